Context: an optimization exercise on an open-source flow, tuned for small area and a short achievable clock period. The choices shown serve that exercise and are no tape-out recipe. At most, simulation tests tie the RTL to the original design; equivalence was not proved. Order is by start time. A run may have started before the one above it ended, and the first run may already hold edits. Some runs may be left out. An edit can pass the tests and still lose a function that they never use. Function not checked in runs 2, 3, 5 and 6: the RTL went through the layout flow alone. No driver is modelled on the clock port, so clocking that relies on it looks cheaper here than on a real chip.

### flow/run.sh
#!/bin/bash
# synth_recipe.tcl (not shown) runs the flow's synth.tcl, then flattens the netlist and writes it again
# the make line also repeats each setting of config.mk as NAME=value (left out here)
make -C /OpenROAD-flow-scripts/flow DESIGN_CONFIG=/design/flow/config.mk WORK_HOME=/design/flow/orfs CLKGATE_MAP_FILE= SYNTH_SCRIPT=/design/flow/synth_recipe.tcl finish
### flow/config.mk
export PLATFORM = sky130hd
export DESIGN_NAME = user_logic
export DESIGN_NICKNAME = user_logic
export VERILOG_FILES = /design/flow/design.v
export SDC_FILE = /design/flow/constraint.sdc
export NUM_CORES = 4
export LEC_CHECK = 0
export CAP_MARGIN = 20
export CORE_MARGIN = 2
export CORE_UTILIZATION = 40
export SLEW_MARGIN = 20
### flow/constraint.sdc
create_clock -name core_clock -period 10.0 [get_ports {Bus2IP_Clk}]
set_input_delay 2.0000 -clock core_clock [delete_from_list [all_inputs] [get_ports {Bus2IP_Clk}]]
set_output_delay 2.0000 -clock core_clock [all_outputs]
set_load 0.01 [all_outputs]
### flow/design.v
`timescale 1ns / 1ps
module acc_step_gen(
    input clk,
    input reset,
    input [31:0] dt_val,
    input [31:0] steps_val,
    input load,
    output reg [31:0] steps,
    output reg [31:0] dt,
    output reg stopped,
    output reg step_stb, 	 
    output reg done 		 
    );
reg [31:0] dt_limit;
reg [31:0] steps_limit;
reg [31:0] next_dt;
reg [31:0] next_steps;
reg next_stopped;
always @(posedge clk)
	begin
		if (reset)
			begin
				dt_limit <= 0;
				steps_limit <= 0;
			end
		else if (load)
			begin
				dt_limit <= dt_val;
				steps_limit <= steps_val;
			end
	end
always @(*)
	begin
		if (reset)
			begin
				next_steps <= 0;
				next_dt <= 0;
				next_stopped <= 1;
			end
		else if (load)
			begin
				next_steps <= 0;
				next_dt <= 0;
				next_stopped <= 0;
			end
		else if (stopped)
			begin
				next_steps <= 0;
				next_dt <= 0;
				next_stopped <= 1;
			end
		else
			begin
				next_steps <= steps;
				next_dt <= dt + 1;
				next_stopped <= 0;
				if (dt >= dt_limit - 1)
					begin
						next_dt <= 0;
						next_steps <= steps + 1;
						if (steps >= steps_limit - 1)
							begin
								next_stopped <= 1;
							end
					end
			end
	end
always @(*)
	begin
		if (reset)
			begin
				done <= 0;
				step_stb <= 0;
			end
		else if (stopped)
			begin
				done <= 0;
				step_stb <= 0;
			end
		else
			begin
				done <= 0;
				step_stb <= 0;
				if (dt >= dt_limit - 1)
					begin
						step_stb <= 1;
						if (steps >= steps_limit - 1)
							begin
								done <= 1;
							end
					end
			end
	end
always @(posedge clk)
	begin
		dt <= next_dt;
		steps <= next_steps;
		stopped <= next_stopped;
	end
endmodule
`timescale 1ns / 1ps
module acc_profile_gen(
    input clk,
    input reset,
    input acc_step,
    input load,
    input set_x,
    input set_v,
    input set_a,
    input set_j,
    input signed [63:0] x_val,
    input signed [31:0] v_val,
    input signed [31:0] a_val,
    input signed [31:0] j_val,
    input [5:0] step_bit,
	 output reg signed [63:0] x,
	 output reg signed [31:0] v,
	 output reg signed [31:0] a,
	 output reg signed [31:0] j,
	 output reg step,
	 output reg dir
);
reg signed [31:0] next_v;
reg signed [31:0] next_a;
reg signed [31:0] next_j;
always @(*)
	begin
		next_v <= v;
		next_a <= a;
		next_j <= j;
		if (reset)
			begin
				next_v <= 0;
				next_a <= 0;
				next_j <= 0;
			end
		else if (load)
			begin
				if (set_v)
					next_v <= v_val;
				if (set_a)
					next_a <= a_val;
				if (set_j)
					next_j <= j_val;
			end
		else if (acc_step)
			begin
				next_v <= v + a;
				next_a <= a + j;
			end
	end
reg next_dir;
reg next_step;
reg signed [63:0] next_x;
wire signed [63:0] x_acc;
assign x_acc = x + v;
always @(*)
	begin
		next_x <= x;
		next_dir <= dir;
		next_step <= 0;
		if (reset)
			begin
				next_x <= 0;
				next_dir <= 0;
			end
		else if (load && set_x)
			begin
				next_x <= x_val;
				next_dir <= 0;
			end
		else
			begin
				next_x <= x_acc;
				if (x[step_bit] != x_acc[step_bit])
					begin
						if (v>0)
							next_dir <= 1;
						else
							next_dir <= 0;
						next_step <= 1;
					end
			end
	end
always @(posedge clk)
	begin
		x <= next_x;
		v <= next_v;
		a <= next_a;
		j <= next_j;
		step <= next_step;
		dir <= next_dir;
	end
endmodule
`timescale 1ns / 1ps
module motor_step_gen(
    input clk,
	 input reset,
    input [31:0] pre_n,
    input [31:0] pulse_n,
    input [31:0] post_n,
    input step_stb,
    input step_dir,
    output reg step,
    output reg dir,
    output reg missed
    );
reg [31:0] cnt;
reg [31:0] next_cnt;
reg next_dir;
reg next_step;
reg next_missed;
always @(*)
	begin
		next_cnt <= 0;
		next_dir <= dir;
		next_step <= 0;
		next_missed <= 0;
		if (reset)
			begin
				next_dir <= 0;
			end
		else if (cnt == 0)
			begin
				if (step_stb)
					begin
						next_dir <= step_dir;
						next_cnt <= 1;
					end
			end
		else
			begin
				if (step_stb)
					next_missed <= 1;
				next_cnt <= cnt + 1;
				if (cnt < pre_n)
					next_step <= 0;
				else if (cnt < pulse_n)
					next_step <= 1;
				else if (cnt < post_n)
					next_step <= 0;
				else
					next_cnt <= 0;
			end
	end
always @(posedge clk)
	begin
		cnt <= next_cnt;
		dir <= next_dir;
		step <= next_step;
		missed <= next_missed;
	end
endmodule
module user_logic
(
  S_Dir,
  S_Step,
  S_Enable,
  E_Min,
  E_Max,
  E_Probe,
  A_Step,
  A_Load,
  Bus2IP_Clk,                      
  Bus2IP_Reset,                    
  Bus2IP_Addr,                     
  Bus2IP_CS,                       
  Bus2IP_RNW,                      
  Bus2IP_Data,                     
  Bus2IP_BE,                       
  Bus2IP_RdCE,                     
  Bus2IP_WrCE,                     
  IP2Bus_Data,                     
  IP2Bus_RdAck,                    
  IP2Bus_WrAck,                    
  IP2Bus_Error,                    
  IP2Bus_IntrEvent                 
);  
parameter C_SLV_AWIDTH                   = 32;
parameter C_SLV_DWIDTH                   = 32;
parameter C_NUM_REG                      = 32;
parameter C_NUM_MEM                      = 1;
parameter C_NUM_INTR                     = 4;
output S_Dir;
output S_Step;
output S_Enable;
input  E_Min;
input  E_Max;
input  E_Probe;
input  A_Step;
input  A_Load;
input                                     Bus2IP_Clk;
input                                     Bus2IP_Reset;
input      [0 : C_SLV_AWIDTH-1]           Bus2IP_Addr;
input      [0 : C_NUM_MEM-1]              Bus2IP_CS;
input                                     Bus2IP_RNW;
input      [C_SLV_DWIDTH-1:0]           Bus2IP_Data;
input      [0 : C_SLV_DWIDTH/8-1]         Bus2IP_BE;
input      [0 : C_NUM_REG-1]              Bus2IP_RdCE;
input      [0 : C_NUM_REG-1]              Bus2IP_WrCE;
output  reg   [C_SLV_DWIDTH-1:0]           IP2Bus_Data;
output                                    IP2Bus_RdAck;
output                                    IP2Bus_WrAck;
output                                    IP2Bus_Error;
output     [0 : C_NUM_INTR-1]             IP2Bus_IntrEvent;
  reg        [C_SLV_DWIDTH-1:0]           reg_cmd;					 
  reg        [C_SLV_DWIDTH-1:0]           reg_next_xl;				 
  reg        [C_SLV_DWIDTH-1:0]           reg_next_xh;				 
  reg        [C_SLV_DWIDTH-1:0]           reg_next_v;				 
  reg        [C_SLV_DWIDTH-1:0]           reg_next_a;				 
  reg        [C_SLV_DWIDTH-1:0]           reg_next_j;				 
  reg        [C_SLV_DWIDTH-1:0]           reg_next_dt;				 
  reg        [C_SLV_DWIDTH-1:0]           reg_next_steps;			 
  reg        [C_SLV_DWIDTH-1:0]           reg_pre_n;				 
  reg        [C_SLV_DWIDTH-1:0]           reg_pulse_n;				 
  reg        [C_SLV_DWIDTH-1:0]           reg_post_n;				 
  reg        [C_SLV_DWIDTH-1:0]           reg_step_bit;			 
  wire       [63:0]								  stat_x;					 
  wire       [C_SLV_DWIDTH-1:0]           stat_v;					 
  wire       [C_SLV_DWIDTH-1:0]           stat_a;					 
  wire       [C_SLV_DWIDTH-1:0]           stat_j;					 
  wire       [C_SLV_DWIDTH-1:0]           stat_dt;					 
  wire       [C_SLV_DWIDTH-1:0]           stat_steps;				 
  wire       [C_SLV_DWIDTH-1:0]           stat_status;				 
  wire        [C_SLV_DWIDTH-1:0]           stat_emin_xl;			 
  wire        [C_SLV_DWIDTH-1:0]           stat_emin_xh;			 
  wire        [C_SLV_DWIDTH-1:0]           stat_emax_xl;			 
  wire        [C_SLV_DWIDTH-1:0]           stat_emax_xh;			 
  wire        [C_SLV_DWIDTH-1:0]           stat_eprobe_xl;			 
  wire        [C_SLV_DWIDTH-1:0]           stat_eprobe_xh;			 
  reg        [C_SLV_DWIDTH-1:0]           stat_missed_steps;		 
  reg        [C_SLV_DWIDTH-1:0]           reg_stop_delay;			 
  reg        [C_SLV_DWIDTH-1:0]           reg_probe_delay;		 
  wire        [C_SLV_DWIDTH-1:0]           stat_min_bounce;    	 
  wire        [C_SLV_DWIDTH-1:0]           stat_max_bounce;    	 
  wire        [C_SLV_DWIDTH-1:0]           stat_probe_bounce;  	 
  wire       [0 : 31]                       slv_reg_write_sel;
  wire       [0 : 31]                       slv_reg_read_sel;
  reg        [C_SLV_DWIDTH-1:0]           slv_ip2bus_data;
  wire                                      slv_read_ack;
  wire                                      slv_write_ack;
  integer                                   byte_index, bit_index;
  wire                                      done;
  wire                                      stopped;
  wire													load;
  wire													missed;
  wire													step_dir;
  wire													step_stb;
  wire													acc_step_stb;
  assign
    slv_reg_write_sel = Bus2IP_WrCE[0:31],
    slv_reg_read_sel  = Bus2IP_RdCE[0:31],
    slv_write_ack     = Bus2IP_WrCE[0] || Bus2IP_WrCE[1] || Bus2IP_WrCE[2] || Bus2IP_WrCE[3] || Bus2IP_WrCE[4] || Bus2IP_WrCE[5] || Bus2IP_WrCE[6] || Bus2IP_WrCE[7] || Bus2IP_WrCE[8] || Bus2IP_WrCE[9] || Bus2IP_WrCE[10] || Bus2IP_WrCE[11] || Bus2IP_WrCE[12] || Bus2IP_WrCE[13] || Bus2IP_WrCE[14] || Bus2IP_WrCE[15] || Bus2IP_WrCE[16] || Bus2IP_WrCE[17] || Bus2IP_WrCE[18] || Bus2IP_WrCE[19] || Bus2IP_WrCE[20] || Bus2IP_WrCE[21] || Bus2IP_WrCE[22] || Bus2IP_WrCE[23] || Bus2IP_WrCE[24] || Bus2IP_WrCE[25] || Bus2IP_WrCE[26] || Bus2IP_WrCE[27] || Bus2IP_WrCE[28] || Bus2IP_WrCE[29] || Bus2IP_WrCE[30] || Bus2IP_WrCE[31],
    slv_read_ack      = Bus2IP_RdCE[0] || Bus2IP_RdCE[1] || Bus2IP_RdCE[2] || Bus2IP_RdCE[3] || Bus2IP_RdCE[4] || Bus2IP_RdCE[5] || Bus2IP_RdCE[6] || Bus2IP_RdCE[7] || Bus2IP_RdCE[8] || Bus2IP_RdCE[9] || Bus2IP_RdCE[10] || Bus2IP_RdCE[11] || Bus2IP_RdCE[12] || Bus2IP_RdCE[13] || Bus2IP_RdCE[14] || Bus2IP_RdCE[15] || Bus2IP_RdCE[16] || Bus2IP_RdCE[17] || Bus2IP_RdCE[18] || Bus2IP_RdCE[19] || Bus2IP_RdCE[20] || Bus2IP_RdCE[21] || Bus2IP_RdCE[22] || Bus2IP_RdCE[23] || Bus2IP_RdCE[24] || Bus2IP_RdCE[25] || Bus2IP_RdCE[26] || Bus2IP_RdCE[27] || Bus2IP_RdCE[28] || Bus2IP_RdCE[29] || Bus2IP_RdCE[30] || Bus2IP_RdCE[31];
  always @( posedge Bus2IP_Clk )
    begin: SLAVE_REG_WRITE_PROC
      if ( Bus2IP_Reset == 1 )
        begin
          reg_cmd <= 0;
          reg_next_xl <= 0;
          reg_next_xh <= 0;
          reg_next_v <= 0;
          reg_next_a <= 0;
          reg_next_j <= 0;
          reg_next_dt <= 0;
          reg_next_steps <= 0;
          reg_pre_n <= 0;
          reg_pulse_n <= 0;
          reg_post_n <= 0;
          reg_step_bit <= 0;
          reg_stop_delay <= 0;
          reg_probe_delay <= 0;
        end
      else
       begin
        case ( slv_reg_write_sel )
          32'b10000000000000000000000000000000 :
            for ( byte_index = 0; byte_index <= (C_SLV_DWIDTH/8)-1; byte_index = byte_index+1 )
              if ( Bus2IP_BE[byte_index] == 1 )
                for ( bit_index = byte_index*8; bit_index <= byte_index*8+7; bit_index = bit_index+1 )
                  reg_cmd[bit_index] <= Bus2IP_Data[bit_index];
          32'b01000000000000000000000000000000 :
            for ( byte_index = 0; byte_index <= (C_SLV_DWIDTH/8)-1; byte_index = byte_index+1 )
              if ( Bus2IP_BE[byte_index] == 1 )
                for ( bit_index = byte_index*8; bit_index <= byte_index*8+7; bit_index = bit_index+1 )
                  reg_next_xl[bit_index] <= Bus2IP_Data[bit_index];
          32'b00100000000000000000000000000000 :
            for ( byte_index = 0; byte_index <= (C_SLV_DWIDTH/8)-1; byte_index = byte_index+1 )
              if ( Bus2IP_BE[byte_index] == 1 )
                for ( bit_index = byte_index*8; bit_index <= byte_index*8+7; bit_index = bit_index+1 )
                  reg_next_xh[bit_index] <= Bus2IP_Data[bit_index];
          32'b00010000000000000000000000000000 :
            for ( byte_index = 0; byte_index <= (C_SLV_DWIDTH/8)-1; byte_index = byte_index+1 )
              if ( Bus2IP_BE[byte_index] == 1 )
                for ( bit_index = byte_index*8; bit_index <= byte_index*8+7; bit_index = bit_index+1 )
                  reg_next_v[bit_index] <= Bus2IP_Data[bit_index];
          32'b00001000000000000000000000000000 :
            for ( byte_index = 0; byte_index <= (C_SLV_DWIDTH/8)-1; byte_index = byte_index+1 )
              if ( Bus2IP_BE[byte_index] == 1 )
                for ( bit_index = byte_index*8; bit_index <= byte_index*8+7; bit_index = bit_index+1 )
                  reg_next_a[bit_index] <= Bus2IP_Data[bit_index];
          32'b00000100000000000000000000000000 :
            for ( byte_index = 0; byte_index <= (C_SLV_DWIDTH/8)-1; byte_index = byte_index+1 )
              if ( Bus2IP_BE[byte_index] == 1 )
                for ( bit_index = byte_index*8; bit_index <= byte_index*8+7; bit_index = bit_index+1 )
                  reg_next_j[bit_index] <= Bus2IP_Data[bit_index];
          32'b00000010000000000000000000000000 :
            for ( byte_index = 0; byte_index <= (C_SLV_DWIDTH/8)-1; byte_index = byte_index+1 )
              if ( Bus2IP_BE[byte_index] == 1 )
                for ( bit_index = byte_index*8; bit_index <= byte_index*8+7; bit_index = bit_index+1 )
                  reg_next_dt[bit_index] <= Bus2IP_Data[bit_index];
          32'b00000001000000000000000000000000 :
            for ( byte_index = 0; byte_index <= (C_SLV_DWIDTH/8)-1; byte_index = byte_index+1 )
              if ( Bus2IP_BE[byte_index] == 1 )
                for ( bit_index = byte_index*8; bit_index <= byte_index*8+7; bit_index = bit_index+1 )
                  reg_next_steps[bit_index] <= Bus2IP_Data[bit_index];
          32'b00000000100000000000000000000000 :
            for ( byte_index = 0; byte_index <= (C_SLV_DWIDTH/8)-1; byte_index = byte_index+1 )
              if ( Bus2IP_BE[byte_index] == 1 )
                for ( bit_index = byte_index*8; bit_index <= byte_index*8+7; bit_index = bit_index+1 )
                  reg_pre_n[bit_index] <= Bus2IP_Data[bit_index];
          32'b00000000010000000000000000000000 :
            for ( byte_index = 0; byte_index <= (C_SLV_DWIDTH/8)-1; byte_index = byte_index+1 )
              if ( Bus2IP_BE[byte_index] == 1 )
                for ( bit_index = byte_index*8; bit_index <= byte_index*8+7; bit_index = bit_index+1 )
                  reg_pulse_n[bit_index] <= Bus2IP_Data[bit_index];
          32'b00000000001000000000000000000000 :
            for ( byte_index = 0; byte_index <= (C_SLV_DWIDTH/8)-1; byte_index = byte_index+1 )
              if ( Bus2IP_BE[byte_index] == 1 )
                for ( bit_index = byte_index*8; bit_index <= byte_index*8+7; bit_index = bit_index+1 )
                  reg_post_n[bit_index] <= Bus2IP_Data[bit_index];
          32'b00000000000100000000000000000000 :
            for ( byte_index = 0; byte_index <= (C_SLV_DWIDTH/8)-1; byte_index = byte_index+1 )
              if ( Bus2IP_BE[byte_index] == 1 )
                for ( bit_index = byte_index*8; bit_index <= byte_index*8+7; bit_index = bit_index+1 )
                  reg_step_bit[bit_index] <= Bus2IP_Data[bit_index];
          32'b00000000000000000000000000010000 :
            for ( byte_index = 0; byte_index <= (C_SLV_DWIDTH/8)-1; byte_index = byte_index+1 )
              if ( Bus2IP_BE[byte_index] == 1 )
                for ( bit_index = byte_index*8; bit_index <= byte_index*8+7; bit_index = bit_index+1 )
                  reg_stop_delay[bit_index] <= Bus2IP_Data[bit_index];
          32'b00000000000000000000000000001000 :
            for ( byte_index = 0; byte_index <= (C_SLV_DWIDTH/8)-1; byte_index = byte_index+1 )
              if ( Bus2IP_BE[byte_index] == 1 )
                for ( bit_index = byte_index*8; bit_index <= byte_index*8+7; bit_index = bit_index+1 )
                  reg_probe_delay[bit_index] <= Bus2IP_Data[bit_index];
          default : ;
        endcase
        if ((slv_reg_write_sel != 32'b10000000000000000000000000000000) && (reg_cmd[0]) && (done || stopped))
          reg_cmd <= 0;
       end
    end  
  always @(*)
    begin: SLAVE_REG_READ_PROC
      case ( slv_reg_read_sel )
        32'b10000000000000000000000000000000 : slv_ip2bus_data <= reg_cmd;
        32'b01000000000000000000000000000000 : slv_ip2bus_data <= reg_next_xl;
        32'b00100000000000000000000000000000 : slv_ip2bus_data <= reg_next_xh;
        32'b00010000000000000000000000000000 : slv_ip2bus_data <= reg_next_v;
        32'b00001000000000000000000000000000 : slv_ip2bus_data <= reg_next_a;
        32'b00000100000000000000000000000000 : slv_ip2bus_data <= reg_next_j;
        32'b00000010000000000000000000000000 : slv_ip2bus_data <= reg_next_dt;
        32'b00000001000000000000000000000000 : slv_ip2bus_data <= reg_next_steps;
        32'b00000000100000000000000000000000 : slv_ip2bus_data <= reg_pre_n;
        32'b00000000010000000000000000000000 : slv_ip2bus_data <= reg_pulse_n;
        32'b00000000001000000000000000000000 : slv_ip2bus_data <= reg_post_n;
        32'b00000000000100000000000000000000 : slv_ip2bus_data <= reg_step_bit;
        32'b00000000000010000000000000000000 : slv_ip2bus_data <= stat_x[31:0];
        32'b00000000000001000000000000000000 : slv_ip2bus_data <= stat_x[63:32];
        32'b00000000000000100000000000000000 : slv_ip2bus_data <= stat_v;
        32'b00000000000000010000000000000000 : slv_ip2bus_data <= stat_a;
        32'b00000000000000001000000000000000 : slv_ip2bus_data <= stat_j;
        32'b00000000000000000100000000000000 : slv_ip2bus_data <= stat_dt;
        32'b00000000000000000010000000000000 : slv_ip2bus_data <= stat_steps;
        32'b00000000000000000001000000000000 : slv_ip2bus_data <= stat_status;
        32'b00000000000000000000100000000000 : slv_ip2bus_data <= stat_emin_xl;
        32'b00000000000000000000010000000000 : slv_ip2bus_data <= stat_emin_xh;
        32'b00000000000000000000001000000000 : slv_ip2bus_data <= stat_emax_xl;
        32'b00000000000000000000000100000000 : slv_ip2bus_data <= stat_emax_xh;
        32'b00000000000000000000000010000000 : slv_ip2bus_data <= stat_eprobe_xl;
        32'b00000000000000000000000001000000 : slv_ip2bus_data <= stat_eprobe_xh;
        32'b00000000000000000000000000100000 : slv_ip2bus_data <= stat_missed_steps;
        32'b00000000000000000000000000010000 : slv_ip2bus_data <= reg_stop_delay;
        32'b00000000000000000000000000001000 : slv_ip2bus_data <= reg_probe_delay;
        32'b00000000000000000000000000000100 : slv_ip2bus_data <= stat_min_bounce;
        32'b00000000000000000000000000000010 : slv_ip2bus_data <= stat_max_bounce;
        32'b00000000000000000000000000000001 : slv_ip2bus_data <= stat_probe_bounce;
        default : slv_ip2bus_data <= 0;
      endcase
    end  
  always @(*)
    for ( bit_index = 0; bit_index < C_SLV_DWIDTH; bit_index = bit_index+1 )
	    IP2Bus_Data[bit_index] <= slv_ip2bus_data[bit_index];
  assign IP2Bus_WrAck   = slv_write_ack;
  assign IP2Bus_RdAck   = slv_read_ack;
  assign IP2Bus_Error   = 0;
  assign IP2Bus_IntrEvent = 0;
  assign stat_emin_xl = 0;
  assign stat_emin_xh = 0;
  assign stat_emax_xl = 0;
  assign stat_emax_xh = 0;
  assign stat_eprobe_xl = 0;
  assign stat_eprobe_xh = 0;
  assign stat_min_bounce = 0;
  assign stat_max_bounce = 0;
  assign stat_probe_bounce = 0;
	acc_step_gen acc_step_gen (
    .clk(Bus2IP_Clk), 
    .reset(Bus2IP_Reset), 
    .dt_val(reg_next_dt), 
    .steps_val(reg_next_steps), 
    .load(load), 
    .steps(stat_steps), 
    .dt(stat_dt), 
    .stopped(stopped), 
    .step_stb(acc_step_stb), 
    .done(done)
    );
  assign stat_status[0] = stopped;
  assign stat_status[31:1] = 0;
  assign load = reg_cmd[0] && (done || stopped);
  assign S_Enable = ~reg_step_bit[31];
  acc_profile_gen acc_profile_gen (
    .clk(Bus2IP_Clk), 
    .reset(Bus2IP_Reset),
    .acc_step(acc_step_stb), 
    .load(load), 
    .set_x(reg_cmd[1]), 
    .set_v(reg_cmd[2]), 
    .set_a(reg_cmd[3]), 
    .set_j(reg_cmd[4]), 
    .x_val({reg_next_xh, reg_next_xl}), 
    .v_val(reg_next_v), 
    .a_val(reg_next_a), 
    .j_val(reg_next_j), 
    .step_bit(reg_step_bit[5:0]), 
    .x(stat_x), 
    .v(stat_v), 
    .a(stat_a), 
    .j(stat_j), 
    .step(step_stb), 
    .dir(step_dir)
    );
	motor_step_gen motor_step_gen (
    .clk(Bus2IP_Clk), 
    .reset(Bus2IP_Reset), 
    .pre_n(reg_pre_n), 
    .pulse_n(reg_pulse_n), 
    .post_n(reg_post_n), 
    .step_stb(step_stb), 
    .step_dir(step_dir), 
    .step(S_Step), 
    .dir(S_Dir), 
    .missed(missed)
    );
  always @(posedge Bus2IP_Clk)
	begin
		if (Bus2IP_Reset)
			stat_missed_steps <= 0;
		else if (slv_reg_write_sel == 32'b00000000000000000000000000100000)
			stat_missed_steps <= 0;
		else if (missed)
			stat_missed_steps <= stat_missed_steps + 1;
	end
endmodule
==> summary.txt, run 1 <==
top cells by area, synth - dfxtp_1, mux2i_1, ha_1, nor2_1, nand2_1
post-DP HPWL - 155300 um
syn avg cell area - 8.175 um^2
outcome - complete, no violations
global-route wire length before repair - 290500 um
R2R Path Start - acc_step_gen.steps_limit[6]
WL/cell - 27.67 um
RSZ-0062 raised after global routing - false
Final Max Tran Viols - 0
largest net degree at the start of global routing - 143
# setup viols final - 0
GP Congestion - 0.9810
Synth Instances - 5738
CTS hold repair buffers - 0
via count - 45180
clock skew - 0.01749 ns
synth warn - 4
initial antenna violation count - 11
Crit-path slowest cell - and3b_1
Async SR Flop Fraction - 0
final core utilization - 0.4552
post-CTS sizing - 0
Root Driver - clkbuf_16
max_slew headroom - 0.1866
Setup Buffers After CTS - 0
fmax - 0.1087 GHz
kind of critical path - primary input to primary output
Tmin final - 9.197 ns
core area - 0.1162 mm^2
Die Wd - 346.4 um
critical path startpoint category - primary input
H-tree levels - 3
DR vias/cell - 6.169
number of global-route vias before repair - 41510
crit share post-route - 0.9197
DR iter-0 viols - 5768
Hold Crit Class - flop to flop
crit-path max FO - 11
Tightest Pin Transition - 1.216 ns
TritonCTS clock tree - built
cell accounting for the most synthesized area - dfxtp_1
Sink Count - 806
synth unique cells - 85
Post-synth top cells - dfxtp_1, nor2_1, nand2_1
Data required, critical path - 8.00 ns
routed wire length - 202600 um
post-route setup TNS - 0 ns
Hold Fails Final Rpt - 0
Largest Register - acc_profile_gen.x
Clock Pin Slew Worst Setup and Hold Paths - 0.06 ns
CTS max path bufs - 3
All-Layer GR Usage - 0.3261
remaining global-route overflow - 0
max reg flops - 64
Yosys top cell area share - 0.3440
critical path cell sequence - clkdlybuf4s50_1, nor4_1, and2_1, nand3_1, or2_2, nor4_1, and3b_1, a221oi_1, and4_1, nand4_1, clkdlybuf4s50_1
worst setup path start - Bus2IP_RdCE[14]
# port buffers - 138
Vert. Die Dim - 346.4 um
Initial Utilization - 0.4037
count of max-cap constraint violations - 0
arrival time worst endpoint - 7.20 ns
die area - 0.1200 mm^2
most frequent cell after synthesis - dfxtp_1
# fillers - 11490
DRT Pass-1 Iters - 9
Area Overhead vs Synth - 12.78%
IO Pins - 183
post-route insts no fill - 7323
Mapped Area - 0.04691 mm^2
Main synth FF type - dfxtp_1
register area share after synthesis - 0.3440
CP max stage delay - 0.73 ns
share of cells above drive strength 1 - 0.05350
Post-synth EDFFs - 0
worst skew pair latency - 0.69 ns
hold path startpoint - reg_cmd[10]
row count - 125
Worst Setup End Kind - primary output
fin nets - 6155
drt drc - 0
cts bufs inserted - 92
DRT antenna net count - 0
placed cells - 7152
#FFs+latches synth - 806
[worst max-delay path, delay by kind of cell]
family / cells / cell delay, ns
AND/OR/NAND/NOR: 8 / 3.67
buffers and inverters: 2 / 1.16
AO/OA/AOI/OAI: 1 / 0.34
[cells in the final DEF, fill, tap and decap left out, types with 23 or more instances in the layout]
| cell type | Yosys | routed |
|---|---|---|
| a211oi_1 | 45 | 45 |
| a21o_1 | 107 | 107 |
| a21oi_1 | 429 | 429 |
| a221oi_1 | 75 | 75 |
| a222oi_1 | 31 | 31 |
| a22o_1 | 67 | 67 |
| a22oi_1 | 161 | 161 |
| a31oi_1 | 24 | 24 |
| and3_1 | 44 | 44 |
| buf_4 | 6 | 69 |
| clkbuf_16 | 0 | 93 |
| clkdlybuf4s50_1 | 0 | 137 |
| dfxtp_1 | 806 | 804 |
| ha_1 | 289 | 289 |
| inv_1 | 163 | 163 |
| mux2i_1 | 399 | 399 |
| mux4_2 | 23 | 23 |
| nand2_1 | 709 | 706 |
| nand2b_1 | 31 | 31 |
| nand3_1 | 160 | 160 |
| nand4_1 | 140 | 140 |
| nor2_1 | 776 | 775 |
| nor2b_1 | 27 | 27 |
| nor3_1 | 91 | 91 |
| nor3b_2 | 0 | 23 |
| nor4_1 | 48 | 47 |
| o21a_1 | 25 | 24 |
| o21ai_0 | 134 | 132 |
| or3_1 | 36 | 36 |
| xnor2_1 | 146 | 146 |
| xor2_1 | 134 | 134 |
[layout make-up]
cell class	count	area (um^2)	share of cell area
flip-flops and latches	806	16140	0.3051
clock inverters	32	361.6	0.006835
inverters	164	615.6	0.01164
repair buffers	217	2105	0.03978
diodes	5	12.51	0.0002365
clock buffers	134	2701	0.05106
well taps	1524	1907	0.03604
multi-input cells	4441	29060	0.5493
[cell families (layout without fill, tap and decap cells)]
kind of cell,count (synthesis),after routing,synth area share
AO/OA/AOI/OAI,1256,1256,0.1788
buffers and inverters,495,547,0.04036
AND/OR/NAND/NOR,2183,2183,0.2092
multiplexers,425,425,0.09691
XOR/XNOR,280,280,0.05228
adder cells (fa/ha/maj),292,292,0.07837
other,1,10,0.00007995
flip-flops,806,806,0.3440
[path summary, 6_finish.rpt]
path | slack [ns] | to | cells after the start
max | 0.80 | IP2Bus_Data[0] | 11
min | 0.46 | reg_cmd[10] | 2
max reg2reg | 1.54 | acc_profile_gen.v[31] | 22
min reg2reg | 0.46 | reg_cmd[10] | 2
[per-layer routing]
metal,track usage,vias to the layer above,share of wire
met5,0,-,0.00032
met2,0.4943,2323,0.43
li1,-,20570,-
met3,0.05049,551,0.083
met4,0.2108,10,0.074
met1,0.4306,21720,0.41
[through the flow]
stage	setup slack (ns)	hold slack, ns	instance area (um^2)
2_1_floorplan	3.245	0.4086	46920
3_3_place_gp	0.9294	0.4433	49820
3_5_place_dp	0.9209	0.4502	49820
4_1_cts	0.8830	0.4580	52880
5_1_grt	0.7081	0.4774	52890
6_report	0.8030	0.4585	52900
Power of run 1 is not shown: the default activity estimate is doubtful for this run.
==> run 2, diff against run 1 <==
==> flow/design.v (replaced) <==
module acc_step_gen(
    input clk,
    input reset,
    input [31:0] dt_val,
    input [31:0] steps_val,
    input load,
    output reg [31:0] steps,
    output reg [31:0] dt,
    output reg stopped,
    output step_stb,
    output done,
    output last
    );
reg [31:0] dt_limit;
reg [31:0] steps_limit;
always @(posedge clk)
	if (load)
		begin
			dt_limit <= dt_val;
			steps_limit <= steps_val;
		end
wire [31:0] dt_inc = dt + 32'd1;
wire [31:0] steps_inc = steps + 32'd1;
wire dt_hit = (dt_inc == dt_limit);
wire steps_hit = (steps_inc == steps_limit);
assign step_stb = ~stopped & dt_hit;
assign last = dt_hit & steps_hit;
assign done = step_stb & steps_hit;
always @(posedge clk)
	begin
		if (reset | load | stopped)
			begin
				dt <= 0;
				steps <= 0;
			end
		else if (dt_hit)
			begin
				dt <= 0;
				steps <= steps_inc;
			end
		else
			dt <= dt_inc;
		stopped <= reset | (~load & (stopped | last));
	end
endmodule
module acc_profile_gen(
    input clk,
    input reset,
    input acc_step,
    input load,
    input set_x,
    input set_v,
    input set_a,
    input set_j,
    input [63:0] x_val,
    input [31:0] v_val,
    input [31:0] a_val,
    input [31:0] j_val,
    input [5:0] step_bit,
    output reg [63:0] x,
    output reg [31:0] v,
    output reg [31:0] a,
    output reg [31:0] j,
    output reg step,
    output reg dir
);
wire [63:0] x_acc = x + {{32{v[31]}}, v};
wire [63:0] x_chg = x ^ x_acc;
wire chg = x_chg[step_bit];
wire ld_x = load & set_x;
wire v_pos = ~v[31] & (|v[30:0]);
always @(posedge clk)
	begin
		if (reset)
			x <= 0;
		else if (ld_x)
			x <= x_val;
		else
			x <= x_acc;
		if (reset)
			v <= 0;
		else if (load)
			begin
				if (set_v)
					v <= v_val;
			end
		else if (acc_step)
			v <= v + a;
		if (reset)
			a <= 0;
		else if (load)
			begin
				if (set_a)
					a <= a_val;
			end
		else if (acc_step)
			a <= a + j;
		if (reset)
			j <= 0;
		else if (load & set_j)
			j <= j_val;
		step <= ~reset & ~ld_x & chg;
		if (reset | ld_x)
			dir <= 0;
		else if (chg)
			dir <= v_pos;
	end
endmodule
module motor_step_gen(
    input clk,
    input reset,
    input [31:0] pre_n,
    input [31:0] pulse_n,
    input [31:0] post_n,
    input step_stb,
    input step_dir,
    output reg step,
    output reg dir,
    output reg missed
    );
reg [31:0] cnt;
wire idle = (cnt == 0);
wire lt_pre = cnt < pre_n;
wire lt_pulse = cnt < pulse_n;
wire lt_post = cnt < post_n;
always @(posedge clk)
	begin
		if (reset)
			cnt <= 0;
		else if (idle)
			cnt <= {31'd0, step_stb};
		else if (lt_pre | lt_pulse | lt_post)
			cnt <= cnt + 32'd1;
		else
			cnt <= 0;
		if (reset)
			dir <= 0;
		else if (idle & step_stb)
			dir <= step_dir;
		step <= ~reset & ~idle & ~lt_pre & lt_pulse;
		missed <= ~reset & ~idle & step_stb;
	end
endmodule
module bus_reg(
    input clk,
    input [3:0] en,
    input [31:0] wd,
    output reg [31:0] q
    );
always @(posedge clk)
	begin
		if (en[0]) q[7:0] <= wd[7:0];
		if (en[1]) q[15:8] <= wd[15:8];
		if (en[2]) q[23:16] <= wd[23:16];
		if (en[3]) q[31:24] <= wd[31:24];
	end
endmodule
module user_logic
(
  S_Dir,
  S_Step,
  S_Enable,
  E_Min,
  E_Max,
  E_Probe,
  A_Step,
  A_Load,
  Bus2IP_Clk,
  Bus2IP_Reset,
  Bus2IP_Addr,
  Bus2IP_CS,
  Bus2IP_RNW,
  Bus2IP_Data,
  Bus2IP_BE,
  Bus2IP_RdCE,
  Bus2IP_WrCE,
  IP2Bus_Data,
  IP2Bus_RdAck,
  IP2Bus_WrAck,
  IP2Bus_Error,
  IP2Bus_IntrEvent
);
parameter C_SLV_AWIDTH                   = 32;
parameter C_SLV_DWIDTH                   = 32;
parameter C_NUM_REG                      = 32;
parameter C_NUM_MEM                      = 1;
parameter C_NUM_INTR                     = 4;
output S_Dir;
output S_Step;
output S_Enable;
input  E_Min;
input  E_Max;
input  E_Probe;
input  A_Step;
input  A_Load;
input                                     Bus2IP_Clk;
input                                     Bus2IP_Reset;
input      [0 : C_SLV_AWIDTH-1]           Bus2IP_Addr;
input      [0 : C_NUM_MEM-1]              Bus2IP_CS;
input                                     Bus2IP_RNW;
input      [C_SLV_DWIDTH-1:0]             Bus2IP_Data;
input      [0 : C_SLV_DWIDTH/8-1]         Bus2IP_BE;
input      [0 : C_NUM_REG-1]              Bus2IP_RdCE;
input      [0 : C_NUM_REG-1]              Bus2IP_WrCE;
output reg [C_SLV_DWIDTH-1:0]             IP2Bus_Data;
output                                    IP2Bus_RdAck;
output                                    IP2Bus_WrAck;
output                                    IP2Bus_Error;
output     [0 : C_NUM_INTR-1]             IP2Bus_IntrEvent;
  wire clk = Bus2IP_Clk;
  wire rst = Bus2IP_Reset;
  wire [31:0] wd = rst ? 32'd0 : Bus2IP_Data;
  wire [3:0]  be = {Bus2IP_BE[3], Bus2IP_BE[2], Bus2IP_BE[1], Bus2IP_BE[0]};
  wire [3:0]  rst4 = {4{rst}};
  wire [31:0] reg_cmd;
  wire [31:0] reg_next_xl, reg_next_xh, reg_next_v, reg_next_a, reg_next_j;
  wire [31:0] reg_next_dt, reg_next_steps;
  wire [31:0] reg_pre_n, reg_pulse_n, reg_post_n, reg_step_bit;
  wire [31:0] reg_stop_delay, reg_probe_delay;
  reg  [31:0] stat_missed_steps;
  wire [63:0] stat_x;
  wire [31:0] stat_v, stat_a, stat_j, stat_dt, stat_steps;
  wire        stopped, done, last, acc_step_stb, load;
  wire        step_stb, step_dir, missed;
  wire        wr_cmd = Bus2IP_WrCE[0];
  wire [31:0] wd_cmd = (rst | ~wr_cmd) ? 32'd0 : Bus2IP_Data;
  wire [3:0]  en_cmd = rst4 | ({4{wr_cmd}} & be) | {4{~wr_cmd & load}};
  bus_reg r_cmd   (.clk(clk), .en(en_cmd), .wd(wd_cmd), .q(reg_cmd));
  bus_reg r_xl    (.clk(clk), .en(rst4 | ({4{Bus2IP_WrCE[1]}}  & be)), .wd(wd), .q(reg_next_xl));
  bus_reg r_xh    (.clk(clk), .en(rst4 | ({4{Bus2IP_WrCE[2]}}  & be)), .wd(wd), .q(reg_next_xh));
  bus_reg r_v     (.clk(clk), .en(rst4 | ({4{Bus2IP_WrCE[3]}}  & be)), .wd(wd), .q(reg_next_v));
  bus_reg r_a     (.clk(clk), .en(rst4 | ({4{Bus2IP_WrCE[4]}}  & be)), .wd(wd), .q(reg_next_a));
  bus_reg r_j     (.clk(clk), .en(rst4 | ({4{Bus2IP_WrCE[5]}}  & be)), .wd(wd), .q(reg_next_j));
  bus_reg r_dt    (.clk(clk), .en(rst4 | ({4{Bus2IP_WrCE[6]}}  & be)), .wd(wd), .q(reg_next_dt));
  bus_reg r_steps (.clk(clk), .en(rst4 | ({4{Bus2IP_WrCE[7]}}  & be)), .wd(wd), .q(reg_next_steps));
  bus_reg r_pre   (.clk(clk), .en(rst4 | ({4{Bus2IP_WrCE[8]}}  & be)), .wd(wd), .q(reg_pre_n));
  bus_reg r_pulse (.clk(clk), .en(rst4 | ({4{Bus2IP_WrCE[9]}}  & be)), .wd(wd), .q(reg_pulse_n));
  bus_reg r_post  (.clk(clk), .en(rst4 | ({4{Bus2IP_WrCE[10]}} & be)), .wd(wd), .q(reg_post_n));
  bus_reg r_sbit  (.clk(clk), .en(rst4 | ({4{Bus2IP_WrCE[11]}} & be)), .wd(wd), .q(reg_step_bit));
  bus_reg r_stopd (.clk(clk), .en(rst4 | ({4{Bus2IP_WrCE[27]}} & be)), .wd(wd), .q(reg_stop_delay));
  bus_reg r_probd (.clk(clk), .en(rst4 | ({4{Bus2IP_WrCE[28]}} & be)), .wd(wd), .q(reg_probe_delay));
  always @(posedge clk)
    if (rst | Bus2IP_WrCE[26])
      stat_missed_steps <= 0;
    else if (missed)
      stat_missed_steps <= stat_missed_steps + 32'd1;
  wire [0:31] rd = Bus2IP_RdCE;
  always @(*)
    IP2Bus_Data = ({32{rd[0]}}  & reg_cmd)
                | ({32{rd[1]}}  & reg_next_xl)
                | ({32{rd[2]}}  & reg_next_xh)
                | ({32{rd[3]}}  & reg_next_v)
                | ({32{rd[4]}}  & reg_next_a)
                | ({32{rd[5]}}  & reg_next_j)
                | ({32{rd[6]}}  & reg_next_dt)
                | ({32{rd[7]}}  & reg_next_steps)
                | ({32{rd[8]}}  & reg_pre_n)
                | ({32{rd[9]}}  & reg_pulse_n)
                | ({32{rd[10]}} & reg_post_n)
                | ({32{rd[11]}} & reg_step_bit)
                | ({32{rd[12]}} & stat_x[31:0])
                | ({32{rd[13]}} & stat_x[63:32])
                | ({32{rd[14]}} & stat_v)
                | ({32{rd[15]}} & stat_a)
                | ({32{rd[16]}} & stat_j)
                | ({32{rd[17]}} & stat_dt)
                | ({32{rd[18]}} & stat_steps)
                | {31'd0, rd[19] & stopped}
                | ({32{rd[26]}} & stat_missed_steps)
                | ({32{rd[27]}} & reg_stop_delay)
                | ({32{rd[28]}} & reg_probe_delay);
  assign IP2Bus_WrAck = |Bus2IP_WrCE;
  assign IP2Bus_RdAck = |Bus2IP_RdCE;
  assign IP2Bus_Error = 1'b0;
  assign IP2Bus_IntrEvent = 4'd0;
  assign load = reg_cmd[0] & (stopped | last);
  assign S_Enable = ~reg_step_bit[31];
  acc_step_gen acc_step_gen (
    .clk(clk),
    .reset(rst),
    .dt_val(reg_next_dt),
    .steps_val(reg_next_steps),
    .load(load),
    .steps(stat_steps),
    .dt(stat_dt),
    .stopped(stopped),
    .step_stb(acc_step_stb),
    .done(done),
    .last(last)
    );
  acc_profile_gen acc_profile_gen (
    .clk(clk),
    .reset(rst),
    .acc_step(acc_step_stb),
    .load(load),
    .set_x(reg_cmd[1]),
    .set_v(reg_cmd[2]),
    .set_a(reg_cmd[3]),
    .set_j(reg_cmd[4]),
    .x_val({reg_next_xh, reg_next_xl}),
    .v_val(reg_next_v),
    .a_val(reg_next_a),
    .j_val(reg_next_j),
    .step_bit(reg_step_bit[5:0]),
    .x(stat_x),
    .v(stat_v),
    .a(stat_a),
    .j(stat_j),
    .step(step_stb),
    .dir(step_dir)
    );
  motor_step_gen motor_step_gen (
    .clk(clk),
    .reset(rst),
    .pre_n(reg_pre_n),
    .pulse_n(reg_pulse_n),
    .post_n(reg_post_n),
    .step_stb(step_stb),
    .step_dir(step_dir),
    .step(S_Step),
    .dir(S_Dir),
    .missed(missed)
    );
endmodule
--- a/flow/config.mk
+++ b/flow/config.mk
@@ -8,4 +8,5 @@
 export CAP_MARGIN = 20
 export CORE_MARGIN = 2
 export CORE_UTILIZATION = 40
+export SETUP_SLACK_MARGIN = 4.5
 export SLEW_MARGIN = 20
==> run 2 against run 1 <==
Against the previous run: die area decreased by 4.3%; non-clock buffer count rose by 101; design area rose by 0.84%; first-iteration DRC count rose by 9.4%.
==> summary.txt, run 2 <==
Synth Instances - 4458
setup ws final - 4.258 ns
cell accounting for the most synthesized area - edfxtp_1
CTS max path bufs - 3
Adder-Cell Fraction of Synth Area - 0.06350
Post-synth EDFFs - 512
kind of critical path - primary input to primary output
Largest Register - acc_profile_gen.x
row count - 122
die area - 0.1149 mm^2
Root Driver - clkbuf_16
Sink Count - 806
fin nets - 4993
H-tree levels - 3
Die Wd - 339.0 um
Final Instance Area - 0.05334 mm^2
Compound-Gate Fraction of Synth Area - 0.1855
met2 GRT Util - 0.4860
syn avg cell area - 10.07 um^2
count of max-cap constraint violations - 0
max reg flops - 64
hold depth - 0
DRT Pass-1 Iters - 7
largest net degree at the start of global routing - 75
Initial Utilization - 0.4045
setup slack, reg-to-reg - 4.52 ns
r2r endpoint - acc_profile_gen.dir
R2R cell count - 16
Hold Crit Class - flop to flop
global-route wire length before repair - 276500 um
worst skew pair latency - 0.68 ns
# port buffers - 138
Placement Cell Area - 0.04753 mm^2
critical path cell sequence - buf_2, buf_8, a221oi_2, nand3_2, nor2_1, nand4_1, buf_2
share of cells above drive strength 1 - 0.1240
met3 Use GR - 0.09040
Clock Pin Slew Worst Setup and Hold Paths - 0.06 ns
#FFs+latches synth - 806
arrival time worst endpoint - 3.74 ns
number of global-route vias before repair - 36030
fmax - 0.1742 GHz
max_slew headroom - 0.1719
routed wire length - 205000 um
CP Buf/Inv Count - 3
Worst Setup End Kind - primary output
Synth Area in XOR/XNOR - 0.07370
top cells by area, synth - edfxtp_1, dfxtp_1, ha_1, a22oi_1, xnor2_1
crit share post-route - 0.5742
core area - 0.1110 mm^2
register area share after synthesis - 0.4737
Tmin final - 5.742 ns
IO Pins - 183
critical path startpoint category - primary input
synth unique cells - 100
remaining global-route overflow - 0
TritonCTS clock tree - built
post-route setup TNS - 0 ns
Crit-path slowest cell - a221oi_2
Mapped Area - 0.04489 mm^2
Data required, critical path - 8.00 ns
Main synth FF type - edfxtp_1
R2R Path Start - acc_profile_gen.v[0]
drt drc - 0
# setup viols final - 0
cell family with most CP delay - buffers and inverters
cts bufs inserted - 89
Hold Path End - acc_step_gen.steps_limit[12]
Hold Fails Final Rpt - 0
crit-path max FO - 27
synth warn - 5
post-DP HPWL - 141400 um
WL/cell - 33.11 um
most frequent cell after synthesis - edfxtp_1
via count - 39820
DR vias/cell - 6.432
most common cell after layout, fill and taps aside - edfxtp_1
grt peak-use layer - met2
Global Route met1 Usage - 0.4402
hold path startpoint - r_steps.q[12]
Most Frequent Cell on Critical Path - buf_2
GP Congestion - 0.9978
clock skew - 0.02136 ns
Final Max Tran Viols - 0
CP max stage delay - 0.35 ns
DR iter-0 viols - 6312
CTS hold repair buffers - 0
All-Layer GR Usage - 0.3391
DP Worst Slack - 3.236 ns
commonest cells after routing, fill and taps aside - edfxtp_1, nor2_1, nand2_1, dfxtp_1, a21oi_1
largest family of logic cells by synthesized area - compound AO/OA/AOI/OAI gates
Post-synth top cells - edfxtp_1, nor2_1, nand2_1
Yosys top cell area share - 0.3425
multiplexer share of the synthesized area - 0.01257
Area Overhead vs Synth - 18.85%
RSZ-0062 raised after global routing - true
fraction of the mapped netlist area in simple logic gates - 0.1550
DRT antenna net count - 0
Async SR Flop Fraction - 0
initial antenna violation count - 10
outcome - complete, no violations
Tightest Pin Transition - 1.240 ns
Vert. Die Dim - 339.0 um
run 2: per-layer routing:
metal	wire, um	up-vias
met3	25200	681
met1	77940	19260
li1	-	17050
met4	17760	8
met5	54	-
met2	84000	2821
run 2: final cells by class:
cell class / count / area (um^2)
fillers: 10220 / 57630
inverters: 152 / 578.1
diodes: 3 / 7.507
flip-flops and latches: 806 / 21260
multi-input cells: 3259 / 23010
clock inverters: 45 / 415.4
repair buffers: 318 / 3712
clock buffers: 120 / 2497
well taps: 1488 / 1862
run 2: how the worst max path moves through the flow:
| stage | endpoint | from | depth (start not counted) | slack (ns) |
|---|---|---|---|---|
| after floorplan | IP2Bus_Data[11] | Bus2IP_RdCE[27] | 7 | 4.96 |
| after global placement | IP2Bus_WrAck | Bus2IP_WrCE[9] | 5 | 3.29 |
| after detailed placement | acc_step_gen.steps[7] | acc_step_gen.dt[0] | 14 | 3.24 |
| after CTS | IP2Bus_Data[31] | Bus2IP_RdCE[5] | 10 | 4.24 |
| after global routing | IP2Bus_Data[16] | Bus2IP_RdCE[28] | 8 | 4.25 |
| final | IP2Bus_Data[19] | Bus2IP_RdCE[18] | 7 | 4.26 |
run 2: logic make-up (layout without fill, tap and decap cells):
| family | Yosys count | in the layout |
|---|---|---|
| fa+ha+maj | 226 | 226 |
| compound gates | 1194 | 1194 |
| simple gates | 1428 | 1428 |
| other cells | 1 | 8 |
| flops | 806 | 806 |
| buf+inv | 397 | 635 |
| mux | 51 | 51 |
| xor+xnor | 355 | 355 |
run 2: metrics by stage:
step	utilization	hold slack [ns]	cells
2_1_floorplan	-	0.4267	4462
3_3_place_gp	0.4283	0.4333	5905
3_5_place_dp	0.4283	0.4378	5905
4_1_cts	0.4700	0.4531	6137
5_1_grt	0.4806	0.4653	6188
6_report	0.4807	0.4553	6191
run 2: timing repair:
action | CTS | global route
cloned | 17 | 8
setup buffers | 50 | 42
endpoints found under the setup margin | 325 | 281
gates resized for setup | 366 | 129
pin swaps | 57 | 83
Power of run 2 is not shown: the default activity estimate is doubtful for this run.
==> run 3, diff against run 2 <==
--- a/flow/config.mk
+++ b/flow/config.mk
@@ -8,5 +8,5 @@
 export CAP_MARGIN = 20
 export CORE_MARGIN = 2
 export CORE_UTILIZATION = 40
-export SETUP_SLACK_MARGIN = 4.5
+export SETUP_SLACK_MARGIN = 3.5
 export SLEW_MARGIN = 20
==> run 3 against run 2 <==
Against the previous run: global-route usage down 2.0 points; die area stayed put; synthesized area unchanged; worst hold slack lost 0.0024 ns; design area decreased by 5.2%; core utilization down 2.5 points; via count down 3.4%; flip-flop and latch count unchanged; setup slack worse by 0.78 ns; clock skew fell by 0.0018 ns; critical endpoint is now IP2Bus_Data[31]; largest cell class unchanged.
==> summary.txt, run 3 <==
#FFs+latches synth - 806
CP max stage delay - 0.54 ns
critical path cell sequence - clkdlybuf4s50_1, buf_12, a22o_1, a221oi_1, nand3_1, nor2_1, nand4_1, clkdlybuf4s50_1
fmax - 0.1534 GHz
crit-path max FO - 33
Most Frequent Cell on Critical Path - clkdlybuf4s50_1
All-Layer GR Usage - 0.3192
DR iter-0 viols - 5295
hold depth - 0
Sink Count - 806
Data required, critical path - 8.00 ns
clock skew - 0.01955 ns
r2r endpoint - acc_profile_gen.j[23]
outcome - complete, no violations
largest net degree at the start of global routing - 75
most common cell after layout, fill and taps aside - edfxtp_1
Async SR Flop Fraction - 0
setup slack, reg-to-reg - 3.68 ns
register area share after synthesis - 0.4737
Clock Pin Slew Worst Setup and Hold Paths - 0.06 ns
GP Congestion - 0.9978
core area - 0.1110 mm^2
Root Driver - clkbuf_16
Largest Register - acc_profile_gen.x
Synth Instances - 4458
Tmin final - 6.519 ns
top cells by area, synth - edfxtp_1, dfxtp_1, ha_1, a22oi_1, xnor2_1
cell accounting for the most synthesized area - edfxtp_1
Hold Fails Final Rpt - 0
max_slew headroom - 0.1991
DRT antenna net count - 0
hold path startpoint - r_dt.q[6]
die area - 0.1149 mm^2
CTS hold repair buffers - 0
row count - 122
commonest cells after routing, fill and taps aside - edfxtp_1, nor2_1, nand2_1, dfxtp_1, a21oi_1
Post-synth top cells - edfxtp_1, nor2_1, nand2_1
number of global-route vias before repair - 35150
Worst Setup End Kind - primary output
Mapped Area - 0.04489 mm^2
synth unique cells - 100
WL/cell - 31.21 um
most frequent cell after synthesis - edfxtp_1
# setup viols final - 0
Crit-path slowest cell - clkdlybuf4s50_1
TritonCTS clock tree - built
R2R Path Start - acc_step_gen.dt[0]
routed wire length - 189500 um
max reg flops - 64
crit share post-route - 0.6519
global-route wire length before repair - 263000 um
IO Pins - 183
kind of critical path - primary input to primary output
via count - 38460
# port buffers - 138
Area Overhead vs Synth - 12.64%
post-DP HPWL - 141400 um
Initial Utilization - 0.4045
share of cells above drive strength 1 - 0.06524
critical path startpoint category - primary input
DRT Pass-1 Iters - 8
Vert. Die Dim - 339.0 um
Main synth FF type - edfxtp_1
cts bufs inserted - 89
synth warn - 5
Tightest Pin Transition - 1.199 ns
R2R cell count - 14
worst skew pair latency - 0.67 ns
DR vias/cell - 6.334
initial antenna violation count - 5
Final Max Tran Viols - 0
post-route setup TNS - 0 ns
Post-synth EDFFs - 512
drt drc - 0
Hold Path End - acc_step_gen.dt_limit[6]
Hold Crit Class - flop to flop
Die Wd - 339.0 um
H-tree levels - 3
Yosys top cell area share - 0.3425
fin nets - 4876
count of max-cap constraint violations - 0
RSZ-0062 raised after global routing - false
Setup Buffers After CTS - 0
CTS max path bufs - 3
arrival time worst endpoint - 4.52 ns
remaining global-route overflow - 0
syn avg cell area - 10.07 um^2
run 3: final cells by class:
cell class                 instances  area (um^2)
fill                           10500        60420
multi-input combinational       3259        22150
inverter                         152        575.6
tap                             1488         1862
sequential                       806        21260
timing repair buffer             201         1790
antenna                            1        2.502
clock buffer                     120         2497
clock inverter                    45        415.4
run 3: worst max path at each step:
stage,from,end,slack (ns),cells past startpoint
3_3_place_gp,Bus2IP_WrCE[9],IP2Bus_WrAck,3.29,5
5_1_grt,Bus2IP_RdCE[28],IP2Bus_Data[8],3.52,8
3_5_place_dp,acc_step_gen.dt[0],acc_step_gen.steps[7],3.24,14
2_1_floorplan,Bus2IP_RdCE[27],IP2Bus_Data[11],4.96,7
4_1_cts,Bus2IP_RdCE[3],IP2Bus_Data[15],3.52,8
6_report,Bus2IP_RdCE[12],IP2Bus_Data[31],3.48,8
run 3: repair_timing:
item                       4_1_cts  5_1_grt
cloned                           0        0
gates resized for setup          6       11
setup endpoints to repair       90      137
run 3: logic make-up after synthesis:
logic type,after synthesis,share of synthesized area
compound gates,1194,0.1855
fa+ha+maj,226,0.06350
other cells,1,0.00008355
mux,51,0.01257
simple gates,1428,0.1550
flops,806,0.4737
xor+xnor,355,0.07370
buf+inv,397,0.03602
run 3: per-stage QoR:
stage,hold slack [ns],area [um^2],std cells,util,setup slack [ns]
after floorplan,0.4267,44900,4462,-,4.956
after global placement,0.4333,47530,5905,0.4283,3.294
after detailed placement,0.4378,47530,5905,0.4283,3.236
after CTS,0.4531,50480,6070,0.4549,3.524
after global routing,0.4636,50550,6071,0.4556,3.518
final,0.4529,50560,6072,0.4556,3.481
run 3: critical path: cells and delay by family:
kind,cells,cell delay [ns]
AND/OR/NAND/NOR,3,0.48
AO/OA/AOI/OAI,2,0.77
buffers and inverters,3,1.18
run 3: routing by layer:
metal	vias to the layer above	part of all wire	wire, um	track usage
li1	16820	-	-	-
met1	18670	0.39	74590	0.4179
met4	8	0.084	15900	0.2251
met2	2420	0.43	80560	0.4738
met5	-	0.00028	54	0
met3	546	0.097	18430	0.06124
Power of run 3 is not shown: the default activity estimate is doubtful for this run.
==> run 4, diff against run 3 <==
--- a/flow/design.v
+++ b/flow/design.v
@@ -19,8 +19,9 @@
 			dt_limit <= dt_val;
 			steps_limit <= steps_val;
 		end
-wire [31:0] dt_inc = dt + 32'd1;
-wire [31:0] steps_inc = steps + 32'd1;
+wire [31:0] dt_inc, steps_inc;
+inc_fast i_dt (.a(dt), .s(dt_inc));
+inc_fast i_steps (.a(steps), .s(steps_inc));
 wire dt_hit = (dt_inc == dt_limit);
 wire steps_hit = (steps_inc == steps_limit);
 assign step_stb = ~stopped & dt_hit;
@@ -43,6 +44,21 @@
 		stopped <= reset | (~load & (stopped | last));
 	end
 endmodule
+module inc_fast (
+    input [31:0] a,
+    output [31:0] s
+    );
+genvar i;
+generate
+	for (i = 0; i < 32; i = i + 1)
+		begin: g
+			if (i == 0)
+				assign s[i] = ~a[0];
+			else
+				assign s[i] = a[i] ^ (&a[i-1:0]);
+		end
+endgenerate
+endmodule
 module acc_profile_gen(
     input clk,
     input reset,
@@ -64,9 +80,33 @@
     output reg step,
     output reg dir
 );
-wire [63:0] x_acc = x + {{32{v[31]}}, v};
-wire [63:0] x_chg = x ^ x_acc;
-wire chg = x_chg[step_bit];
+wire [31:0] xl_sum;
+wire        c32;
+add_bk #(.N(32)) add_x (.a(x[31:0]), .b(v), .s(xl_sum), .co(c32));
+wire [31:0] xh = x[63:32];
+wire        inc = c32 & ~v[31];
+wire        dec = ~c32 & v[31];
+reg  [31:0] ones, zeros;	 
+integer i;
+always @(*)
+	for (i = 0; i < 32; i = i + 1)
+		begin
+			ones[i] = &(xh | ({32{1'b1}} << i));
+			zeros[i] = ~|(xh & ~({32{1'b1}} << i));
+		end
+wire [31:0] xh_inc = xh ^ ones;
+wire [31:0] xh_dec = xh ^ zeros;
+wire [31:0] xh_acc = inc ? xh_inc : (dec ? xh_dec : xh);
+wire [63:0] x_acc = {xh_acc, xl_sum};
+wire [4:0] sb = step_bit[4:0];
+wire chg_lo = (x[31:0] ^ xl_sum) >> sb;
+wire one_sb = ones[sb];
+wire zero_sb = zeros[sb];
+wire chg_hi = (inc & one_sb) | (dec & zero_sb);
+wire chg = step_bit[5] ? chg_hi : chg_lo;
+wire [31:0] va_sum, aj_sum;
+add_bk #(.N(32)) add_v (.a(v), .b(a), .s(va_sum), .co());
+add_bk #(.N(32)) add_a (.a(a), .b(j), .s(aj_sum), .co());
 wire ld_x = load & set_x;
 wire v_pos = ~v[31] & (|v[30:0]);
 always @(posedge clk)
@@ -85,7 +125,7 @@
 					v <= v_val;
 			end
 		else if (acc_step)
-			v <= v + a;
+			v <= va_sum;
 		if (reset)
 			a <= 0;
 		else if (load)
@@ -94,7 +134,7 @@
 					a <= a_val;
 			end
 		else if (acc_step)
-			a <= a + j;
+			a <= aj_sum;
 		if (reset)
 			j <= 0;
 		else if (load & set_j)
@@ -106,6 +146,35 @@
 			dir <= v_pos;
 	end
 endmodule
+module add_bk #(parameter N = 32) (
+    input [N-1:0] a,
+    input [N-1:0] b,
+    output [N-1:0] s,
+    output co
+    );
+wire [N-1:0] p = a ^ b;
+reg [N-1:0] G, P;
+integer lv, k, d;
+always @(*)
+	begin
+		G = a & b;
+		P = p;
+		for (d = 1; d < N; d = d * 2)
+			for (k = 2*d - 1; k < N; k = k + 2*d)
+				begin
+					G[k] = G[k] | (P[k] & G[k-d]);
+					P[k] = P[k] & P[k-d];
+				end
+		for (d = N/4; d >= 1; d = d / 2)
+			for (k = 3*d - 1; k < N; k = k + 2*d)
+				begin
+					G[k] = G[k] | (P[k] & G[k-d]);
+					P[k] = P[k] & P[k-d];
+				end
+	end
+assign s = p ^ {G[N-2:0], 1'b0};
+assign co = G[N-1];
+endmodule
 module motor_step_gen(
     input clk,
     input reset,
@@ -120,9 +189,12 @@
     );
 reg [31:0] cnt;
 wire idle = (cnt == 0);
-wire lt_pre = cnt < pre_n;
-wire lt_pulse = cnt < pulse_n;
-wire lt_post = cnt < post_n;
+wire lt_pre, lt_pulse, lt_post;
+lt_cmp c_pre (.a(cnt), .b(pre_n), .lt(lt_pre));
+lt_cmp c_pulse (.a(cnt), .b(pulse_n), .lt(lt_pulse));
+lt_cmp c_post (.a(cnt), .b(post_n), .lt(lt_post));
+wire [31:0] cnt_inc;
+inc_split c_inc (.a(cnt), .s(cnt_inc));
 always @(posedge clk)
 	begin
 		if (reset)
@@ -130,7 +202,7 @@
 		else if (idle)
 			cnt <= {31'd0, step_stb};
 		else if (lt_pre | lt_pulse | lt_post)
-			cnt <= cnt + 32'd1;
+			cnt <= cnt_inc;
 		else
 			cnt <= 0;
 		if (reset)
@@ -141,6 +213,35 @@
 		missed <= ~reset & ~idle & step_stb;
 	end
 endmodule
+module lt_cmp (
+    input [31:0] a,
+    input [31:0] b,
+    output lt
+    );
+reg c;
+integer i;
+always @(*)
+	begin
+		c = 1'b0;
+		for (i = 0; i < 32; i = i + 1)
+			c = (~a[i] & b[i]) | (~a[i] & c) | (b[i] & c);
+	end
+assign lt = c;
+endmodule
+module inc_split (
+    input [31:0] a,
+    output [31:0] s
+    );
+reg [32:0] c;
+integer i;
+always @(*)
+	begin
+		c[0] = 1'b1;
+		for (i = 0; i < 32; i = i + 1)
+			c[i+1] = (i == 15) ? &a[15:0] : (a[i] & c[i]);
+	end
+assign s = a ^ c[31:0];
+endmodule
 module bus_reg(
     input clk,
     input [3:0] en,
@@ -239,11 +340,13 @@
   bus_reg r_sbit  (.clk(clk), .en(rst4 | ({4{Bus2IP_WrCE[11]}} & be)), .wd(wd), .q(reg_step_bit));
   bus_reg r_stopd (.clk(clk), .en(rst4 | ({4{Bus2IP_WrCE[27]}} & be)), .wd(wd), .q(reg_stop_delay));
   bus_reg r_probd (.clk(clk), .en(rst4 | ({4{Bus2IP_WrCE[28]}} & be)), .wd(wd), .q(reg_probe_delay));
+  wire [31:0] missed_inc;
+  inc_split i_missed (.a(stat_missed_steps), .s(missed_inc));
   always @(posedge clk)
     if (rst | Bus2IP_WrCE[26])
       stat_missed_steps <= 0;
     else if (missed)
-      stat_missed_steps <= stat_missed_steps + 32'd1;
+      stat_missed_steps <= missed_inc;
   wire [0:31] rd = Bus2IP_RdCE;
   always @(*)
     IP2Bus_Data = ({32{rd[0]}}  & reg_cmd)
--- a/flow/config.mk
+++ b/flow/config.mk
@@ -8,5 +8,5 @@
 export CAP_MARGIN = 20
 export CORE_MARGIN = 2
 export CORE_UTILIZATION = 40
-export SETUP_SLACK_MARGIN = 3.5
+export SETUP_SLACK_MARGIN = 4.5
 export SLEW_MARGIN = 20
==> run 4 against run 3 <==
Against the previous run: via count fell by 4.5%; cell count fell by 8.6%; count of clock-buffer cells in the layout fell by 2; flip-flop and latch count did not move; worst hold slack improved by 0.0057 ns; non-clock buffer count rose by 121; global-route usage rose by 1.8 points.
==> summary.txt, run 4 <==
Met3 Wirelength - 27690 um
crit-path max FO - 33
Final Max Tran Viols - 0
max_slew headroom - 0.1642
#FFs+latches synth - 806
WL/cell - 34.05 um
All-Layer GR Usage - 0.3376
fin nets - 4438
GP Congestion - 0.9649
TritonCTS clock tree - built
Clock Pin Slew Worst Setup and Hold Paths - 0.06 ns
cts bufs inserted - 89
register area share after synthesis - 0.5078
clock skew - 0.02790 ns
core area - 0.1036 mm^2
Post-synth EDFFs - 512
Most Frequent Cell on Critical Path - buf_2
Root Driver - clkbuf_16
Routed met1 length - 69200 um
Synth Instances - 3916
worst skew pair latency - 0.68 ns
Hold Crit Class - flop to flop
DR vias/cell - 6.617
commonest cells after routing, fill and taps aside - edfxtp_1, nand2_1, nor2_1, dfxtp_1, a22oi_1
routed wire length - 189000 um
Data required, critical path - 8.00 ns
critical path cell sequence - buf_2, buf_6, a221oi_2, nand3_1, nor2_2, nand4_1, buf_2
Post-synth top cells - edfxtp_1, nand2_1, nor2_1
number of global-route vias before repair - 33380
outcome - complete, no violations
most frequent cell after synthesis - edfxtp_1
H-tree levels - 3
drt drc - 0
CTS max path bufs - 3
Worst Setup End Kind - primary output
crit share post-route - 0.5746
R2R Path Start - acc_profile_gen.a[0]
Initial Utilization - 0.4040
initial antenna violation count - 19
post-DP HPWL - 122100 um
share of cells above drive strength 1 - 0.1416
max reg flops - 64
DRT antenna net count - 0
Main synth FF type - edfxtp_1
max layer used - met5
global-route wire length before repair - 255700 um
row count - 118
# port buffers - 138
Hold Path End - acc_step_gen.dt_limit[28]
Sink Count - 806
Area Overhead vs Synth - 19.67%
post-route setup TNS - 0 ns
IO Pins - 183
synth warn - 8
Die Wd - 327.5 um
fmax - 0.1740 GHz
hold path startpoint - r_dt.q[28]
# setup viols final - 0
die area - 0.1073 mm^2
remaining global-route overflow - 0
R2R cell count - 18
Hold Fails Final Rpt - 0
RSZ-0062 raised after global routing - true
Vert. Die Dim - 327.5 um
via count - 36740
critical path startpoint category - primary input
DR iter-0 viols - 6198
CP max stage delay - 0.40 ns
syn avg cell area - 10.69 um^2
count of max-cap constraint violations - 0
Tightest Pin Transition - 1.254 ns
arrival time worst endpoint - 3.75 ns
Largest Register - acc_profile_gen.x
setup slack, reg-to-reg - 4.47 ns
DRT Pass-1 Iters - 6
Mapped Area - 0.04187 mm^2
Crit-path slowest cell - nand4_1
met2 WL post-DR - 78880 um
cell accounting for the most synthesized area - edfxtp_1
r2r endpoint - acc_profile_gen.a[30]
most common cell after layout, fill and taps aside - edfxtp_1
Async SR Flop Fraction - 0
hold depth - 0
top cells by area, synth - edfxtp_1, dfxtp_1, ha_1, a22oi_1, nand2_1
largest net degree at the start of global routing - 114
kind of critical path - primary input to primary output
synth unique cells - 90
Tmin final - 5.746 ns
Yosys top cell area share - 0.3672
==> run 4: changes by cell type in the layout (fill, tap and decap cells not counted), moves of 55 or more <==
cell / delta
a21oi_1: -148
xor2_1: -72
nor2_1: -130
a21o_1: -108
ha_1: -66
xnor2_1: -67
buf_4: +55
==> run 4: stage by stage <==
| stage | utilization | instances | hold slack, ns | setup slack, ns | area (um^2) |
|---|---|---|---|---|---|
| 3_3_place_gp | 0.4289 | 5264 | 0.4342 | 3.209 | 44450 |
| 5_1_grt | 0.4833 | 5549 | 0.4691 | 4.300 | 50100 |
| 2_1_floorplan | - | 3920 | 0.4209 | 4.657 | 41880 |
| 6_report | 0.4834 | 5552 | 0.4585 | 4.254 | 50100 |
| 4_1_cts | 0.4764 | 5507 | 0.4559 | 4.277 | 49370 |
| 3_5_place_dp | 0.4293 | 5266 | 0.4415 | 3.338 | 44500 |
==> run 4: cell type report <==
type                    count  area [um^2]
repair buffers            322         3568
clock buffers             118         2511
fillers                  9503        53540
flip-flops and latches    806        21270
multi-input cells        2745        19990
diodes                      4        10.01
well taps                1380         1727
clock inverters            50        546.8
inverters                 127        481.7
==> run 4: kinds of logic (layout without fill, tap and decap cells) <==
family | after synthesis | count (layout) | synth area share
buffers and inverters | 370 | 617 | 0.03520
other | 1 | 9 | 0.00008957
adder cells (fa/ha/maj) | 224 | 224 | 0.07447
flip-flops | 806 | 806 | 0.5078
AO/OA/AOI/OAI | 945 | 946 | 0.1618
AND/OR/NAND/NOR | 1272 | 1272 | 0.1509
XOR/XNOR | 205 | 205 | 0.04387
multiplexers | 93 | 93 | 0.02585
==> run 4: worst max path at each step <==
stage	start	to	slack, ns	depth (start not counted)
after global placement	acc_step_gen.dt[11]	acc_profile_gen.j[11]	3.21	18
after global routing	Bus2IP_RdCE[27]	IP2Bus_Data[15]	4.30	9
after detailed placement	acc_profile_gen.v[0]	acc_profile_gen.dir	3.34	21
after floorplan	acc_profile_gen.v[0]	acc_profile_gen.dir	4.66	21
after CTS	acc_profile_gen.v[0]	acc_profile_gen.dir	4.28	21
final	Bus2IP_RdCE[0]	IP2Bus_Data[15]	4.25	7
==> run 4: per-layer routing <==
layer / track usage / vias to the layer above
li1: - / 15140
met3: 0.09210 / 647
met5: 0 / -
met2: 0.4985 / 3003
met1: 0.4501 / 17940
met4: 0.1816 / 14
==> run 4: worst max-delay path: cells and delay by family <==
family,cells,cell delay [ns]
and+or+nand+nor,3,0.67
buffers and inverters,3,0.67
AOI/OAI and AO/OA,1,0.35
==> run 4: what timing repair did <==
item / 4_1_cts / 5_1_grt
pin swaps: 85 / 86
buffers inserted: 57 / 35
gates resized for setup: 353 / 84
hold buffers: 0 / 0
cloned: 16 / 5
endpoints found under the setup margin: 222 / 191
Power of run 4 is not shown: the default activity estimate is doubtful for this run.
==> run 5, diff against run 4 <==
--- a/flow/design.v
+++ b/flow/design.v
@@ -11,22 +11,43 @@
     output done,
     output last
     );
-reg [31:0] dt_limit;
-reg [31:0] steps_limit;
-always @(posedge clk)
-	if (load)
-		begin
-			dt_limit <= dt_val;
-			steps_limit <= steps_val;
-		end
+reg [31:0] dt_lim1;
+reg [31:0] st_lim1;
+reg        dt_one;		 
+reg        dt_hit;		 
+reg        st_hit;		 
+wire [31:0] dt_val_m1, steps_val_m1;
+dec_split d_dt (.a(dt_val), .s(dt_val_m1));
+dec_split d_steps (.a(steps_val), .s(steps_val_m1));
+wire dt_val_one = (dt_val == 32'd1);
+wire steps_val_one = (steps_val == 32'd1);
 wire [31:0] dt_inc, steps_inc;
 inc_fast i_dt (.a(dt), .s(dt_inc));
 inc_fast i_steps (.a(steps), .s(steps_inc));
-wire dt_hit = (dt_inc == dt_limit);
-wire steps_hit = (steps_inc == steps_limit);
+always @(posedge clk)
+	begin
+		if (load)
+			begin
+				dt_lim1 <= dt_val_m1;
+				st_lim1 <= steps_val_m1;
+				dt_one <= dt_val_one;
+			end
+		if (load)
+			begin
+				dt_hit <= dt_val_one;
+				st_hit <= steps_val_one;
+			end
+		else if (dt_hit)
+			begin
+				dt_hit <= dt_one;
+				st_hit <= (steps_inc == st_lim1);
+			end
+		else
+			dt_hit <= (dt_inc == dt_lim1);
+	end
 assign step_stb = ~stopped & dt_hit;
-assign last = dt_hit & steps_hit;
-assign done = step_stb & steps_hit;
+assign last = dt_hit & st_hit;
+assign done = step_stb & st_hit;
 always @(posedge clk)
 	begin
 		if (reset | load | stopped)
@@ -59,6 +80,20 @@
 		end
 endgenerate
 endmodule
+module dec_split (
+    input [31:0] a,
+    output [31:0] s
+    );
+reg [32:0] b;
+integer i;
+always @(*)
+	begin
+		b[0] = 1'b1;
+		for (i = 0; i < 32; i = i + 1)
+			b[i+1] = (i == 15) ? ~|a[15:0] : (~a[i] & b[i]);
+	end
+assign s = a ^ b[31:0];
+endmodule
 module acc_profile_gen(
     input clk,
     input reset,
--- a/flow/config.mk
+++ b/flow/config.mk
@@ -10,3 +10,4 @@
 export CORE_UTILIZATION = 40
 export SETUP_SLACK_MARGIN = 4.5
 export SLEW_MARGIN = 20
+export TNS_END_PERCENT = 0
==> run 5 against run 4 <==
Against the previous run: sequential share of layout area increased by 0.40 points; register-to-register slack lost 0.23 ns; largest cell class unchanged; core utilization fell by 1.1 points; synthesized area rose by 1.8%; cell count is 1.5% higher; critical path type unchanged; count of clock-buffer cells in the layout rose by 6; design area shrank 0.60%.
==> summary.txt, run 5 <==
CP max stage delay - 0.53 ns
syn avg cell area - 10.53 um^2
Mapped Area - 0.04261 mm^2
Data required, critical path - 8.00 ns
RSZ-0062 raised after global routing - true
Hold Fails Final Rpt - 0
Placement Cell Area - 0.04535 mm^2
Die Wd - 330.4 um
Root Driver - clkbuf_16
TritonCTS clock tree - built
Largest Register - acc_profile_gen.x
IO Pins - 183
All-Layer GR Usage - 0.3394
arrival time worst endpoint - 3.85 ns
initial antenna violation count - 15
most frequent cell after synthesis - edfxtp_1
max_slew headroom - 0.1032
Post-synth EDFFs - 514
Seq. cell area - 0.02134 mm^2
r2r endpoint - acc_profile_gen.step
cell accounting for the most synthesized area - edfxtp_1
#FFs+latches synth - 809
# setup viols final - 0
via count - 36730
count of max-cap constraint violations - 0
max reg flops - 64
Final Instance Area - 0.04980 mm^2
post-DP HPWL - 127400 um
largest net degree at the start of global routing - 65
row count - 119
Async SR Flop Fraction - 0
CP Buf/Inv Count - 3
R2R Path Start - acc_profile_gen.v[0]
GP Congestion - 0.9802
Hold Crit Class - flop to flop
Crit-path slowest cell - nand4_1
Sink Count - 809
met2 GRT Util - 0.4813
Most Frequent Cell on Critical Path - buf_12
Main synth FF type - edfxtp_1
global-route wire length before repair - 259400 um
area of the multi-input gates - 0.01994 mm^2
Final Max Tran Viols - 0
DR iter-0 viols - 5770
post-route setup TNS - 0 ns
Initial Utilization - 0.4043
Global Route met1 Usage - 0.4459
drt drc - 0
cts bufs inserted - 88
remaining global-route overflow - 0
# fillers - 9834
kind of critical path - primary input to primary output
worst skew pair latency - 0.69 ns
hold path startpoint - acc_profile_gen.step
core area - 0.1054 mm^2
die area - 0.1092 mm^2
Post-synth top cells - edfxtp_1, nand2_1, dfxtp_1
R2R cell count - 18
met3 Use GR - 0.1350
top cells by area, synth - edfxtp_1, dfxtp_1, ha_1, a22oi_1, nand2_1
fmax - 0.1710 GHz
most common cell after layout, fill and taps aside - edfxtp_1
crit-path max FO - 5
DRT antenna net count - 0
clock skew - 0.03522 ns
cell family with most CP delay - simple AND/OR/NAND/NOR gates
Yosys top cell area share - 0.3622
outcome - complete, no violations
# port buffers - 138
Worst Setup End Kind - primary output
register area share after synthesis - 0.5008
share of cells above drive strength 1 - 0.1003
Synth Instances - 4046
DR vias/cell - 6.517
Hold Path End - motor_step_gen.missed
Area Overhead vs Synth - 16.86%
Vert. Die Dim - 330.4 um
setup slack, reg-to-reg - 4.24 ns
hold depth - 2
CTS max path bufs - 3
crit share post-route - 0.5849
Tightest Pin Transition - 1.340 ns
critical path cell sequence - buf_12, buf_12, a22o_1, a221oi_4, nand3_1, nor2_1, nand4_1, buf_2
critical path startpoint category - primary input
routed wire length - 188300 um
H-tree levels - 3
synth warn - 9
synth unique cells - 95
commonest cells after routing, fill and taps aside - edfxtp_1, nand2_1, dfxtp_1, inv_1, nor2_1
DRT Pass-1 Iters - 6
grt peak-use layer - met2
Tmin final - 5.849 ns
WL/cell - 33.41 um
number of global-route vias before repair - 33950
Clock Pin Slew Worst Setup and Hold Paths - 0.06 ns
fin nets - 4572
## run 5: cell types whose count changed in the layout (fill, tap and decap cells not counted), moves of 45 or more
cell     before  now
nand3_1     172  119
nand2_1     301  451
nor2_1      291  245
ha_1        157  218
buf_4       114   69
inv_1       124  245
## run 5: worst max-delay path by stage
stage	from	end	slack (ns)	cells past startpoint
floorplan	Bus2IP_RdCE[12]	IP2Bus_Data[12]	4.90	5
global placement	Bus2IP_RdCE[28]	IP2Bus_RdAck	3.39	6
detailed placement	Bus2IP_RdCE[28]	IP2Bus_RdAck	3.40	6
CTS	Bus2IP_RdCE[2]	IP2Bus_Data[1]	4.35	8
global route	Bus2IP_WrCE[28]	IP2Bus_WrAck	4.27	5
finish	Bus2IP_RdCE[2]	IP2Bus_Data[1]	4.15	8
## run 5: layout make-up
cell class              instances  area share
multi-input cells            2761      0.4003
inverters                     248     0.01874
flip-flops and latches        809      0.4285
clock buffers                 124     0.04937
well taps                    1391     0.03495
repair buffers                257     0.05872
diodes                          6   0.0003015
clock inverters                40    0.009070
## run 5: per-layer routing
layer / vias to the layer above / part of all wire
met4: 6 / 0.062
li1: 15260 / -
met3: 617 / 0.16
met1: 17860 / 0.37
met5: - / 0.00037
met2: 2987 / 0.41
## run 5: worst reg2reg max path: cells and delay by family, from the launching register on
| kind | cells | cell delay (ns) |
|---|---|---|
| compound gates | 10 | 2.40 |
| xor+xnor | 1 | 0.16 |
| mux | 2 | 1.02 |
| flops | 1 | 0.36 |
| simple gates | 2 | 0.55 |
| fa+ha+maj | 3 | 1.14 |
## run 5: cells by family (layout without fill, tap and decap cells)
family          count (synthesis)  count (layout)  synth area share
buf+inv                       480             669           0.04301
other cells                     1              11        0.00008800
flops                         809             809            0.5008
compound gates                934             934            0.1584
simple gates                 1259            1259            0.1440
mux                            58              58           0.01665
xor+xnor                      227             227           0.04765
fa+ha+maj                     278             278           0.08937
## run 5: what timing repair did
action,CTS,global route
pin swaps,28,11
gates resized for setup,272,12
buffers inserted,31,2
gates cloned,16,0
hold buffers,0,0
setup endpoints to repair,36,37
## run 5: through the flow
step,setup slack [ns],std cells,hold WS [ns],util
after global placement,3.391,5416,0.4446,0.4301
after CTS,4.353,5628,0.4431,0.4715
after global routing,4.271,5630,0.4745,0.4723
final,4.151,5636,0.4462,0.4724
after detailed placement,3.397,5417,0.4276,0.4302
after floorplan,4.903,4050,0.4086,-
Power of run 5 is not shown: the default activity estimate is doubtful for this run.
==> run 6, diff against run 5 <==
--- a/flow/config.mk
+++ b/flow/config.mk
@@ -7,7 +7,7 @@
 export LEC_CHECK = 0
 export CAP_MARGIN = 20
 export CORE_MARGIN = 2
-export CORE_UTILIZATION = 40
+export CORE_UTILIZATION = 65
 export SETUP_SLACK_MARGIN = 4.5
 export SLEW_MARGIN = 20
 export TNS_END_PERCENT = 0
==> run 6 against run 5 <==
Against the previous run: worst hold slack worse by 0.030 ns; global-route usage is 19 points higher; highest routed layer unchanged; flip-flop and latch count stayed put; largest cell class unchanged; first-iteration DRC count is 39% higher.
==> summary.txt, run 6 <==
largest net degree at the start of global routing - 68
post-route setup TNS - 0 ns
Worst Setup End Kind - flop
hold path startpoint - acc_profile_gen.step
remaining global-route overflow - 0
number of global-route vias before repair - 36350
Synth Instances - 4046
worst skew pair latency - 0.66 ns
most frequent cell after synthesis - edfxtp_1
H-tree levels - 3
count of max-cap constraint violations - 0
cts bufs inserted - 86
Final Max Tran Viols - 0
DRT Pass-1 Iters - 13
critical path startpoint category - flop
commonest cells after routing, fill and taps aside - edfxtp_1, nand2_1, dfxtp_1, nor2_1, inv_1
CTS max path bufs - 3
drt drc - 0
TritonCTS clock tree - built
Data required, critical path - 10.39 ns
via count - 39000
Yosys top cell area share - 0.3622
cell accounting for the most synthesized area - edfxtp_1
# setup viols final - 0
post-DP HPWL - 122200 um
Clock Pin Slew Worst Setup and Hold Paths - 0.07 ns
Tightest Pin Transition - 1.371 ns
synth warn - 9
# port buffers - 138
top cells by area, synth - edfxtp_1, dfxtp_1, ha_1, a22oi_1, nand2_1
routed wire length - 183300 um
fin nets - 4560
r2r endpoint - acc_step_gen.st_hit
GP Congestion - 1.035
Hold Path End - motor_step_gen.missed
Tmin final - 5.875 ns
DR iter-0 viols - 8049
initial antenna violation count - 13
die area - 0.06763 mm^2
hold depth - 2
Die Wd - 260.1 um
Largest Register - acc_profile_gen.x
most common cell after layout, fill and taps aside - edfxtp_1
DR vias/cell - 7.654
# fillers - 4164
synth unique cells - 95
Async SR Flop Fraction - 0
crit share post-route - 0.5875
Main synth FF type - edfxtp_1
RSZ-0062 raised after global routing - true
max reg flops - 64
CTS hold repair buffers - 0
core area - 0.06458 mm^2
syn avg cell area - 10.53 um^2
register area share after synthesis - 0.5008
kind of critical path - flop to flop
Post-synth EDFFs - 514
setup slack, reg-to-reg - 4.12 ns
Sink Count - 809
Area Overhead vs Synth - 14.78%
global-route wire length before repair - 253200 um
share of cells above drive strength 1 - 0.1004
IO Pins - 183
outcome - complete, no violations
DP Worst Slack - 3.060 ns
setup ws final - 4.125 ns
WL/cell - 35.97 um
DRT antenna net count - 0
Hold Crit Class - flop to flop
max_slew headroom - 0.08633
clock skew - 0.03226 ns
All-Layer GR Usage - 0.5297
R2R cell count - 15
row count - 93
arrival time worst endpoint - 6.27 ns
crit-path max FO - 5
R2R Path Start - acc_step_gen.steps[0]
Initial Utilization - 0.6599
Hold Fails Final Rpt - 0
Root Driver - clkbuf_16
#FFs+latches synth - 809
Vert. Die Dim - 260.1 um
Mapped Area - 0.04261 mm^2
Post-synth top cells - edfxtp_1, nand2_1, dfxtp_1
fmax - 0.1702 GHz
==> run 6: cell types whose count changed in the layout (fill, tap and decap cells not counted), moves of 5 or more <==
cell,change
buf_6,-5
clkbuf_16,+6
buf_12,-8
clkbuf_1,-6
bufbuf_16,-5
clkinv_2,+5
clkbuf_2,+10
diode_2,+9
==> run 6: area by class of cell <==
class | instances | area, um^2 | area share
antenna | 15 | 37.54 | 0.0007674
clock buffer | 122 | 2491 | 0.05093
clock inverter | 38 | 400.4 | 0.008186
inverter | 248 | 933.4 | 0.01908
multi-input combinational | 2761 | 19970 | 0.4082
sequential | 809 | 21340 | 0.4363
tap | 855 | 1070 | 0.02187
timing repair buffer | 247 | 2674 | 0.05466
==> run 6: per-stage QoR <==
step / area [um^2] / hold WS, ns / util / std cells
4_1_cts: 48430 / 0.4115 / 0.7499 / 5060
3_3_place_gp: 44670 / 0.4073 / 0.6916 / 4876
2_1_floorplan: 42630 / 0.4086 / - / 4050
5_1_grt: 48880 / 0.4494 / 0.7568 / 5080
3_5_place_dp: 44680 / 0.4225 / 0.6918 / 4876
6_report: 48910 / 0.4165 / 0.7574 / 5095
==> run 6: per-layer routing <==
layer | share of wire | global-route usage | vias up
li1 | - | - | 15240
met1 | 0.32 | 0.6520 | 18370
met2 | 0.38 | 0.7163 | 4215
met3 | 0.21 | 0.2904 | 1155
met4 | 0.089 | 0.3332 | 18
met5 | 0.0015 | 0.02778 | -
==> run 6: logic make-up (layout without fill, tap and decap cells) <==
group | Yosys count | after routing | share of synthesized area
AOI/OAI and AO/OA | 934 | 934 | 0.1584
adders and majority gates | 278 | 278 | 0.08937
xor gates and xnor gates | 227 | 227 | 0.04765
muxes | 58 | 58 | 0.01665
DFF | 809 | 809 | 0.5008
other | 1 | 20 | 0.00008800
and+or+nand+nor | 1259 | 1259 | 0.1440
buffers and inverters | 480 | 655 | 0.04301
==> run 6: worst max-delay path by stage <==
stage                                      from             endpoint  cells after the start
after global routing             Bus2IP_RdCE[2]      IP2Bus_Data[18]                      8
after floorplan                 Bus2IP_RdCE[12]      IP2Bus_Data[12]                      5
after detailed placement         Bus2IP_RdCE[8]      IP2Bus_Data[10]                      7
final                     acc_step_gen.steps[0]  acc_step_gen.st_hit                     15
after global placement           Bus2IP_RdCE[8]      IP2Bus_Data[10]                      7
after CTS                        Bus2IP_RdCE[2]       IP2Bus_Data[6]                      8
==> run 6: repair_timing <==
item | CTS | global route
resized for setup | 238 | 75
setup endpoints to repair | 37 | 38
cloned | 11 | 5
setup buffers | 13 | 15
pin swaps | 5 | 16
==> run 6: critical path, stage by stage, from the launching register on <==
cell and delay (ns):
dfxtp_1 0.72, ha_1 0.33, nand3_2 0.15, or4_1 0.81, nor4_4 0.40, and2_1 0.20
ha_1 0.19, xor2_1 0.09, xnor2_1 0.59, nand4_1 0.18, nor3_1 0.16, o21ai_0 0.29
nor4_2 0.64, nand4_1 0.17, a211o_1 0.29, o22ai_1 0.40
Power of run 6 is not shown: the default activity estimate is doubtful for this run.
==> run 7, diff against run 6 <==
--- a/flow/design.v
+++ b/flow/design.v
@@ -11,43 +11,22 @@
     output done,
     output last
     );
-reg [31:0] dt_lim1;
-reg [31:0] st_lim1;
-reg        dt_one;		 
-reg        dt_hit;		 
-reg        st_hit;		 
-wire [31:0] dt_val_m1, steps_val_m1;
-dec_split d_dt (.a(dt_val), .s(dt_val_m1));
-dec_split d_steps (.a(steps_val), .s(steps_val_m1));
-wire dt_val_one = (dt_val == 32'd1);
-wire steps_val_one = (steps_val == 32'd1);
+reg [31:0] dt_limit;
+reg [31:0] steps_limit;
+always @(posedge clk)
+	if (load)
+		begin
+			dt_limit <= dt_val;
+			steps_limit <= steps_val;
+		end
 wire [31:0] dt_inc, steps_inc;
 inc_fast i_dt (.a(dt), .s(dt_inc));
 inc_fast i_steps (.a(steps), .s(steps_inc));
-always @(posedge clk)
-	begin
-		if (load)
-			begin
-				dt_lim1 <= dt_val_m1;
-				st_lim1 <= steps_val_m1;
-				dt_one <= dt_val_one;
-			end
-		if (load)
-			begin
-				dt_hit <= dt_val_one;
-				st_hit <= steps_val_one;
-			end
-		else if (dt_hit)
-			begin
-				dt_hit <= dt_one;
-				st_hit <= (steps_inc == st_lim1);
-			end
-		else
-			dt_hit <= (dt_inc == dt_lim1);
-	end
+wire dt_hit = (dt_inc == dt_limit);
+wire steps_hit = (steps_inc == steps_limit);
 assign step_stb = ~stopped & dt_hit;
-assign last = dt_hit & st_hit;
-assign done = step_stb & st_hit;
+assign last = dt_hit & steps_hit;
+assign done = step_stb & steps_hit;
 always @(posedge clk)
 	begin
 		if (reset | load | stopped)
@@ -80,20 +59,6 @@
 		end
 endgenerate
 endmodule
-module dec_split (
-    input [31:0] a,
-    output [31:0] s
-    );
-reg [32:0] b;
-integer i;
-always @(*)
-	begin
-		b[0] = 1'b1;
-		for (i = 0; i < 32; i = i + 1)
-			b[i+1] = (i == 15) ? ~|a[15:0] : (~a[i] & b[i]);
-	end
-assign s = a ^ b[31:0];
-endmodule
 module acc_profile_gen(
     input clk,
     input reset,
--- a/flow/config.mk
+++ b/flow/config.mk
@@ -7,7 +7,7 @@
 export LEC_CHECK = 0
 export CAP_MARGIN = 20
 export CORE_MARGIN = 2
-export CORE_UTILIZATION = 65
+export CORE_UTILIZATION = 40
 export SETUP_SLACK_MARGIN = 4.5
 export SLEW_MARGIN = 20
 export TNS_END_PERCENT = 0
==> run 7 against run 6 <==
Against the previous run: still clean on timing, DRC and antenna; sequential share of layout area grew 0.32 points; synthesized cell count shrank 3.2%; die area up 59%; count of clock-buffer cells in the layout shrank 4; via count decreased by 8.8%; flip-flop and latch count shrank 3; critical path depth decreased by 7; worst hold slack better by 0.044 ns; core utilization decreased by 29 points; critical path type is now primary input to primary output; largest cell class unchanged; highest routed layer unchanged.
==> summary.txt, run 7 <==
max reg flops - 64
final core utilization - 0.4669
register area share after synthesis - 0.5078
WL/cell - 32.76 um
share of cells above drive strength 1 - 0.1037
fin nets - 4358
count of max-cap constraint violations - 0
setup slack, reg-to-reg - 4.36 ns
clock skew - 0.02765 ns
row count - 118
Main synth FF type - edfxtp_1
met2 GRT Util - 0.4875
Worst Setup End Kind - primary output
number of global-route vias before repair - 32870
kind of critical path - primary input to primary output
Initial Utilization - 0.4040
outcome - complete, no violations
Synth Instances - 3916
met3 Use GR - 0.08696
Yosys top cell area share - 0.3672
die area - 0.1073 mm^2
grt peak-use layer - met2
fmax - 0.1729 GHz
top cells by area, synth - edfxtp_1, dfxtp_1, ha_1, a22oi_1, nand2_1
arrival time worst endpoint - 3.78 ns
Tmin final - 5.783 ns
Post-synth top cells - edfxtp_1, nand2_1, nor2_1
via count - 35580
drt drc - 0
global-route wire length before repair - 247400 um
Root Driver - clkbuf_16
RSZ-0062 raised after global routing - true
GP Congestion - 0.9649
most common cell after layout, fill and taps aside - edfxtp_1
All-Layer GR Usage - 0.3244
Sink Count - 806
Mapped Area - 0.04187 mm^2
synth warn - 8
Global Route met1 Usage - 0.4364
Tightest Pin Transition - 1.166 ns
Data required, critical path - 8.00 ns
R2R Path Start - acc_profile_gen.v[0]
DRT antenna net count - 0
commonest cells after routing, fill and taps aside - edfxtp_1, nand2_1, nor2_1, dfxtp_1, a22oi_1
Area Overhead vs Synth - 15.58%
post-route insts no fill - 5470
H-tree levels - 3
Clock Pin Slew Worst Setup and Hold Paths - 0.06 ns
Post-synth EDFFs - 512
post-DP HPWL - 122100 um
TritonCTS clock tree - built
Vert. Die Dim - 327.5 um
r2r endpoint - acc_profile_gen.dir
most frequent cell after synthesis - edfxtp_1
Hold Fails Final Rpt - 0
IO Pins - 183
crit share post-route - 0.5783
post-route setup TNS - 0 ns
CTS hold repair buffers - 0
cell accounting for the most synthesized area - edfxtp_1
critical path startpoint category - primary input
hold depth - 0
hold path startpoint - r_dt.q[28]
Die Wd - 327.5 um
placed cells - 5266
CTS max path bufs - 3
Final Instance Area - 0.04839 mm^2
# port buffers - 138
initial antenna violation count - 18
# setup viols final - 0
max_slew headroom - 0.2213
synth unique cells - 90
largest net degree at the start of global routing - 114
R2R cell count - 21
DR vias/cell - 6.505
Async SR Flop Fraction - 0
Hold Crit Class - flop to flop
DR iter-0 viols - 5564
Final Max Tran Viols - 0
core area - 0.1036 mm^2
remaining global-route overflow - 0
routed wire length - 179200 um
Hold Path End - acc_step_gen.dt_limit[28]
worst skew pair latency - 0.68 ns
DRT Pass-1 Iters - 8
crit-path max FO - 33
cts bufs inserted - 89
syn avg cell area - 10.69 um^2
Placement Cell Area - 0.04450 mm^2
Largest Register - acc_profile_gen.x
#FFs+latches synth - 806
==> run 7: through the flow <==
step                setup WS (ns)  hold WS [ns]
finish                      4.217        0.4601
global route                4.184        0.4697
CTS                         4.269        0.4559
detailed placement          3.338        0.4415
global placement            3.209        0.4342
floorplan                   4.657        0.4209
==> run 7: area by class of cell <==
| cell class | count | area (um^2) |
|---|---|---|
| Clock buffer | 118 | 2511 |
| Sequential cell | 806 | 21270 |
| Multi-Input combinational cell | 2745 | 19520 |
| Antenna cell | 2 | 5.005 |
| Tap cell | 1380 | 1727 |
| Timing Repair Buffer | 242 | 2333 |
| Inverter | 127 | 481.7 |
| Fill cell | 9666 | 55260 |
| Clock inverter | 50 | 546.8 |
==> run 7: what timing repair did <==
item,4_1_cts,5_1_grt
endpoints found under the setup margin,222,196
cloned,3,2
pin swaps,28,12
endpoints found under the hold margin,0,0
gates resized for setup,187,31
setup buffers,19,9
==> run 7: critical path: stages <==
cell and delay (ns):
buf_2 0.12, buf_12 0.21, a22o_1 0.28, a221oi_1 0.21
nand3_1 0.22, nor2_1 0.15, nand4_1 0.29, buf_2 0.26
==> run 7: how the worst max path moves through the flow <==
stage	from	to	slack, ns	cells after the start
finish	Bus2IP_RdCE[13]	IP2Bus_Data[12]	4.22	8
global route	Bus2IP_RdCE[27]	IP2Bus_Data[4]	4.18	9
CTS	acc_step_gen.dt[12]	acc_profile_gen.x[35]	4.27	13
detailed placement	acc_profile_gen.v[0]	acc_profile_gen.dir	3.34	21
global placement	acc_step_gen.dt[11]	acc_profile_gen.j[11]	3.21	18
floorplan	acc_profile_gen.v[0]	acc_profile_gen.dir	4.66	21
==> run 7: cells by family (layout without fill, tap and decap cells) <==
family | Yosys count | after routing | synth area share
AOI/OAI and AO/OA | 945 | 946 | 0.1618
xor gates and xnor gates | 205 | 205 | 0.04387
adders and majority gates | 224 | 224 | 0.07447
buffers and inverters | 370 | 537 | 0.03520
DFF | 806 | 806 | 0.5078
muxes | 93 | 93 | 0.02585
other | 1 | 7 | 0.00008957
and+or+nand+nor | 1272 | 1272 | 0.1509
==> run 7: metal layers <==
layer,up-vias,routed length (um),share of wire
met5,-,99,0.00055
met4,14,9306,0.052
met3,456,23970,0.13
met2,2561,76970,0.43
met1,17590,68830,0.38
li1,14960,-,-
Power of run 7 is not shown: the default activity estimate is doubtful for this run.
==> run 8, diff against run 7 <==
--- a/flow/design.v
+++ b/flow/design.v
@@ -13,20 +13,43 @@
     );
 reg [31:0] dt_limit;
 reg [31:0] steps_limit;
-always @(posedge clk)
-	if (load)
-		begin
-			dt_limit <= dt_val;
-			steps_limit <= steps_val;
-		end
+reg        dt_one;		 
+reg        dt_hit;		 
+reg        st_hit;		 
+wire dt_val_one = (dt_val == 32'd1);
+wire steps_val_one = (steps_val == 32'd1);
 wire [31:0] dt_inc, steps_inc;
-inc_fast i_dt (.a(dt), .s(dt_inc));
-inc_fast i_steps (.a(steps), .s(steps_inc));
-wire dt_hit = (dt_inc == dt_limit);
-wire steps_hit = (steps_inc == steps_limit);
+inc_split i_dt (.a(dt), .s(dt_inc));
+inc_split i_steps (.a(steps), .s(steps_inc));
+wire [30:0] dt_h, steps_h;
+inc31_split i_dt2 (.a(dt[31:1]), .s(dt_h));
+inc31_split i_steps2 (.a(steps[31:1]), .s(steps_h));
+wire [31:0] dt_inc2 = {dt_h, dt[0]};
+wire [31:0] steps_inc2 = {steps_h, steps[0]};
+always @(posedge clk)
+	begin
+		if (load)
+			begin
+				dt_limit <= dt_val;
+				steps_limit <= steps_val;
+				dt_one <= dt_val_one;
+			end
+		if (load)
+			begin
+				dt_hit <= dt_val_one;
+				st_hit <= steps_val_one;
+			end
+		else if (dt_hit)
+			begin
+				dt_hit <= dt_one;
+				st_hit <= (steps_inc2 == steps_limit);
+			end
+		else
+			dt_hit <= (dt_inc2 == dt_limit);
+	end
 assign step_stb = ~stopped & dt_hit;
-assign last = dt_hit & steps_hit;
-assign done = step_stb & steps_hit;
+assign last = dt_hit & st_hit;
+assign done = step_stb & st_hit;
 always @(posedge clk)
 	begin
 		if (reset | load | stopped)
@@ -44,20 +67,19 @@
 		stopped <= reset | (~load & (stopped | last));
 	end
 endmodule
-module inc_fast (
-    input [31:0] a,
-    output [31:0] s
+module inc31_split (
+    input [30:0] a,
+    output [30:0] s
     );
-genvar i;
-generate
-	for (i = 0; i < 32; i = i + 1)
-		begin: g
-			if (i == 0)
-				assign s[i] = ~a[0];
-			else
-				assign s[i] = a[i] ^ (&a[i-1:0]);
-		end
-endgenerate
+reg [31:0] c;
+integer i;
+always @(*)
+	begin
+		c[0] = 1'b1;
+		for (i = 0; i < 31; i = i + 1)
+			c[i+1] = (i == 15) ? &a[15:0] : (a[i] & c[i]);
+	end
+assign s = a ^ c[30:0];
 endmodule
 module acc_profile_gen(
     input clk,
@@ -81,8 +103,9 @@
     output reg dir
 );
 wire [31:0] xl_sum;
+wire [31:0] xl_c;	 
 wire        c32;
-add_bk #(.N(32)) add_x (.a(x[31:0]), .b(v), .s(xl_sum), .co(c32));
+add_bk #(.N(32)) add_x (.a(x[31:0]), .b(v), .s(xl_sum), .c(xl_c), .co(c32));
 wire [31:0] xh = x[63:32];
 wire        inc = c32 & ~v[31];
 wire        dec = ~c32 & v[31];
@@ -99,14 +122,16 @@
 wire [31:0] xh_acc = inc ? xh_inc : (dec ? xh_dec : xh);
 wire [63:0] x_acc = {xh_acc, xl_sum};
 wire [4:0] sb = step_bit[4:0];
-wire chg_lo = (x[31:0] ^ xl_sum) >> sb;
+wire v_sb = v[sb];
+wire c_sb = xl_c[sb];
+wire chg_lo = v_sb ^ c_sb;
 wire one_sb = ones[sb];
 wire zero_sb = zeros[sb];
 wire chg_hi = (inc & one_sb) | (dec & zero_sb);
 wire chg = step_bit[5] ? chg_hi : chg_lo;
 wire [31:0] va_sum, aj_sum;
-add_bk #(.N(32)) add_v (.a(v), .b(a), .s(va_sum), .co());
-add_bk #(.N(32)) add_a (.a(a), .b(j), .s(aj_sum), .co());
+add_bk #(.N(32)) add_v (.a(v), .b(a), .s(va_sum), .c(), .co());
+add_bk #(.N(32)) add_a (.a(a), .b(j), .s(aj_sum), .c(), .co());
 wire ld_x = load & set_x;
 wire v_pos = ~v[31] & (|v[30:0]);
 always @(posedge clk)
@@ -150,6 +175,7 @@
     input [N-1:0] a,
     input [N-1:0] b,
     output [N-1:0] s,
+    output [N-1:0] c,
     output co
     );
 wire [N-1:0] p = a ^ b;
@@ -172,7 +198,8 @@
 					P[k] = P[k] & P[k-d];
 				end
 	end
-assign s = p ^ {G[N-2:0], 1'b0};
+assign c = {G[N-2:0], 1'b0};
+assign s = p ^ c;
 assign co = G[N-1];
 endmodule
 module motor_step_gen(
--- a/flow/config.mk
+++ b/flow/config.mk
@@ -8,6 +8,9 @@
 export CAP_MARGIN = 20
 export CORE_MARGIN = 2
 export CORE_UTILIZATION = 40
+export CTS_BUF_LIST = sky130_fd_sc_hd__clkbuf_16
+export CTS_CLUSTER_DIAMETER = 80
+export CTS_CLUSTER_SIZE = 20
 export SETUP_SLACK_MARGIN = 4.5
 export SLEW_MARGIN = 20
 export TNS_END_PERCENT = 0
==> run 8 against run 7 <==
Against the previous run: design area down 3.5%; global-route usage grew 0.65 points; fmax fell by 2.8%; largest cell class unchanged.
==> summary.txt, run 8 <==
commonest cells after routing, fill and taps aside - edfxtp_1, nand2_1, dfxtp_1, ha_1, nor2_1
die area - 0.1060 mm^2
critical path cell sequence - buf_4, buf_12, a22oi_1, nand4_1, buf_2
CTS hold repair buffers - 0
number of global-route vias before repair - 32390
crit share post-route - 0.5947
Mapped Area - 0.04138 mm^2
fraction of the mapped netlist area in simple logic gates - 0.1284
fin nets - 4280
RSZ-0062 raised after global routing - true
Area Overhead vs Synth - 12.87%
multiplexer share of the synthesized area - 0.02220
Root Driver - clkbuf_16
Worst Setup End Kind - primary output
post-DP HPWL - 121500 um
core area - 0.1022 mm^2
fmax - 0.1682 GHz
Vert. Die Dim - 325.6 um
synth warn - 9
arrival time worst endpoint - 3.95 ns
CTS max path bufs - 3
Final Max Tran Viols - 0
largest net degree at the start of global routing - 161
register area share after synthesis - 0.5158
synth unique cells - 76
Die Wd - 325.6 um
Tightest Pin Transition - 1.194 ns
syn avg cell area - 11.05 um^2
Yosys top cell area share - 0.3730
GP Congestion - 0.9801
cts bufs inserted - 49
Data required, critical path - 8.00 ns
Post-synth top cells - edfxtp_1, nand2_1, dfxtp_1
Hold Fails Final Rpt - 0
most frequent cell after synthesis - edfxtp_1
DRT antenna net count - 0
largest family of logic cells by synthesized area - compound AO/OA/AOI/OAI gates
# setup viols final - 0
CP max stage delay - 0.59 ns
IO Pins - 183
worst skew pair latency - 0.67 ns
row count - 117
most common cell after layout, fill and taps aside - edfxtp_1
Synth Area in XOR/XNOR - 0.03091
area of the multi-input gates - 0.01907 mm^2
Compound-Gate Fraction of Synth Area - 0.1647
DR iter-0 viols - 5512
DR vias/cell - 6.550
Main synth FF type - edfxtp_1
Seq. cell area - 0.02134 mm^2
Adder-Cell Fraction of Synth Area - 0.1083
# port buffers - 138
count of max-cap constraint violations - 0
WL/cell - 34.47 um
# fillers - 9647
Largest Register - acc_profile_gen.x
DRT Pass-1 Iters - 7
post-route setup TNS - 0 ns
Crit-path slowest cell - a22oi_1
routed wire length - 180800 um
All-Layer GR Usage - 0.3309
via count - 34350
TritonCTS clock tree - built
remaining global-route overflow - 0
max_slew headroom - 0.2041
Initial Utilization - 0.4049
share of cells above drive strength 1 - 0.07601
initial antenna violation count - 20
Post-synth EDFFs - 514
H-tree levels - 2
outcome - complete, no violations
#FFs+latches synth - 809
Sink Count - 809
Clock Pin Slew Worst Setup and Hold Paths - 0.08 ns
drt drc - 0
cell accounting for the most synthesized area - edfxtp_1
Tmin final - 5.947 ns
clock skew - 0.03162 ns
kind of critical path - primary input to primary output
global-route wire length before repair - 248600 um
top cells by area, synth - edfxtp_1, dfxtp_1, ha_1, a22oi_1, nand2_1
Hold Crit Class - flop to flop
critical path startpoint category - primary input
crit-path max FO - 20
Synth Instances - 3745
Async SR Flop Fraction - 0
max reg flops - 64
run 8: cell count changes in the layout (fill, tap and decap cells not counted), sizes merged, moves of 26 or more:
cell,previous run,this run
o21ai,123,72
a211oi,73,39
nor2b,78,51
clkbuf,123,54
nand2,309,376
a21o,38,86
xor2,74,15
ha,158,262
o211ai,10,39
a311oi,3,33
a21oi,133,169
nand3,180,89
clkinv,31,5
nor2,303,248
run 8: cells by family after synthesis:
logic type,Yosys count
flip-flops,809
AO/OA/AOI/OAI,948
multiplexers,78
other,1
AND/OR/NAND/NOR,1111
XOR/XNOR,146
buffers and inverters,318
adder cells (fa/ha/maj),334
run 8: final cells by class:
class                   count  share of cell area
diodes                      9           0.0004822
repair buffers            267             0.05902
clock buffers              52             0.02786
flip-flops and latches    809              0.4570
well taps                1368             0.03665
inverters                  80            0.006483
clock inverters            38            0.004206
multi-input cells        2622              0.4083
run 8: path summary, 6_finish.rpt:
| kind | slack, ns | cells after the start | to | from |
|---|---|---|---|---|
| max | 4.05 | 5 | IP2Bus_Data[16] | Bus2IP_RdCE[18] |
| max reg2reg | 4.37 | 18 | acc_profile_gen.a[31] | acc_profile_gen.a[2] |
| min reg2reg | 0.48 | 2 | acc_profile_gen.j[9] | acc_profile_gen.j[9] |
| min | 0.48 | 2 | acc_profile_gen.j[9] | acc_profile_gen.j[9] |
run 8: repair_timing:
item | in CTS | in global routing
resized for setup | 185 | 5
cloned | 9 | 1
setup endpoints to repair | 34 | 48
pin swaps | 20 | 8
hold endpoints to repair | 0 | 0
setup buffers | 42 | 4
run 8: worst max-delay path, delay by kind of cell:
family | cells | cell delay, ns
AO/OA/AOI/OAI | 1 | 0.59
buffers and inverters | 3 | 0.76
AND/OR/NAND/NOR | 1 | 0.55
run 8: metrics by stage:
| step | setup WS (ns) | utilization | cell area, um^2 | hold slack [ns] | cells |
|---|---|---|---|---|---|
| 5_1_grt | 4.058 | 0.4569 | 46690 | 0.4943 | 5239 |
| 3_3_place_gp | 3.383 | 0.4310 | 44040 | 0.4566 | 5089 |
| 6_report | 4.053 | 0.4571 | 46700 | 0.4824 | 5245 |
| 4_1_cts | 4.209 | 0.4561 | 46600 | 0.4822 | 5231 |
| 3_5_place_dp | 3.416 | 0.4311 | 44050 | 0.4709 | 5090 |
| 2_1_floorplan | 4.897 | - | 41390 | 0.4387 | 3749 |
run 8: per-layer routing:
metal / global-route usage / wire length, um
met1: 0.4314 / 67260
met2: 0.4889 / 76250
met3: 0.1004 / 24850
met4: 0.1862 / 12300
met5: 0 / 143
Power of run 8 is not shown: the default activity estimate is doubtful for this run.
==> run 9, diff against run 8 <==
==> flow/flow/run.sh (new file) <==
#!/bin/bash
# Standard layout, with the read path's ports constrained to one edge before
# pin placement.
set -euo pipefail
echo "export PRE_IO_PLACEMENT_TCL = $PWD/flow/io.tcl" >> config.mk
bash standard.sh > standard_flow.log 2>&1
==> flow/flow/io.tcl (new file) <==
# Keep the read path's ports (RdCE in, data and RdAck out) together on the top edge.
set grp {}
foreach p [get_ports {IP2Bus_Data* Bus2IP_RdCE* IP2Bus_RdAck}] { lappend grp [get_full_name $p] }
set_io_pin_constraint -pin_names $grp -region top:*
==> flow/standard.sh (new file) <==
#!/bin/bash
# synth_recipe.tcl (not shown) runs the flow's synth.tcl, then flattens the netlist and writes it again
# the make line also repeats each setting of config.mk as NAME=value (left out here)
make -C /OpenROAD-flow-scripts/flow DESIGN_CONFIG=/design/flow/config.mk WORK_HOME=/design/flow/orfs CLKGATE_MAP_FILE= SYNTH_SCRIPT=/design/flow/synth_recipe.tcl "${@:-finish}"
--- a/flow/config.mk
+++ b/flow/config.mk
@@ -14,3 +14,4 @@
 export SETUP_SLACK_MARGIN = 4.5
 export SLEW_MARGIN = 20
 export TNS_END_PERCENT = 0
+export PRE_IO_PLACEMENT_TCL = /design/flow/flow/io.tcl
removed: flow/run.sh
==> run 9 against run 8 <==
Against the previous run: setup slack gained 0.048 ns; worst hold slack gained 0.0024 ns; flip-flop and latch count is the same; critical endpoint is now IP2Bus_Data[0]; largest cell class unchanged.
==> summary.txt, run 9 <==
largest net degree at the start of global routing - 138
register area share after synthesis - 0.5158
Sink Count - 809
#FFs+latches synth - 809
Worst Setup End Kind - primary output
worst setup path start - Bus2IP_RdCE[4]
All-Layer GR Usage - 0.3317
Post-synth EDFFs - 514
H-tree levels - 2
WHS - 0.4848 ns
Yosys top cell area share - 0.3730
Async SR Flop Fraction - 0
remaining global-route overflow - 0
count of max-cap constraint violations - 0
largest family of logic cells by synthesized area - compound AO/OA/AOI/OAI gates
placed cells - 5095
global-route wire length before repair - 248500 um
fraction of the mapped netlist area in simple logic gates - 0.1284
Vert. Die Dim - 325.6 um
post-route insts no fill - 5208
Post-synth top cells - edfxtp_1, nand2_1, dfxtp_1
fmax - 0.1695 GHz
synth unique cells - 76
crit-path max FO - 11
die area - 0.1060 mm^2
drt drc - 0
# port buffers - 138
Die Wd - 325.6 um
WL/cell - 34.68 um
arrival time worst endpoint - 3.90 ns
outcome - complete, no violations
cts bufs inserted - 48
share of cells above drive strength 1 - 0.07618
RSZ-0062 raised after global routing - true
R2R Path Start - acc_profile_gen.a[2]
GP Congestion - 1.009
DRT Pass-1 Iters - 7
row count - 117
DR iter-0 viols - 5352
via count - 34110
routed wire length - 180600 um
Final Max Tran Viols - 0
core area - 0.1022 mm^2
syn avg cell area - 11.05 um^2
CTS max path bufs - 3
synth warn - 9
crit share post-route - 0.5899
Synth Area in XOR/XNOR - 0.03091
fin nets - 4247
most common cell after layout, fill and taps aside - edfxtp_1
Hold Fails Final Rpt - 0
initial antenna violation count - 8
# fillers - 9712
Area Overhead vs Synth - 12.08%
commonest cells after routing, fill and taps aside - edfxtp_1, nand2_1, dfxtp_1, ha_1, nor2_1
Initial Utilization - 0.4049
Mapped Area - 0.04138 mm^2
Synth Instances - 3745
Adder-Cell Fraction of Synth Area - 0.1083
Clock Pin Slew Worst Setup and Hold Paths - 0.08 ns
max_slew headroom - 0.1808
# setup viols final - 0
DR vias/cell - 6.550
Tightest Pin Transition - 1.226 ns
top cells by area, synth - edfxtp_1, dfxtp_1, ha_1, a22oi_1, nand2_1
most frequent cell after synthesis - edfxtp_1
IO Pins - 183
critical path startpoint category - primary input
max reg flops - 64
clock skew - 0.02965 ns
cell accounting for the most synthesized area - edfxtp_1
post-route setup TNS - 0 ns
Compound-Gate Fraction of Synth Area - 0.1647
DRT antenna net count - 0
number of global-route vias before repair - 32060
worst skew pair latency - 0.65 ns
Largest Register - acc_profile_gen.x
Main synth FF type - edfxtp_1
post-DP HPWL - 127800 um
Root Driver - clkbuf_16
hold path startpoint - acc_profile_gen.j[23]
Data required, critical path - 8.00 ns
TritonCTS clock tree - built
kind of critical path - primary input to primary output
Tmin final - 5.899 ns
Hold Crit Class - flop to flop
multiplexer share of the synthesized area - 0.02220
[run 9: path summary, 6_finish.rpt]
path | end | slack [ns] | cells past startpoint
setup / recovery | IP2Bus_Data[0] | 4.10 | 8
hold / removal | acc_profile_gen.j[23] | 0.48 | 2
setup reg to reg | acc_profile_gen.a[31] | 4.36 | 18
hold reg to reg | acc_profile_gen.j[23] | 0.48 | 2
[run 9: worst max-delay path: stages]
cell and delay (ns):
buf_6 0.17, buf_12 0.18, a22o_1 0.27, a221oi_4 0.30, nand3_1 0.13, nor2_1 0.12
nand4_1 0.39, buf_2 0.31
[run 9: timing repair]
action                                  CTS  global route
resized for setup                       240            32
cloned                                    8             0
endpoints found under the setup margin   39            58
hold buffers                              0             0
buffers inserted                         11             0
pin swaps                                29             6
[run 9: metrics by stage]
stage               worst slack [ns]  cell area (um^2)    util
floorplan                      4.897             41390       -
global route                   4.200             46360  0.4537
finish                         4.101             46380  0.4539
global placement               3.376             44090  0.4315
CTS                            4.207             46310  0.4532
detailed placement             3.389             44100  0.4316
[run 9: logic make-up (layout without fill, tap and decap cells)]
| family | Yosys count | after routing |
|---|---|---|
| AND/OR/NAND/NOR | 1111 | 1111 |
| AO/OA/AOI/OAI | 948 | 948 |
| flip-flops | 809 | 809 |
| adder cells (fa/ha/maj) | 334 | 334 |
| buffers and inverters | 318 | 402 |
| XOR/XNOR | 146 | 146 |
| multiplexers | 78 | 78 |
| other | 1 | 12 |
[run 9: layer usage]
layer  wire [um]  vias up  GRT usage
li1            -    14290          -
met1       65810    16810     0.4225
met2       76640     2485     0.4938
met3       23090      534    0.08915
met4       15050        2     0.2227
met5          13        -          0
[run 9: layout make-up]
| cell class | count | area, um^2 | share of cell area |
|---|---|---|---|
| multi-input combinational | 2622 | 19140 | 0.4126 |
| antenna | 7 | 17.52 | 0.0003777 |
| clock inverter | 38 | 193.9 | 0.004182 |
| timing repair buffer | 235 | 2445 | 0.05272 |
| tap | 1368 | 1712 | 0.03691 |
| clock buffer | 49 | 1226 | 0.02644 |
| sequential | 809 | 21340 | 0.4602 |
| inverter | 80 | 302.8 | 0.006529 |
Power of run 9 is not shown: the default activity estimate is doubtful for this run.
==> run 10, diff against run 9 <==
==> flow/flow/run.sh (replaced) <==
#!/bin/bash
# Standard layout, with the read path's ports constrained to one edge before
# pin placement, and the read-data output buffers moved next to their drivers
# after CTS (then legalized and timing-repaired).
set -euo pipefail
echo "export PRE_IO_PLACEMENT_TCL = $PWD/flow/io.tcl" >> config.mk
echo "export POST_CTS_TCL = $PWD/flow/post_cts.tcl" >> config.mk
bash standard.sh > standard_flow.log 2>&1
==> flow/flow/post_cts.tcl (new file) <==
# Move each read-data output buffer next to the gate that drives it, so the
# buffer (not the gate) drives the long wire to the pin.
set block [ord::get_db_block]
foreach port [get_ports {IP2Bus_Data* IP2Bus_RdAck IP2Bus_WrAck}] {
  set net [get_nets [get_full_name $port]]
  foreach bp [get_pins -of_objects $net -filter "direction==output"] {
    set buf [get_cells -of_objects $bp]
    set bi [$block findInst [get_full_name $buf]]
    foreach ip [get_pins -of_objects $buf -filter "direction==input"] {
      set n2 [get_nets -of_objects $ip]
      foreach dp [get_pins -of_objects $n2 -filter "direction==output"] {
        set di [$block findInst [get_full_name [get_cells -of_objects $dp]]]
        set dl [$di getLocation]
        $bi setLocation [lindex $dl 0] [lindex $dl 1]
      }
    }
  }
}
detailed_placement
check_placement -verbose
estimate_parasitics -placement
repair_timing -setup -setup_margin 4.5 -repair_tns 0 -verbose
detailed_placement
check_placement -verbose
--- a/flow/config.mk
+++ b/flow/config.mk
@@ -15,3 +15,4 @@
 export SLEW_MARGIN = 20
 export TNS_END_PERCENT = 0
 export PRE_IO_PLACEMENT_TCL = /design/flow/flow/io.tcl
+export POST_CTS_TCL = /design/flow/flow/post_cts.tcl
==> run 10 against run 9 <==
Against the previous run: still clean on timing, DRC and antenna; critical path depth unchanged; first-iteration DRC count up 4.1%; cell count about the same; count of clock-buffer cells in the layout unchanged; design area about the same; highest routed layer is now met4.
==> summary.txt, run 10 <==
share of cells above drive strength 1 - 0.07279
worst setup path start - Bus2IP_RdCE[12]
Final Max Tran Viols - 0
Hold Fails Final Rpt - 0
crit share post-route - 0.5772
R2R cell count - 18
clock skew - 0.03005 ns
post-DP HPWL - 127800 um
number of global-route vias before repair - 32130
max_slew headroom - 0.1702
most common cell after layout, fill and taps aside - edfxtp_1
Yosys top cell area share - 0.3730
DR iter-0 viols - 5571
cell family with most CP delay - buffers and inverters
Synth Instances - 3745
DRT Pass-1 Iters - 6
Largest Register - acc_profile_gen.x
remaining global-route overflow - 0
Mapped Area - 0.04138 mm^2
crit-path max FO - 15
WHS - 0.4834 ns
syn avg cell area - 11.05 um^2
CP endpoint - IP2Bus_Data[21]
most frequent cell after synthesis - edfxtp_1
RSZ-0062 raised after global routing - true
Tightest Pin Transition - 1.242 ns
Tmin final - 5.772 ns
routed wire length - 180700 um
initial antenna violation count - 6
Sink Count - 809
Worst path depth - 8
IO Pins - 183
worst skew pair latency - 0.65 ns
synth warn - 9
die area - 0.1060 mm^2
arrival time worst endpoint - 3.77 ns
Initial Utilization - 0.4049
#FFs+latches synth - 809
max reg flops - 64
post-route insts no fill - 5206
row count - 117
Most Frequent Cell on Critical Path - buf_4
# setup viols final - 0
TritonCTS clock tree - built
# fillers - 9709
setup slack, reg-to-reg - 4.37 ns
GP Congestion - 1.009
DR vias/cell - 6.548
Post-synth EDFFs - 514
Main synth FF type - edfxtp_1
r2r endpoint - acc_profile_gen.a[31]
post-route setup TNS - 0 ns
Area Overhead vs Synth - 11.98%
All-Layer GR Usage - 0.3323
commonest cells after routing, fill and taps aside - edfxtp_1, nand2_1, dfxtp_1, ha_1, nor2_1
drt drc - 0
fmax - 0.1732 GHz
largest net degree at the start of global routing - 138
Die Wd - 325.6 um
Crit-path slowest cell - dlygate4sd2_1
placed cells - 5095
Data required, critical path - 8.00 ns
core area - 0.1022 mm^2
Hold Crit Class - flop to flop
Vert. Die Dim - 325.6 um
Clock Pin Slew Worst Setup and Hold Paths - 0.08 ns
DRT antenna net count - 0
fin nets - 4247
CP max stage delay - 0.37 ns
Worst Setup End Kind - primary output
R2R Path Start - acc_profile_gen.a[2]
global-route wire length before repair - 249100 um
count of max-cap constraint violations - 0
WL/cell - 34.71 um
Post-synth top cells - edfxtp_1, nand2_1, dfxtp_1
# port buffers - 138
CP Buf/Inv Count - 3
final core utilization - 0.4534
cell accounting for the most synthesized area - edfxtp_1
kind of critical path - primary input to primary output
register area share after synthesis - 0.5158
critical path startpoint category - primary input
critical path cell sequence - buf_4, buf_4, a22o_1, a221oi_1, nand3_1, nor2_1, nand4_1, dlygate4sd2_1
via count - 34090
outcome - complete, no violations
top cells by area, synth - edfxtp_1, dfxtp_1, ha_1, a22oi_1, nand2_1
synth unique cells - 76
Async SR Flop Fraction - 0
[run 10: per-stage QoR]
stage	area [um^2]	setup slack, ns
finish	46330	4.228
detailed placement	44100	3.389
global placement	44090	3.376
floorplan	41390	4.897
global route	46320	4.203
[run 10: layout make-up]
cell class | count | area (um^2) | area share
clock buffers | 49 | 1226 | 0.02647
clock inverters | 38 | 193.9 | 0.004186
flip-flops and latches | 809 | 21340 | 0.4607
repair buffers | 235 | 2467 | 0.05325
well taps | 1368 | 1712 | 0.03694
diodes | 5 | 12.51 | 0.0002701
inverters | 80 | 302.8 | 0.006535
multi-input cells | 2622 | 19070 | 0.4117
[run 10: routing by layer]
metal  vias to the layer above  GRT usage  wire length [um]
met5                         -          0                 0
met4                         0     0.2226             14690
met3                       560    0.08970             23760
met2                      2551     0.4946             76860
met1                     16690     0.4235             65380
li1                      14290          -                 -
[run 10: worst min path at each step]
stage                     startpoint                         to  slack [ns]  cells past startpoint
6_report       acc_profile_gen.j[23]      acc_profile_gen.j[23]        0.48                      2
5_1_grt        acc_profile_gen.j[23]      acc_profile_gen.j[23]        0.50                      2
3_5_place_dp              r_dt.q[18]  acc_step_gen.dt_limit[18]        0.47                      0
3_3_place_gp              r_dt.q[29]  acc_step_gen.dt_limit[29]        0.46                      0
2_1_floorplan    acc_profile_gen.dir        acc_profile_gen.dir        0.44                      2
[run 10: kinds of logic after synthesis]
| kind of cell | synth area share |
|---|---|
| AOI/OAI and AO/OA | 0.1647 |
| xor gates and xnor gates | 0.03091 |
| adders and majority gates | 0.1083 |
| buffers and inverters | 0.02970 |
| DFF | 0.5158 |
| muxes | 0.02220 |
| other | 0.00009063 |
| and+or+nand+nor | 0.1284 |
[run 10: worst register-to-register path: cells and delay by family, from the launching register on]
family	cells	cell delay (ns)
AO/OA/AOI/OAI	12	3.74
adder cells (fa/ha/maj)	2	0.70
flip-flops	1	0.55
AND/OR/NAND/NOR	2	0.20
buffers and inverters	1	0.19
XOR/XNOR	1	0.17
Power of run 10 is not shown: the default activity estimate is doubtful for this run.
==> run 11, diff against run 10 <==
==> flow/flow/run.sh (replaced) <==
#!/bin/bash
# Standard layout, with: the read path's ports constrained to one edge before
# pin placement; plain buffers (not delay cells) as the port buffers; and the
# read-data output buffers moved next to their drivers after CTS (then
# legalized and timing-repaired).
set -euo pipefail
echo "export PRE_IO_PLACEMENT_TCL = $PWD/flow/io.tcl" >> config.mk
echo "export POST_CTS_TCL = $PWD/flow/post_cts.tcl" >> config.mk
echo "export BUFFER_PORTS_ARGS = -buffer_cell sky130_fd_sc_hd__buf_4" >> config.mk
bash standard.sh > standard_flow.log 2>&1
--- a/flow/config.mk
+++ b/flow/config.mk
@@ -16,3 +16,4 @@
 export TNS_END_PERCENT = 0
 export PRE_IO_PLACEMENT_TCL = /design/flow/flow/io.tcl
 export POST_CTS_TCL = /design/flow/flow/post_cts.tcl
+export BUFFER_PORTS_ARGS = -buffer_cell sky130_fd_sc_hd__buf_4
==> run 11 against run 10 <==
Against the previous run: critical path depth rose by 4; critical path type is now flop to flop; design area fell by 0.86%; non-clock buffer count fell by 2; synthesized cell count did not move; core utilization fell by 0.39 points; register-to-register slack got worse by 0.02 ns; highest routed layer is now met5; count of clock-buffer cells in the layout did not move; largest cell class unchanged; still clean.
==> summary.txt, run 11 <==
DR iter-0 viols - 5285
row count - 117
clock skew - 0.03071 ns
Synth Instances - 3745
All-Layer GR Usage - 0.3303
Initial Utilization - 0.4049
Final Instance Area - 0.04594 mm^2
post-DP HPWL - 125800 um
#FFs+latches synth - 809
RSZ-0062 raised after global routing - true
register area share after synthesis - 0.5158
Tightest Pin Transition - 1.250 ns
via count - 34240
Crit-path slowest cell - a2111oi_0
routed wire length - 179800 um
most common cell after layout, fill and taps aside - edfxtp_1
# setup viols final - 0
outcome - complete, no violations
Die Wd - 325.6 um
CP max stage delay - 0.73 ns
placed cells - 5090
synth unique cells - 76
DRT antenna net count - 0
setup slack, reg-to-reg - 4.35 ns
largest net degree at the start of global routing - 95
met2 GRT Util - 0.4928
max_slew headroom - 0.1670
# port buffers - 138
Vert. Die Dim - 325.6 um
IO Pins - 183
Data required, critical path - 10.49 ns
remaining global-route overflow - 0
crit-path max FO - 20
fmax - 0.1771 GHz
grt peak-use layer - met2
Global Route met1 Usage - 0.4183
Hold Fails Final Rpt - 0
Area Overhead vs Synth - 11.02%
Mapped Area - 0.04138 mm^2
initial antenna violation count - 10
post-route setup TNS - 0 ns
kind of critical path - flop to flop
crit share post-route - 0.5645
core area - 0.1022 mm^2
fin nets - 4244
cell family with most CP delay - compound AO/OA/AOI/OAI gates
post-route insts no fill - 5203
die area - 0.1060 mm^2
synth warn - 9
global-route wire length before repair - 248700 um
max reg flops - 64
CP Buf/Inv Count - 1
share of cells above drive strength 1 - 0.09347
GP Congestion - 0.9885
Largest Register - acc_profile_gen.x
TritonCTS clock tree - built
Most Frequent Cell on Critical Path - maj3_1
cell accounting for the most synthesized area - edfxtp_1
Hold Crit Class - flop to flop
commonest cells after routing, fill and taps aside - edfxtp_1, nand2_1, dfxtp_1, ha_1, nor2_1
Sink Count - 809
Worst Setup End Kind - flop
Placement Cell Area - 0.04381 mm^2
DRT Pass-1 Iters - 9
Async SR Flop Fraction - 0
Post-synth EDFFs - 514
top cells by area, synth - edfxtp_1, dfxtp_1, ha_1, a22oi_1, nand2_1
count of max-cap constraint violations - 0
WHS - 0.4723 ns
DR vias/cell - 6.581
met3 Use GR - 0.09615
WL/cell - 34.56 um
critical path cell sequence - nor2b_1, maj3_1, maj3_1, maj3_1, a211o_1, a21oi_1, a21oi_1, a2111oi_0, o21ai_0, a21oi_2, buf_4, nor4_1
Main synth FF type - edfxtp_1
worst skew pair latency - 0.65 ns
drt drc - 0
Final Max Tran Viols - 0
Tmin final - 5.645 ns
syn avg cell area - 11.05 um^2
most frequent cell after synthesis - edfxtp_1
Clock Pin Slew Worst Setup and Hold Paths - 0.09 ns
critical path startpoint category - flop
arrival time worst endpoint - 6.14 ns
Yosys top cell area share - 0.3730
number of global-route vias before repair - 31910
Post-synth top cells - edfxtp_1, nand2_1, dfxtp_1
[run 11: logic make-up (layout without fill, tap and decap cells)]
logic type / count (synthesis) / count (layout) / share of synthesized area
buf+inv: 318 / 399 / 0.02970
simple gates: 1111 / 1111 / 0.1284
other cells: 1 / 10 / 0.00009063
xor+xnor: 146 / 146 / 0.03091
compound gates: 948 / 948 / 0.1647
flops: 809 / 809 / 0.5158
fa+ha+maj: 334 / 334 / 0.1083
mux: 78 / 78 / 0.02220
[run 11: layout make-up]
type	count	area [um^2]
multi-input cells	2622	19050
diodes	5	12.51
clock buffers	49	1226
flip-flops and latches	809	21340
repair buffers	233	2133
clock inverters	37	152.6
fillers	9660	56250
well taps	1368	1712
inverters	80	302.8
[run 11: per-stage QoR]
step	setup slack (ns)	utilization
after global placement	3.765	0.4288
after global routing	4.305	0.4495
after detailed placement	3.775	0.4288
after floorplan	4.897	-
final	4.355	0.4496
[run 11: worst paths after layout]
kind,from,endpoint,cells past startpoint
min reg2reg,acc_profile_gen.dir,acc_profile_gen.dir,2
max reg2reg,motor_step_gen.cnt[0],motor_step_gen.cnt[15],12
min,acc_profile_gen.dir,acc_profile_gen.dir,2
max,motor_step_gen.cnt[0],motor_step_gen.cnt[15],12
[run 11: worst min-delay path: stages, from the launching register on]
cell	delay (ns)
dfxtp_1	0.32
nand2_1	0.05
mux2i_1	0.05
[run 11: routing by layer]
metal  part of all wire  vias to the layer above
li1                   -                    14270
met1               0.36                    16720
met2               0.42                     2639
met3               0.13                      595
met4              0.082                       12
met5            0.00046                        -
Power of run 11 is not shown: the default activity estimate is doubtful for this run.
==> run 12, diff against run 11 <==
--- a/flow/config.mk
+++ b/flow/config.mk
@@ -9,8 +9,8 @@
 export CORE_MARGIN = 2
 export CORE_UTILIZATION = 40
 export CTS_BUF_LIST = sky130_fd_sc_hd__clkbuf_16
-export CTS_CLUSTER_DIAMETER = 80
-export CTS_CLUSTER_SIZE = 20
+export CTS_CLUSTER_DIAMETER = 90
+export CTS_CLUSTER_SIZE = 25
 export SETUP_SLACK_MARGIN = 4.5
 export SLEW_MARGIN = 20
 export TNS_END_PERCENT = 0
==> run 12 against run 11 <==
Against the previous run: synthesized cell count did not move; sequential share of layout area increased by 0.28 points; critical path type is now primary input to primary output; design area decreased by 0.59%; setup slack lost 0.041 ns; still clean; global-route usage barely moved.
==> summary.txt, run 12 <==
Mapped Area - 0.04138 mm^2
hold path startpoint - acc_profile_gen.dir
clock skew - 0.03581 ns
Worst Setup End Kind - primary output
synth unique cells - 76
post-route setup TNS - 0 ns
critical path startpoint category - primary input
setup slack, reg-to-reg - 4.32 ns
max reg flops - 64
outcome - complete, no violations
fin nets - 4236
# setup viols final - 0
Post-synth EDFFs - 514
IO Pins - 183
Die Wd - 325.6 um
critical path cell sequence - buf_4, buf_4, a22o_1, a221oi_1, nand3_1, nor2_1, nand4_1, buf_4
All-Layer GR Usage - 0.3299
drt drc - 0
share of cells above drive strength 1 - 0.09127
RSZ-0062 raised after global routing - true
#FFs+latches synth - 809
hold depth - 2
crit-path max FO - 20
worst skew pair latency - 0.63 ns
top cells by area, synth - edfxtp_1, dfxtp_1, ha_1, a22oi_1, nand2_1
Tmin final - 5.687 ns
routed wire length - 180000 um
largest net degree at the start of global routing - 95
Vert. Die Dim - 325.6 um
global-route wire length before repair - 248500 um
Sink Count - 809
die area - 0.1060 mm^2
fmax - 0.1758 GHz
GP Congestion - 0.9885
Hold Path End - acc_profile_gen.dir
Initial Utilization - 0.4049
Synth Instances - 3745
remaining global-route overflow - 0
Largest Register - acc_profile_gen.x
most common cell after layout, fill and taps aside - edfxtp_1
row count - 117
Main synth FF type - edfxtp_1
DRT antenna net count - 0
Hold Fails Final Rpt - 0
Post-synth top cells - edfxtp_1, nand2_1, dfxtp_1
Final Max Tran Viols - 0
most frequent cell after synthesis - edfxtp_1
TritonCTS clock tree - built
count of max-cap constraint violations - 0
R2R Path Start - motor_step_gen.cnt[0]
syn avg cell area - 11.05 um^2
Most Frequent Cell on Critical Path - buf_4
# port buffers - 138
max_slew headroom - 0.1673
register area share after synthesis - 0.5158
arrival time worst endpoint - 3.69 ns
initial antenna violation count - 12
R2R cell count - 12
commonest cells after routing, fill and taps aside - edfxtp_1, nand2_1, dfxtp_1, ha_1, nor2_1
Async SR Flop Fraction - 0
Data required, critical path - 8.00 ns
core area - 0.1022 mm^2
WL/cell - 34.72 um
kind of critical path - primary input to primary output
crit share post-route - 0.5687
r2r endpoint - motor_step_gen.cnt[15]
Hold Crit Class - flop to flop
DR vias/cell - 6.618
CP max stage delay - 0.32 ns
Yosys top cell area share - 0.3730
post-DP HPWL - 125800 um
DRT Pass-1 Iters - 8
Clock Pin Slew Worst Setup and Hold Paths - 0.11 ns
DR iter-0 viols - 5497
Area Overhead vs Synth - 10.36%
cell accounting for the most synthesized area - edfxtp_1
Tightest Pin Transition - 1.247 ns
number of global-route vias before repair - 31800
via count - 34310
Crit-path slowest cell - buf_4
synth warn - 9
[run 12: cell counts after synthesis]
Identical to the previous run, type by type.
[run 12: metrics by stage]
step	hold WS (ns)	worst slack, ns	util	cell area (um^2)	std cells
3_5_place_dp	0.4553	3.775	0.4288	43810	5090
2_1_floorplan	0.4387	4.897	-	41390	3749
5_1_grt	0.4970	4.249	0.4468	45650	5181
6_report	0.4748	4.313	0.4469	45660	5185
3_3_place_gp	0.4514	3.765	0.4288	43810	5090
[run 12: metal layers]
layer,vias up,global-route usage,routed length (um)
met4,14,0.2152,14840
met2,2647,0.4918,76250
met3,602,0.08702,23410
met1,16800,0.4233,65440
met5,-,0,96
li1,14250,-,-
[run 12: worst max path at each step]
stage                         startpoint             endpoint  slack (ns)  cells after the start
finish                   Bus2IP_RdCE[12]      IP2Bus_Data[21]        4.31                      8
global route        acc_profile_gen.v[0]  acc_profile_gen.dir        4.25                     18
detailed placement        Bus2IP_RdCE[4]      IP2Bus_Data[10]        3.77                      8
global placement          Bus2IP_RdCE[4]      IP2Bus_Data[10]        3.77                      8
floorplan                Bus2IP_RdCE[12]      IP2Bus_Data[13]        4.90                      5
[run 12: worst max-delay path: cells and delay by family]
kind / cells / cell delay [ns]
buf+inv: 3 / 0.74
compound gates: 2 / 0.56
simple gates: 3 / 0.36
[run 12: cell families (layout without fill, tap and decap cells)]
group                    Yosys count  after routing  synth area share
other                              1              9        0.00009063
multiplexers                      78             78           0.02220
adder cells (fa/ha/maj)          334            334            0.1083
flip-flops                       809            809            0.5158
AND/OR/NAND/NOR                 1111           1111            0.1284
buffers and inverters            318            382           0.02970
AO/OA/AOI/OAI                    948            948            0.1647
XOR/XNOR                         146            146           0.03091
[run 12: area by class of cell]
cell class | instances | area [um^2]
Antenna cell | 4 | 10.01
Clock buffer | 39 | 975.9
Clock inverter | 30 | 146.4
Fill cell | 9697 | 56520
Inverter | 80 | 302.8
Multi-Input combinational cell | 2622 | 19040
Sequential cell | 809 | 21340
Tap cell | 1368 | 1712
Timing Repair Buffer | 233 | 2130
Power of run 12 is not shown: the default activity estimate is doubtful for this run.

[afterwards: timing with drivers on the ports]
How much do the figures lean on ideal ports? The routed layouts below were timed once more, with nothing changed but the port constraints.
Step 1, drivers: a clkbuf_16 drives Bus2IP_Clk and a buf_2 each remaining input, both assumed.
Step 2 adds t to the input delays and takes it off the output delays; t is the mean of the earliest and latest rising clock arrival at the registers after step 1. Input paths then give back, and output paths get back, about the clock's delay inside the block.
Slacks: ideal ports / drivers / drivers and shift; pairs: ideal ports / drivers.
run	t, ns	slack for setup (ns)	worst register clock-pin slew, ns	worst slew at a driven data input, ns	cell pins on the clock port's net
run 1	0.756	0.803 / 0.780 / 0.780	0.06 / 0.06	0.26	1
run 2	0.746	4.258 / 4.167 / 4.167	0.07 / 0.07	0.20	1
run 3	0.740	3.481 / 3.444 / 3.444	0.07 / 0.07	0.19	1
run 4	0.742	4.254 / 4.212 / 4.212	0.07 / 0.07	0.20	1
run 5	0.743	4.151 / 4.074 / 4.074	0.07 / 0.07	0.18	1
run 6	0.712	4.125 / 4.123 / 4.123	0.07 / 0.07	0.04	1
run 7	0.744	4.217 / 4.192 / 4.192	0.07 / 0.07	0.21	1
run 8	0.719	4.053 / 4.031 / 4.031	0.10 / 0.10	0.18	1
run 9	0.701	4.101 / 4.066 / 4.066	0.10 / 0.10	0.22	1
run 10	0.708	4.228 / 4.201 / 4.201	0.10 / 0.10	0.22	1
run 11	0.712	4.355 / 4.334 / 4.334	0.10 / 0.10	0.24	1
run 12	0.689	4.313 / 4.280 / 4.280	0.12 / 0.12	0.23	1
After both steps setup and hold are still met in every run listed. For run 2, which loses most, drivers alone change the setup slack by -0.091 ns; drivers and shift together by -0.091 ns.
